Background: an optimization exercise with open tools, aiming at small area. Do not read the settings as production practice. At most, simulation tests tie the RTL to the original design; equivalence was not proved. The runs stand in the order in which they began. Some may have run side by side, so a run need not build on the results above it, and the first need not be the original design. Some runs may be left out. An edit can pass the tests and still lose a function that they never use. Only the layout flow was run in run 10; the RTL was not checked for function there. In runs 8 to 13 the design's own scripts or RTL, not TritonCTS, make the clock network. No driver is modelled on the clock port, so clock power and skew are understated where the tree is cut down; a real chip needs a root buffer or a tree. No activity file was given, so power comes from the tool's default toggle rates.

==> flow/design.v <==
module elevator(
	input [63:0] requested_floor,	
	input [63:0] destination_floor_elevator1,
	input [63:0] destination_floor_elevator2,
	input [63:0] current_floor_elevator1,
	input [63:0] current_floor_elevator2,
	input clk,
	input reset_elevator1,
	input in_emergency_elevator1,
	input reset_elevator2,
	input in_emergency_elevator2,
	output reg [1:0] direction_elevator1,
	output reg [1:0] direction_elevator2,
	output reg request_taken,
	output reg elevator1_status,
	output reg elevator2_status,
	output reg arrived_elevator1,
	output reg arrived_elevator2,
	output reg emergency_signal_elevator1,
	output reg emergency_signal_elevator2,
	output reg [63:0] current_floor_output_elevator1,
	output reg [63:0] current_floor_output_elevator2,
	output reg [63:0] final_floor_elevator1,
	output reg [63:0] final_floor_elevator2
	);
always @ (posedge clk) begin
	if(elevator1_status == 1'b0 && request_taken == 1'b0 && final_floor_elevator2 != requested_floor && current_floor_output_elevator1 == destination_floor_elevator1) begin
		final_floor_elevator1 = requested_floor; 
		request_taken = 1'b1;
	end
	else if (elevator2_status == 1'b0 && request_taken == 1'b0 && final_floor_elevator1 != requested_floor && current_floor_output_elevator2 == destination_floor_elevator2) begin
		final_floor_elevator2 = requested_floor; 
		request_taken = 1'b1;
	end
	if (reset_elevator1) begin
		direction_elevator1 = 2'b00;
		request_taken = 1'b0;
		arrived_elevator1 = 1'b0;
		elevator1_status = 1'b0;
		emergency_signal_elevator1 = 1'b0;
		current_floor_output_elevator1 = current_floor_elevator1;
		final_floor_elevator1 = destination_floor_elevator1;
	end
	if (in_emergency_elevator1 == 1'b1) begin
		emergency_signal_elevator1 = 1'b1;
		arrived_elevator1 = 1'b1;
		direction_elevator1 = 2'b00;
	end
	else if (in_emergency_elevator1 == 1'b0) begin
		emergency_signal_elevator1 = 1'b0;
	end
	if ((final_floor_elevator1 > current_floor_output_elevator1) && !in_emergency_elevator1) begin
		emergency_signal_elevator1 = 1'b0;
		direction_elevator1 = 2'b01;
		current_floor_output_elevator1 = current_floor_output_elevator1 << 1;
		arrived_elevator1 = 1'b0;
		elevator1_status = 1'b1;
	end
	else if ((final_floor_elevator1 < current_floor_output_elevator1) && !in_emergency_elevator1) begin
		emergency_signal_elevator1 = 1'b0;
		direction_elevator1 = 2'b10;
		current_floor_output_elevator1 = current_floor_output_elevator1 >> 1;
		arrived_elevator1 = 1'b0;
		elevator1_status = 1'b1;
	end
	else if (final_floor_elevator1 == current_floor_output_elevator1) begin
		direction_elevator1 = 2'b00;
		arrived_elevator1 = 1'b1;
		elevator1_status = 1'b0;
		request_taken = 1'b0;
	end
	if (reset_elevator2) begin
		direction_elevator2 = 2'b00;
		request_taken = 1'b0;
		arrived_elevator2 = 1'b0;
		elevator2_status = 1'b0;
		emergency_signal_elevator2 = 1'b0;
		current_floor_output_elevator2 = current_floor_elevator2;
		final_floor_elevator2 = destination_floor_elevator2;
	end
	if (in_emergency_elevator2 == 1'b1) begin
		emergency_signal_elevator2 = 1'b1;
		arrived_elevator2 = 1'b1;
		direction_elevator2 = 2'b00;
	end
	else if (in_emergency_elevator2 == 1'b0) begin
		emergency_signal_elevator2 = 1'b0;
	end
	if ((final_floor_elevator2 > current_floor_output_elevator2) && !in_emergency_elevator2) begin
		emergency_signal_elevator2 = 1'b0;
		direction_elevator2 = 2'b01;
		current_floor_output_elevator2 = current_floor_output_elevator2 << 1;
		arrived_elevator2 = 1'b0;
		elevator2_status = 1'b1;
	end
	else if ((final_floor_elevator2 < current_floor_output_elevator2) && !in_emergency_elevator2) begin
		emergency_signal_elevator2 = 1'b0;
		direction_elevator2 = 2'b10;
		current_floor_output_elevator2 = current_floor_output_elevator2 >> 1;
		arrived_elevator2 = 1'b0;
		elevator2_status = 1'b1;
	end
	else if (final_floor_elevator2 == current_floor_output_elevator2) begin
		direction_elevator2 = 2'b00;
		arrived_elevator2 = 1'b1;
		elevator2_status = 1'b0;
		request_taken = 1'b0;
	end
end
endmodule
==> flow/run.sh <==
#!/bin/bash
# synth_recipe.tcl (not shown) runs the flow's synth.tcl, then flattens the netlist and writes it again
# the make line also repeats each setting of config.mk as NAME=value (left out here)
make -C /OpenROAD-flow-scripts/flow DESIGN_CONFIG=/design/flow/config.mk WORK_HOME=/design/flow/orfs CLKGATE_MAP_FILE= SYNTH_SCRIPT=/design/flow/synth_recipe.tcl finish
==> flow/config.mk <==
export PLATFORM = sky130hd
export DESIGN_NAME = elevator
export DESIGN_NICKNAME = elevator
export VERILOG_FILES = /design/flow/design.v
export SDC_FILE = /design/flow/constraint.sdc
export NUM_CORES = 4
export LEC_CHECK = 0
export CAP_MARGIN = 20
export CORE_AREA = 10 10 210 210
export DIE_AREA = 0 0 220 220
export SLEW_MARGIN = 20
==> flow/constraint.sdc <==
create_clock -name core_clock -period 10.0 [get_ports {clk}]
set_input_delay 2.0000 -clock core_clock [delete_from_list [all_inputs] [get_ports {clk}]]
set_output_delay 2.0000 -clock core_clock [all_outputs]
set_load 0.01 [all_outputs]
==> results of run 1 <==
==> state kept, by name, summed over array words and instances, names as in the netlist <==
register	count
arrived_elevator1	1
arrived_elevator2	1
current_floor_output_elevator1	64
current_floor_output_elevator2	64
direction_elevator1	2
direction_elevator2	2
elevator1_status	1
elevator2_status	1
emergency_signal_elevator1	1
emergency_signal_elevator2	1
final_floor_elevator1	64
final_floor_elevator2	64
request_taken	1
==> area by class of cell <==
class                   count  share of cell area (%)
multi-input cells        1593                    47.1
repair buffers            608                    23.5
flip-flops and latches    267                    20.7
clock buffers              51                    4.06
well taps                 525                    2.54
inverters                  92                    1.34
clock inverters             8                   0.654
diodes                     10                  0.0969
==> power by group <==
part           total, uW  switching [uW]  internal, uW
registers           1530             266          1270
logic               2030            1090           942
clock network       1360             508           853
total               4930            1870          3060
==> critical path, delay by kind of cell <==
kind                     cells  cell delay [ns]
AND/OR/NAND/NOR              8             3.65
buffers and inverters        3             1.62
multiplexers                 3             0.76
AO/OA/AOI/OAI                4             0.73
adder cells (fa/ha/maj)      1             0.35
XOR/XNOR                     1             0.24
==> per-layer routing <==
metal,vias to the layer above,part of all wire (%),global-route usage [%]
li1,8688,-,-
met1,9242,37,45.2
met2,1219,47,60.9
met3,240,9.4,6.94
met4,0,6.9,25.1
met5,-,0,0
==> synth_stat cells, drive strengths merged (13+ instances only) <==
cell and number:
xnor2 86, nor3 16, nor4 48, o22a 40, a22oi 13, a32oi 47
xor2 136, dfxtp 267, ha 128, nor2 68, nand2b 17, nor2b 16
a21oi 48, mux2i 229, o311a 47, inv 91, buf 53, nand2 209
clkbuf 67, o21ai 191, nand3 22, nand4 60, a21o 18, mux2 72
==> metrics by stage <==
step	area, sq um	hold slack, ns
after detailed placement	24600	0.491
after global placement	24600	0.484
final	25800	0.502
after floorplan	18500	0.499
after CTS	25800	0.500
after global routing	25800	0.525
==> worst min path at each step <==
stage | start | cells past startpoint | end | slack [ns]
detailed placement | elevator2_status$_SDFFE_PP1P_ | 2 | elevator2_status$_SDFFE_PP1P_ | 0.49
global route | elevator2_status$_SDFFE_PP1P_ | 2 | elevator2_status$_SDFFE_PP1P_ | 0.52
floorplan | elevator2_status$_SDFFE_PP1P_ | 2 | elevator2_status$_SDFFE_PP1P_ | 0.50
global placement | elevator2_status$_SDFFE_PP1P_ | 2 | elevator2_status$_SDFFE_PP1P_ | 0.48
finish | elevator2_status$_SDFFE_PP1P_ | 2 | elevator2_status$_SDFFE_PP1P_ | 0.50
CTS | elevator2_status$_SDFFE_PP1P_ | 2 | elevator2_status$_SDFFE_PP1P_ | 0.50
==> cells by family after synthesis <==
group | count (synthesis) | synth area share (%)
AOI/OAI and AO/OA | 470 | 17.4
buffers and inverters | 212 | 5.29
xor gates and xnor gates | 222 | 10.5
adders and majority gates | 128 | 8.68
DFF | 267 | 29.0
and+or+nand+nor | 472 | 12.3
muxes | 301 | 16.8
==> results.toml, run 1 <==
[cts]
clkTransAtPathRegs_ns = 0.06
cts_buffers = 34
clk_path_buf_depth = 3
cts_setup_buffers = 0
clock_sinks = 267
post_cts_resized = 0
htreeDepth = 2
cts_hold_buffers = 0
cts_tree = "yes"
clk_latency_ns = 0.53
cts_root_buffer = "clkbuf_16"

[critical_path]
path_cells = "clkdlybuf4s50_1 > xor2_1 > nor4_1 > nand4_1 > nor4_1 > nor4_1 > nand2b_4 > buf_4 > mux2i_1 > o21ai_1 > ha_1 > nand4_1 > nor3_1 > a22oi_1 > o211ai_1 > a22oi_1 > nand2_2 > buf_12 > mux2_1 > mux2i_1"
cp_max_fo = 36
r2r-end = "current_floor_output_elevator2[41]$_DFF_P_"
regToRegSetupSlack_ns = 2.89
critical_path_arrival_ns = 9.44
crit_required_ns = 10.45
worstSetupPathType = "input pin to flop"
r2r_cells = 19
max_stage_delay_ns = 0.73
path_common_cell = "nor4_1"
critPathCapture = "current_floor_output_elevator2[41]$_DFF_P_"
startpoint_type = "input pin"
startpoint = "requested_floor[24]"
r2r-start = "final_floor_elevator1[24]$_DFF_P_"
crit_path_end_kind = "flop"
crit_path_top_delay_cell = "nor4_1"

[run_status]
status = "no timing/DRC/antenna violations"

[placed_design]
place_congestion = 0.994
hpwl_um = 79500
dp.cells = 3085
pre_cts_slack_ns = 0.921
portBuffers = 591

[yosys]
synth_top_area_share_pct = 29.0
synthArstFlopShare_pct = 0
synth_area_leaders = "dfxtp_1 29%, mux2i_1 12%, ha_1 8.7%, xor2_1 6.5%, o21ai_1 4.5%"
syn_avg_cell_area_sq_um = 8.91
yosys_register_bits = 267
ys_types = 69
syn_nets = 2525
syn_inst = 2072
yosysTopAreaCell = "dfxtp_1"
synth_edf_count = 0
seq_area_frac_synth_pct = 29.0
synth_flop_cell = "dfxtp_1"
synth_warnings = 1
synthesis.area_sq_um = 18500

[job]
maxCapViolCount = 0

[sta]
slew_headroom_pct = 25.4
rsz0062_at_grt = "no"
slew_violations = 0
tns_ns = 0
worst_slack_ns = 1.01
tightestPinTransition_ns = 1.12
period_minus_slack_ns = 8.99
finClkSkew_ns = 0.0108
period_share_pct = 89.9
hold_viol = 0
fmax_mhz = 111
setup_violations = 0

[floorplan]
die_w_um = 220
initial_core_util_pct = 46.6
ios = 592
core_sq_um = 39600
dieArea_sq_um = 48400
die_height_um = 220
core.rowCount = 73

[global_route]
grt_pass1_wl_um = 134000
grt_use_total_pct = 37.7
gr-total-overflow = 0
antenna_found_initial = 10
grt_pass1_vias = 19200
grt_max_degree = 119

[detailed_routing]
drtPass1Iterations = 7
vias = 19400
wl_per_cell_um = 30.3
ant_nets = 0
vias_per_cell = 6.15
routed_wl_um = 95500
drt_iter0_drc = 2323
drc = 0

[final_layout]
final_nets = 3049
layout_common_cells = "588 x clkdlybuf4s50_1, 267 x dfxtp_1, 229 x mux2i_1, 207 x nand2_1, 167 x o21ai_1"
fin_cells = 3154
fillers = 3264
multi_input_area_sq_um = 12200
area_growth_pct = 39.9
drive_gt1_share_pct = 5.12
final_common_cell = "clkdlybuf4s50_1"
seq_area_sq_um = 5350
final_core_util_pct = 65.2

[pwr]
irDropWorstVdd_v = 0.000108
leakage_uw = 0.0109
power_density_nw_per_um2 = 191
finalPower_uw = 4930

[min_path]
min_path_type = "flop to flop"
==> run 2: changes to the inputs <==
==> flow/design.v (replaced) <==
module elevator(
	input [63:0] requested_floor,
	input [63:0] destination_floor_elevator1,
	input [63:0] destination_floor_elevator2,
	input [63:0] current_floor_elevator1,
	input [63:0] current_floor_elevator2,
	input clk,
	input reset_elevator1,
	input in_emergency_elevator1,
	input reset_elevator2,
	input in_emergency_elevator2,
	output reg [1:0] direction_elevator1,
	output reg [1:0] direction_elevator2,
	output reg request_taken,
	output reg elevator1_status,
	output reg elevator2_status,
	output reg arrived_elevator1,
	output reg arrived_elevator2,
	output reg emergency_signal_elevator1,
	output reg emergency_signal_elevator2,
	output [63:0] current_floor_output_elevator1,
	output [63:0] current_floor_output_elevator2,
	output [63:0] final_floor_elevator1,
	output [63:0] final_floor_elevator2
	);
function [5:0] enc;
	input [63:0] x;
	integer i;
	begin
		enc = 6'd0;
		for (i = 0; i < 64; i = i + 1)
			if (x[i]) enc = enc | i[5:0];
	end
endfunction
reg [5:0] cur1, cur2, fin1, fin2;
assign current_floor_output_elevator1 = 64'd1 << cur1;
assign current_floor_output_elevator2 = 64'd1 << cur2;
assign final_floor_elevator1 = 64'd1 << fin1;
assign final_floor_elevator2 = 64'd1 << fin2;
wire [5:0] req = enc(requested_floor);
wire [5:0] dst1 = enc(destination_floor_elevator1);
wire [5:0] dst2 = enc(destination_floor_elevator2);
wire [5:0] ld1 = enc(current_floor_elevator1);
wire [5:0] ld2 = enc(current_floor_elevator2);
wire take1 = !elevator1_status && !request_taken && fin2 != req && cur1 == dst1;
wire take2 = !take1 && !elevator2_status && !request_taken && fin1 != req && cur2 == dst2;
wire [5:0] f1 = reset_elevator1 ? dst1 : take1 ? req : fin1;
wire [5:0] c1 = reset_elevator1 ? ld1 : cur1;
wire [5:0] f2 = reset_elevator2 ? dst2 : take2 ? req : fin2;
wire [5:0] c2 = reset_elevator2 ? ld2 : cur2;
wire up1 = !in_emergency_elevator1 && f1 > c1;
wire dn1 = !in_emergency_elevator1 && f1 < c1;
wire eq1 = f1 == c1;
wire up2 = !in_emergency_elevator2 && f2 > c2;
wire dn2 = !in_emergency_elevator2 && f2 < c2;
wire eq2 = f2 == c2;
always @(posedge clk) begin
	fin1 <= f1;
	fin2 <= f2;
	cur1 <= up1 ? c1 + 6'd1 : dn1 ? c1 - 6'd1 : c1;
	cur2 <= up2 ? c2 + 6'd1 : dn2 ? c2 - 6'd1 : c2;
	direction_elevator1 <= {dn1, up1};
	direction_elevator2 <= {dn2, up2};
	arrived_elevator1 <= in_emergency_elevator1 | eq1;
	arrived_elevator2 <= in_emergency_elevator2 | eq2;
	emergency_signal_elevator1 <= in_emergency_elevator1;
	emergency_signal_elevator2 <= in_emergency_elevator2;
	elevator1_status <= !eq1 && (!in_emergency_elevator1 || (!reset_elevator1 && elevator1_status));
	elevator2_status <= !eq2 && (!in_emergency_elevator2 || (!reset_elevator2 && elevator2_status));
	request_taken <= (request_taken | take1 | take2) & !reset_elevator1 & !reset_elevator2 & !eq1 & !eq2;
end
endmodule
==> results.toml, run 2 <==
[pwr]
swShare_pct = 46.8
leakage_uw = 0.00389
internal_power_uw = 653
combPwrFrac_pct = 62.4
pwr-share-clk_pct = 15.1
finalPower_uw = 1230
seq_power_share_pct = 22.5
irDropWorstVdd_v = 0.0000815
p_switching_uw = 574
power_density_nw_per_um2 = 103

[yosys]
ys_types = 55
synth_top_area_share_pct = 21.4
synthArstFlopShare_pct = 0
syn_avg_cell_area_sq_um = 5.84
synth_common_cells = "304 x nor2_1, 114 x nor4_1, 71 x nand2_1"
synth_edf_count = 0
yosys_register_bits = 35
yosys.area_share.simple_pct = 62.9
muxShareOfSynthArea_pct = 3.96
syn_inst = 915
synthAdderAreaFrac_pct = 3.75
synth_warnings = 1
yosysTopAreaCell = "nor2_1"
syn_nets = 1256
synth_xor_area_share_pct = 4.57
synth_flop_cell = "dfxtp_1"
synth_compound_area_share_pct = 7.26
synth_top_family_by_area = "simple AND/OR/NAND/NOR gates"
seq_area_frac_synth_pct = 13.1
synth_area_leaders = "nor2_1 21%, nor4_1 13%, dfxtp_1 13%, nor3_1 5.1%, nand2_1 5.0%"
synthesis.area_sq_um = 5340
yosysMostFrequentCell = "nor2_1"

[sta]
hold_viol = 0
slew_violations = 0
rsz0062_at_grt = "no"
tightestPinTransition_ns = 1.02
fmax_mhz = 132
tns_ns = 0
slew_headroom_pct = 31.3
period_minus_slack_ns = 7.60
setup_violations = 0
finClkSkew_ns = 0.0123
period_share_pct = 76.0

[detailed_routing]
ant_nets = 0
wl_met2_um = 22300
dr.max_layer_used = "met4"
vias = 9212
drtPass1Iterations = 5
wl_met1_um = 16500
routed_wl_um = 44000
wl_met3_um = 4080
vias_per_cell = 4.63
drt_iter0_drc = 460
drc = 0
wl_per_cell_um = 22.1

[job]
maxCapViolCount = 0

[cts]
cts_buffers = 5
cts_tree = "yes"
cts_root_buffer = "clkbuf_16"
cts_setup_buffers = 0
post_cts_resized = 0
cts_hold_buffers = 0
clkTransAtPathRegs_ns = 0.07
htreeDepth = 2
clk_latency_ns = 0.29
clk_path_buf_depth = 2
clock_sinks = 35

[critical_path]
crit_required_ns = 10.17
crit_path_end_kind = "flop"
r2r-start = "fin1[3]$_DFF_P_"
worstSetupPathType = "input pin to flop"
cp_max_fo = 13
r2r-end = "cur2[5]$_DFF_P_"
r2r_cells = 18
regToRegSetupSlack_ns = 5.27
startpoint_type = "input pin"
critical_path_arrival_ns = 7.77

[run_status]
status = "no timing/DRC/antenna violations"

[placed_design]
portBuffers = 586
place_area_sq_um = 11700
hpwl_um = 38500
place_congestion = 0.937

[global_route]
grt_pass1_vias = 9699
grt_pass1_wl_um = 61200
grt_max_degree = 24
grt_use_total_pct = 16.5
antenna_found_initial = 0
gr-total-overflow = 0

[floorplan]
core_sq_um = 39600
core.rowCount = 73
die_height_um = 220
initial_core_util_pct = 13.5
dieArea_sq_um = 48400
ios = 592
die_w_um = 220

[min_path]
min-delay-start = "elevator2_status$_DFF_P_"
min_path_type = "flop to flop"
whs_endpoint = "elevator2_status$_DFF_P_"
hold_depth = 2

[final_layout]
final_common_cell = "clkdlybuf4s50_1"
final_cell_area_sq_um = 11900
drive_gt1_share_pct = 1.64
final_nets = 1804
area_growth_pct = 122
layout_common_cells = "586 x clkdlybuf4s50_1, 304 x nor2_1, 114 x nor4_1, 71 x nand2_1, 54 x nor3_1"
[run 2: changes by cell type after synthesis, sizes merged, moves of 66 or more]
cell   previous run  this run
nor2             68       304
mux2i           229        17
nand2           209        71
inv              91        16
nor4             48       114
o21ai           191        15
mux2             72         3
xnor2            86        18
dfxtp           267        35
xor2            136         9
ha              128        16
[run 2: through the flow]
stage          instances  utilization, %  setup WS [ns]  hold slack, ns
5_1_grt             1989            29.9           1.96           0.562
3_3_place_gp        1981            29.5           2.13           0.501
2_1_floorplan        915               -           3.68           0.507
6_report            1990            29.9           2.40           0.519
3_5_place_dp        1981            29.5           2.12           0.507
4_1_cts             1989            29.9           2.40           0.519
[run 2: worst max path at each step]
| stage | startpoint | to | slack, ns | cells after the start |
|---|---|---|---|---|
| global route | requested_floor[25] | cur2[5]$_DFF_P_ | 1.96 | 20 |
| finish | requested_floor[23] | cur2[5]$_DFF_P_ | 2.40 | 20 |
| global placement | requested_floor[23] | cur2[5]$_DFF_P_ | 2.13 | 20 |
| detailed placement | requested_floor[58] | cur2[5]$_DFF_P_ | 2.12 | 20 |
| CTS | requested_floor[58] | cur2[5]$_DFF_P_ | 2.40 | 20 |
| floorplan | requested_floor[38] | cur2[5]$_DFF_P_ | 3.68 | 20 |
[run 2: cell type report]
| type | instances | area [sq um] |
|---|---|---|
| tap | 525 | 657 |
| inverter | 16 | 60.1 |
| antenna | 1 | 2.50 |
| timing repair buffer | 587 | 5870 |
| clock inverter | 3 | 47.5 |
| fill | 4291 | 27800 |
| multi-input combinational | 818 | 4400 |
| sequential | 35 | 701 |
| clock buffer | 5 | 125 |
[run 2: logic make-up (layout without fill, tap and decap cells)]
group                      Yosys count  in the layout
muxes                               20             20
AOI/OAI and AO/OA                   59             59
adders and majority gates           16             16
other                                0              1
DFF                                 35             35
buffers and inverters               62            611
xor gates and xnor gates            27             27
and+or+nand+nor                    696            696
[run 2: layer usage]
layer,track usage (%),vias to the layer above
met2,30.5,494
met4,4.45,0
li1,-,4392
met1,17.9,4277
met5,0,-
met3,4.95,49
[run 2: power by group through the flow]
| stage | clock network, uW | registers (uW) | logic (uW) |
|---|---|---|---|
| 2_1_floorplan | 0 | 205 | 419 |
| 3_3_place_gp | 0 | 282 | 767 |
| 3_5_place_dp | 0 | 282 | 767 |
| 4_1_cts | 193 | 280 | 773 |
| 5_1_grt | 198 | 289 | 835 |
| 6_report | 185 | 275 | 766 |
[run 2: worst max-delay path: stages]
cell             delay [ns]
clkdlybuf4s50_1        0.46
or4_1                  0.56
nor3_1                 0.60
nand3_1                0.37
xnor2_1                0.25
nand4_1                0.13
o211ai_2               0.52
nand3b_4               0.23
mux2i_1                0.18
o21ai_0                0.28
ha_1                   0.30
nor2b_1                0.13
o21a_1                 0.16
o21a_1                 0.16
o21a_1                 0.16
o21a_1                 0.17
nor3_1                 0.54
and3_1                 0.27
a32oi_1                0.11
xor2_1                 0.18
==> run 3: changes to the inputs <==
==> flow/flow/run.sh (new file) <==
#!/bin/bash
# Standard ORFS layout, with the smallest buffer cell for the port buffers.
set -euo pipefail
export BUFFER_PORTS_ARGS="-buffer_cell sky130_fd_sc_hd__buf_1"
bash standard.sh finish > standard_flow.log 2>&1
==> flow/standard.sh (new file) <==
#!/bin/bash
# synth_recipe.tcl (not shown) runs the flow's synth.tcl, then flattens the netlist and writes it again
# the make line also repeats each setting of config.mk as NAME=value (left out here)
make -C /OpenROAD-flow-scripts/flow DESIGN_CONFIG=/design/flow/config.mk WORK_HOME=/design/flow/orfs CLKGATE_MAP_FILE= SYNTH_SCRIPT=/design/flow/synth_recipe.tcl "${@:-finish}"
removed: flow/run.sh
==> results.toml, run 3 <==
[yosys]
yosysMostFrequentCell = "nor2_1"
syn_inst = 915
syn_nets = 1256
synth_flop_cell = "dfxtp_1"
synth_area_leaders = "nor2_1 21%, nor4_1 13%, dfxtp_1 13%, nor3_1 5.1%, nand2_1 5.0%"
ys_types = 55
synth_top_area_share_pct = 21.4
synth_edf_count = 0
synthesis.area_sq_um = 5340
syn_avg_cell_area_sq_um = 5.84
yosys.area_share.simple_pct = 62.9
synth_xor_area_share_pct = 4.57
seq_area_frac_synth_pct = 13.1
yosysTopAreaCell = "nor2_1"
synthArstFlopShare_pct = 0
synthAdderAreaFrac_pct = 3.75
synth_compound_area_share_pct = 7.26
muxShareOfSynthArea_pct = 3.96
synth_warnings = 1
synth_common_cells = "304 x nor2_1, 114 x nor4_1, 71 x nand2_1"
synth_top_family_by_area = "simple AND/OR/NAND/NOR gates"
yosys_register_bits = 35

[critical_path]
crit_family = "simple AND/OR/NAND/NOR gates"
regToRegSetupSlack_ns = 5.19
r2r-start = "fin1[3]$_DFF_P_"
startpoint_type = "input pin"
crit_required_ns = 10.16
cp_max_fo = 13
path_cells = "buf_1 > nor4_1 > nand4b_1 > or3_1 > xnor2_1 > nand4_1 > o211ai_2 > nand3b_4 > mux2i_1 > o21ai_0 > ha_1 > nor2b_1 > o21a_1 > o21a_1 > o21a_1 > o21a_1 > nor3_1 > and3_1 > a32oi_1 > xor2_1"
cp.depth = 20
r2r_cells = 18
critical_path_arrival_ns = 7.45
r2r-end = "cur2[5]$_DFF_P_"
cp_num_buf_inv = 1
crit_path_top_delay_cell = "nor4_1"
path_common_cell = "o21a_1"
worstSetupPathType = "input pin to flop"
max_stage_delay_ns = 0.75
crit_path_end_kind = "flop"

[pwr]
finalPower_uw = 1040
irDropWorstVdd_v = 0.0000882
leakage_uw = 0.00242
power_density_nw_per_um2 = 128

[sta]
slew_headroom_pct = 36.7
setup_violations = 0
fmax_mhz = 137
tightestPinTransition_ns = 0.941
period_share_pct = 72.9
hold_viol = 0
slew_violations = 0
finClkSkew_ns = 0.00556
tns_ns = 0
rsz0062_at_grt = "no"
period_minus_slack_ns = 7.29

[global_route]
grt_busiest_layer = "met2"
met3_usage_pct = 3.72
grtUsageMet1_pct = 16.7
grt_pass1_vias = 9238
grt_use_met2_pct = 28.7
grt_use_total_pct = 15.2
grt_pass1_wl_um = 56300
grt_max_degree = 24
antenna_found_initial = 0
gr-total-overflow = 0

[final_layout]
area_growth_pct = 53.2
layout_common_cells = "586 x buf_1, 304 x nor2_1, 114 x nor4_1, 71 x nand2_1, 54 x nor3_1"
drive_gt1_share_pct = 1.64
final_nets = 1805
final_common_cell = "buf_1"
antenna_cells = 0
fillers = 4669

[floorplan]
core_sq_um = 39600
initial_core_util_pct = 13.5
die_height_um = 220
dieArea_sq_um = 48400
core.rowCount = 73
die_w_um = 220
ios = 592

[detailed_routing]
vias = 9115
drc = 0
drt_iter0_drc = 495
vias_per_cell = 4.58
routed_wl_um = 40700
wl_per_cell_um = 20.5
drtPass1Iterations = 5
ant_nets = 0

[placed_design]
place_congestion = 1.00
hpwl_um = 35900
portBuffers = 586

[min_path]
whs_endpoint = "elevator2_status$_DFF_P_"
hold_depth = 2
min_path_type = "flop to flop"
min-delay-start = "elevator2_status$_DFF_P_"

[cts]
clkTransAtPathRegs_ns = 0.06
post_cts_resized = 0
cts_tree = "yes"
cts_buffers = 5
cts_hold_buffers = 0
cts_setup_buffers = 0
clk_latency_ns = 0.28
htreeDepth = 2
clock_sinks = 35
cts_root_buffer = "clkbuf_16"
clk_path_buf_depth = 2

[job]
maxCapViolCount = 0

[run_status]
status = "no timing/DRC/antenna violations"
## run 3: cell counts after synthesis
No cell type changed its count.
## run 3: kinds of logic after synthesis
family,count (synthesis)
simple gates,696
compound gates,59
mux,20
xor+xnor,27
fa+ha+maj,16
flops,35
buf+inv,62
## run 3: final cells by class
type	count	area, sq um	area share (%)
Clock buffer	6	139	1.70
Clock inverter	1	5.00	0.0612
Inverter	16	60.1	0.734
Multi-Input combinational cell	818	4400	53.8
Sequential cell	35	701	8.57
Tap cell	525	657	8.03
Timing Repair Buffer	588	2210	27.1
## run 3: worst reg2reg max path: stages, from the launching register on
cell      delay [ns]
dfxtp_1         0.50
inv_1           0.13
or4_1           0.52
and4b_1         0.21
nand4_1         0.16
o211ai_1        0.17
nand3b_4        0.25
mux2i_1         0.17
o21ai_0         0.32
ha_1            0.31
nor2b_1         0.13
o21a_1          0.16
o21a_1          0.16
o21a_1          0.16
o21a_1          0.17
nor3_1          0.59
and3_1          0.27
a32oi_1         0.12
xor2_1          0.18
## run 3: worst max-delay path by stage
stage | startpoint | endpoint
after global routing | requested_floor[23] | cur2[5]$_DFF_P_
after CTS | destination_floor_elevator2[60] | cur2[5]$_DFF_P_
after global placement | destination_floor_elevator2[60] | cur2[5]$_DFF_P_
after floorplan | requested_floor[38] | cur2[5]$_DFF_P_
final | requested_floor[25] | cur2[5]$_DFF_P_
after detailed placement | destination_floor_elevator2[60] | cur2[5]$_DFF_P_
## run 3: metrics by stage
stage / util, % / hold slack (ns) / worst slack, ns / area [sq um] / instances
2_1_floorplan: - / 0.507 / 3.68 / 5340 / 915
6_report: 20.6 / 0.514 / 2.71 / 8180 / 1989
3_3_place_gp: 20.3 / 0.502 / 2.44 / 8040 / 1982
5_1_grt: 20.6 / 0.544 / 2.29 / 8180 / 1989
3_5_place_dp: 20.3 / 0.503 / 2.45 / 8040 / 1982
4_1_cts: 20.6 / 0.513 / 2.73 / 8180 / 1989
## run 3: per-layer routing
layer / wire (um) / vias to the layer above / share of wire, %
li1: - / 4395 / -
met1: 15100 / 4113 / 37
met2: 21000 / 561 / 51
met4: 813 / 0 / 2.0
met5: 0 / - / 0
met3: 3880 / 46 / 9.5
## run 3: where the power goes
part	leakage, uW	switching [uW]	internal [uW]
clock	0.0000727	62.5	97.4
sequential	0.000290	99.5	179
combinational	0.00205	405	200
total	0.00242	567	477
==> run 4: changes to the inputs <==
--- a/flow/design.v
+++ b/flow/design.v
@@ -14,8 +14,8 @@
 	output reg request_taken,
 	output reg elevator1_status,
 	output reg elevator2_status,
-	output reg arrived_elevator1,
-	output reg arrived_elevator2,
+	output arrived_elevator1,
+	output arrived_elevator2,
 	output reg emergency_signal_elevator1,
 	output reg emergency_signal_elevator2,
 	output [63:0] current_floor_output_elevator1,
@@ -25,18 +25,52 @@
 	);
 function [5:0] enc;
 	input [63:0] x;
+	reg [7:0] row, col;
 	integer i;
 	begin
-		enc = 6'd0;
+		for (i = 0; i < 8; i = i + 1) begin
+			row[i] = |x[8*i +: 8];
+			col[i] = x[i] | x[8+i] | x[16+i] | x[24+i] | x[32+i] | x[40+i] | x[48+i] | x[56+i];
+		end
+		enc[0] = col[1] | col[3] | col[5] | col[7];
+		enc[1] = col[2] | col[3] | col[6] | col[7];
+		enc[2] = col[4] | col[5] | col[6] | col[7];
+		enc[3] = row[1] | row[3] | row[5] | row[7];
+		enc[4] = row[2] | row[3] | row[6] | row[7];
+		enc[5] = row[4] | row[5] | row[6] | row[7];
+	end
+endfunction
+function [63:0] dec;
+	input [5:0] k;
+	reg [7:0] row, col;
+	integer i;
+	begin
+		row = 8'd1 << k[5:3];
+		col = 8'd1 << k[2:0];
 		for (i = 0; i < 64; i = i + 1)
-			if (x[i]) enc = enc | i[5:0];
+			dec[i] = row[i / 8] & col[i % 8];
+	end
+endfunction
+function [5:0] step;
+	input [5:0] c;
+	input up, dn;
+	reg u, d;
+	integer i;
+	begin
+		u = up;
+		d = dn;
+		for (i = 0; i < 6; i = i + 1) begin
+			step[i] = c[i] ^ (u | d);
+			u = u & c[i];
+			d = d & !c[i];
+		end
 	end
 endfunction
 reg [5:0] cur1, cur2, fin1, fin2;
-assign current_floor_output_elevator1 = 64'd1 << cur1;
-assign current_floor_output_elevator2 = 64'd1 << cur2;
-assign final_floor_elevator1 = 64'd1 << fin1;
-assign final_floor_elevator2 = 64'd1 << fin2;
+assign current_floor_output_elevator1 = dec(cur1);
+assign current_floor_output_elevator2 = dec(cur2);
+assign final_floor_elevator1 = dec(fin1);
+assign final_floor_elevator2 = dec(fin2);
 wire [5:0] req = enc(requested_floor);
 wire [5:0] dst1 = enc(destination_floor_elevator1);
 wire [5:0] dst2 = enc(destination_floor_elevator2);
@@ -54,15 +88,15 @@
 wire up2 = !in_emergency_elevator2 && f2 > c2;
 wire dn2 = !in_emergency_elevator2 && f2 < c2;
 wire eq2 = f2 == c2;
+assign arrived_elevator1 = !(direction_elevator1[0] | direction_elevator1[1]);
+assign arrived_elevator2 = !(direction_elevator2[0] | direction_elevator2[1]);
 always @(posedge clk) begin
 	fin1 <= f1;
 	fin2 <= f2;
-	cur1 <= up1 ? c1 + 6'd1 : dn1 ? c1 - 6'd1 : c1;
-	cur2 <= up2 ? c2 + 6'd1 : dn2 ? c2 - 6'd1 : c2;
+	cur1 <= step(c1, up1, dn1);
+	cur2 <= step(c2, up2, dn2);
 	direction_elevator1 <= {dn1, up1};
 	direction_elevator2 <= {dn2, up2};
-	arrived_elevator1 <= in_emergency_elevator1 | eq1;
-	arrived_elevator2 <= in_emergency_elevator2 | eq2;
 	emergency_signal_elevator1 <= in_emergency_elevator1;
 	emergency_signal_elevator2 <= in_emergency_elevator2;
 	elevator1_status <= !eq1 && (!in_emergency_elevator1 || (!reset_elevator1 && elevator1_status));
==> flow/flow/run.sh (replaced) <==
#!/bin/bash
# The standard ORFS layout, with an area-oriented synthesis (flow/synth.tcl) and the
# smallest buffer cell for the port buffers. Full tool output: standard_flow.log and
# orfs/logs/.
set -euo pipefail
export MY_WORK=$(pwd)
export MY_ABC_SCRIPT=$MY_WORK/flow/area.script
export BUFFER_PORTS_ARGS="-buffer_cell sky130_fd_sc_hd__buf_1"
bash standard.sh SYNTH_SCRIPT=$MY_WORK/flow/synth.tcl finish > standard_flow.log 2>&1
==> flow/flow/area.script (new file) <==
strash
&get -n
&fraig -x
&put
scorr
dc2
strash
dch -f
amap -F 20 -A 40 -C 5000
==> flow/flow/synth.tcl (new file) <==
# The standard synthesis (synth_recipe.tcl in the work folder), with two changes that
# leave the registers alone: ABC maps with the area-oriented script in flow/area.script, and
# Yosys does not extract half/full adders (ABC maps that logic instead).
proc abc {args} {
  set i [lsearch -exact $args -script]
  if {$i >= 0} { lset args [expr {$i + 1}] $::env(MY_ABC_SCRIPT) }
  yosys abc {*}$args
}
proc extract_fa {args} {}
source $::env(MY_WORK)/synth_recipe.tcl
==> results.toml, run 4 <==
[yosys]
syn_inst = 795
synthArstFlopShare_pct = 0
synth_common_cells = "291 x nor2_1, 103 x nor4_1, 72 x nand3_1"
synth_edf_count = 0
syn_avg_cell_area_sq_um = 5.57
yosys_register_bits = 33
synth_flop_cell = "dfxtp_1"
yosysTopAreaCell = "nor2_1"
syn_nets = 1120
seq_area_frac_synth_pct = 14.9
synth_area_leaders = "nor2_1 25%, dfxtp_1 15%, nor4_1 15%, or4_1 8.8%, nand3_1 8.1%"
yosysMostFrequentCell = "nor2_1"
ys_types = 30
synthesis.area_sq_um = 4420
synth_warnings = 1
synth_top_area_share_pct = 24.7

[sta]
fin_hold_ws_ns = 0.488
fmax_mhz = 123
tightestPinTransition_ns = 1.09
slew_violations = 0
rsz0062_at_grt = "no"
slew_headroom_pct = 26.8
setup_violations = 0
period_minus_slack_ns = 8.15
period_share_pct = 81.5
hold_viol = 0
finClkSkew_ns = 0.00678
tns_ns = 0

[critical_path]
critical_path_arrival_ns = 8.36
startpoint = "destination_floor_elevator2[19]"
startpoint_type = "input pin"
cp.depth = 25
crit_path_top_delay_cell = "nor4_1"
cp_max_fo = 7
r2r-end = "cur2[5]$_DFF_P_"
r2r_cells = 20
cp_num_buf_inv = 3
crit_path_end_kind = "flop"
crit_required_ns = 10.21
crit_family = "simple AND/OR/NAND/NOR gates"
worstSetupPathType = "input pin to flop"
regToRegSetupSlack_ns = 5.24
max_stage_delay_ns = 0.67
r2r-start = "cur2[0]$_DFF_P_"

[global_route]
antenna_found_initial = 0
gr-total-overflow = 0
grt_use_total_pct = 14.0
grt_max_degree = 15
grt_pass1_vias = 9022
grt_pass1_wl_um = 52800

[floorplan]
ios = 592
dieArea_sq_um = 48400
core.rowCount = 73
die_w_um = 220
die_height_um = 220
core_sq_um = 39600
initial_core_util_pct = 11.2

[min_path]
whs_endpoint = "elevator1_status$_DFF_P_"
min_path_type = "flop to flop"
min-delay-start = "elevator1_status$_DFF_P_"
hold_depth = 2

[cts]
clk_latency_ns = 0.28
htreeDepth = 2
cts_setup_buffers = 0
clock_sinks = 33
clkTransAtPathRegs_ns = 0.06
cts_buffers = 5
cts_tree = "yes"
cts_hold_buffers = 0
cts_root_buffer = "clkbuf_16"
post_cts_resized = 0
clk_path_buf_depth = 2

[final_layout]
antenna_cells = 0
layout_common_cells = "586 x buf_1, 291 x nor2_1, 102 x nor4_1, 72 x nand3_1, 55 x clkinv_1"
fillers = 4680
drive_gt1_share_pct = 1.01
final_common_cell = "buf_1"
area_growth_pct = 69.5
final_nets = 1717
fin_cells = 1918

[pwr]
irDropWorstVdd_v = 0.0000846
power_density_nw_per_um2 = 134
leakage_uw = 0.00188
finalPower_uw = 1010

[detailed_routing]
vias_per_cell = 4.59
vias = 8795
ant_nets = 0
drt_iter0_drc = 693
wl_per_cell_um = 19.7
routed_wl_um = 37700
drtPass1Iterations = 5
drc = 0

[placed_design]
place_congestion = 0.983
dp.cells = 1910
portBuffers = 586
hpwl_um = 33900

[run_status]
status = "no timing/DRC/antenna violations"

[job]
maxCapViolCount = 0
run 4: cell types whose count changed after synthesis, moves of 14 or more:
cell      delta
nand3_1     +30
nand2_1     -20
nor3_1      -39
clkbuf_1    -43
xnor2_1     -17
clkinv_1    +55
o22ai_1     +35
nand4_1     -28
ha_1        -16
inv_1       -16
mux2i_1     -17
nor2b_1     -18
or4_1       +41
nand2b_1    -14
run 4: worst max-delay path by stage:
stage                            endpoint  slack (ns)
after floorplan           cur2[5]$_DFF_P_        3.22
after global placement    cur2[5]$_DFF_P_        1.63
after detailed placement  cur2[5]$_DFF_P_        1.59
after CTS                 cur2[5]$_DFF_P_        1.86
after global routing      cur2[5]$_DFF_P_        1.18
final                     cur2[5]$_DFF_P_        1.85
run 4: worst min-delay path, cell delays in order, from the launching register on:
cell	delay [ns]
dfxtp_1	0.33
nand2_1	0.06
a21oi_1	0.06
run 4: layout make-up:
cell class              instances  area [sq um]  share of cell area (%)
multi-input cells             707          3570                    47.6
repair buffers                590          2230                    29.7
flip-flops and latches         33           661                    8.81
well taps                     525           657                    8.76
inverters                      55           206                    2.75
clock buffers                   6           139                    1.85
clock inverters                 2          37.5                   0.501
run 4: routing by layer:
| metal | part of all wire [%] | routed length, um | up-vias | track usage [%] |
|---|---|---|---|---|
| met5 | 0 | 0 | - | 0 |
| met4 | 2.6 | 1000 | 0 | 3.61 |
| met3 | 10 | 3940 | 78 | 3.63 |
| met2 | 50 | 18900 | 642 | 25.9 |
| met1 | 37 | 13900 | 3891 | 15.5 |
| li1 | - | - | 4184 | - |
run 4: logic make-up (layout without fill, tap and decap cells):
kind of cell,Yosys count,after routing,synth area share (%)
DFF,33,33,14.9
AOI/OAI and AO/OA,99,99,14.7
and+or+nand+nor,608,608,65.7
buffers and inverters,55,653,4.67
run 4: metrics by stage:
step | util (%) | setup slack, ns | instance area, sq um
after floorplan | - | 3.22 | 4420
after global placement | 18.5 | 1.63 | 7320
after detailed placement | 18.5 | 1.59 | 7320
after CTS | 18.9 | 1.86 | 7490
after global routing | 18.9 | 1.18 | 7500
final | 18.9 | 1.85 | 7500
run 4: power breakdown:
group	total [uW]	switching [uW]	internal, uW	leakage, uW
Sequential	244	75.1	169	0.000275
Clock	184	60.0	124	0.0000831
Combinational	577	415	163	0.00152
Total	1010	550	456	0.00188
==> run 5: changes to the inputs <==
--- a/flow/flow/run.sh
+++ b/flow/flow/run.sh
@@ -6,4 +6,5 @@
 export MY_WORK=$(pwd)
 export MY_ABC_SCRIPT=$MY_WORK/flow/area.script
 export BUFFER_PORTS_ARGS="-buffer_cell sky130_fd_sc_hd__buf_1"
+export CTS_ARGS="-sink_clustering_enable -repair_clock_nets -dont_use_dummy_load -root_buf sky130_fd_sc_hd__clkbuf_4 -buf_list sky130_fd_sc_hd__clkbuf_4 -sink_clustering_size 20"
 bash standard.sh SYNTH_SCRIPT=$MY_WORK/flow/synth.tcl finish > standard_flow.log 2>&1
--- a/flow/config.mk
+++ b/flow/config.mk
@@ -8,4 +8,5 @@
 export CAP_MARGIN = 20
 export CORE_AREA = 10 10 210 210
 export DIE_AREA = 0 0 220 220
+export GPL_TIMING_DRIVEN = 0
 export SLEW_MARGIN = 20
==> results.toml, run 5 <==
[pwr]
pwr-share-clk_pct = 8.4
irDropWorstVdd_v = 0.000116
seq_power_share_pct = 27.2
leakage_uw = 0.00180
power_density_nw_per_um2 = 122
p_switching_uw = 544
internal_power_uw = 355
combPwrFrac_pct = 64.5
swShare_pct = 60.5

[critical_path]
crit_path_end_kind = "flop"
critical_path_arrival_ns = 8.60
worstSetupPathType = "input pin to flop"
startpoint_type = "input pin"
crit_required_ns = 10.29
cp_max_fo = 7
r2r-start = "cur2[0]$_DFF_P_"
startpoint = "destination_floor_elevator2[19]"

[final_layout]
final_common_cell = "buf_1"
fin_cells = 1914
seq_area_sq_um = 661
layout_common_cells = "586 x buf_1, 291 x nor2_1, 101 x nor4_1, 72 x nand3_1, 55 x clkinv_1"
multi_input_area_sq_um = 3580
final_nets = 1715
fillers = 4705
drive_gt1_share_pct = 0.720
area_growth_pct = 66.2

[cts]
cts_tree = "yes"
clk_latency_ns = 0.37
htreeDepth = 2
cts_hold_buffers = 0
clk_path_buf_depth = 2
clkTransAtPathRegs_ns = 0.12
clock_sinks = 33
cts_buffers = 5
cts_root_buffer = "clkbuf_4"
post_cts_resized = 0
cts_setup_buffers = 0

[floorplan]
initial_core_util_pct = 11.2
dieArea_sq_um = 48400
core_sq_um = 39600
core.rowCount = 73
die_height_um = 220
die_w_um = 220
ios = 592

[detailed_routing]
routed_wl_um = 37800
drtPass1Iterations = 5
wl_per_cell_um = 19.8
ant_nets = 0
vias = 8895
drc = 0
drt_iter0_drc = 616
vias_per_cell = 4.65

[placed_design]
pre_cts_slack_ns = 1.28
place_congestion = 0.993
dp.cells = 1908
hpwl_um = 33700
portBuffers = 586

[global_route]
grt_max_degree = 15
gr-total-overflow = 0
grt_use_total_pct = 13.9
grt_pass1_vias = 8900
grt_pass1_wl_um = 51700
antenna_found_initial = 1

[sta]
tightestPinTransition_ns = 0.963
finClkSkew_ns = 0.0200
worst_slack_ns = 1.70
period_minus_slack_ns = 8.30
rsz0062_at_grt = "no"
slew_violations = 0
slew_headroom_pct = 35.2
hold_viol = 0
tns_ns = 0
period_share_pct = 83.0
setup_violations = 0
fmax_mhz = 120

[yosys]
synth_warnings = 1
syn_inst = 795
synth_flop_cell = "dfxtp_1"
syn_avg_cell_area_sq_um = 5.57
yosysMostFrequentCell = "nor2_1"
synth_top_area_share_pct = 24.7
synthArstFlopShare_pct = 0
synth_area_leaders = "nor2_1 25%, dfxtp_1 15%, nor4_1 15%, or4_1 8.8%, nand3_1 8.1%"
synthesis.area_sq_um = 4420
synth_edf_count = 0
yosysTopAreaCell = "nor2_1"
ys_types = 30
yosys_register_bits = 33
syn_nets = 1120
seq_area_frac_synth_pct = 14.9
synth_common_cells = "291 x nor2_1, 103 x nor4_1, 72 x nand3_1"

[job]
maxCapViolCount = 0

[min_path]
min_path_type = "flop to flop"
min-delay-start = "elevator1_status$_DFF_P_"

[run_status]
status = "no timing/DRC/antenna violations"
-- run 5: cells by family (layout without fill, tap and decap cells) --
logic type | after synthesis | after routing | synth area share [%]
AOI/OAI and AO/OA | 99 | 99 | 14.7
buffers and inverters | 55 | 648 | 4.67
DFF | 33 | 33 | 14.9
other | 0 | 1 | 0
and+or+nand+nor | 608 | 608 | 65.7
-- run 5: final cells by class --
| type | count | share of cell area [%] |
|---|---|---|
| Clock buffer | 5 | 0.511 |
| Tap cell | 525 | 8.93 |
| Antenna cell | 1 | 0.0340 |
| Inverter | 55 | 2.81 |
| Multi-Input combinational cell | 707 | 48.6 |
| Timing Repair Buffer | 588 | 30.1 |
| Sequential cell | 33 | 8.99 |
-- run 5: path summary, 6_finish.rpt --
check / endpoint / slack (ns) / cells past startpoint
setup / recovery: cur2[5]$_DFF_P_ / 1.70 / 25
hold / removal: elevator1_status$_DFF_P_ / 0.49 / 2
setup reg to reg: cur2[5]$_DFF_P_ / 4.96 / 20
hold reg to reg: elevator1_status$_DFF_P_ / 0.49 / 2
-- run 5: power groups by stage --
| stage | clock, uW | sequential [uW] | combinational, uW |
|---|---|---|---|
| floorplan | 0 | 217 | 328 |
| global placement | 0 | 247 | 574 |
| detailed placement | 0 | 246 | 573 |
| CTS | 82.5 | 243 | 576 |
| global route | 86.9 | 250 | 640 |
| finish | 75.2 | 244 | 579 |
-- run 5: per-stage QoR --
| stage | util, % | hold slack [ns] | power [uW] | instance area (sq um) |
|---|---|---|---|---|
| floorplan | - | 0.492 | 545 | 4420 |
| global placement | 18.4 | 0.477 | 820 | 7280 |
| detailed placement | 18.4 | 0.477 | 818 | 7310 |
| CTS | 18.5 | 0.495 | 901 | 7340 |
| global route | 18.5 | 0.535 | 977 | 7350 |
| finish | 18.5 | 0.491 | 899 | 7350 |
-- run 5: critical path, cell delays in order --
cell       delay (ns)
buf_1            0.11
or4_1            0.52
or3_1            0.31
or4_1            0.51
nor4_1           0.59
clkinv_1         0.21
a222oi_1         0.28
o2111ai_1        0.28
a31o_1           0.32
nor4_1           0.58
nand2_1          0.32
clkinv_1         0.19
o22ai_1          0.13
o22ai_1          0.33
nor2_1           0.09
a2111oi_0        0.49
o21ai_0          0.17
o311ai_0         0.17
nand2_1          0.17
nor2_1           0.16
nand2_1          0.11
nor3_1           0.25
o22a_1           0.17
nor2_1           0.04
a21oi_1          0.11
-- run 5: routing by layer --
layer  GRT usage, %  share of wire (%)  vias to the layer above
met3           3.72                 10                       66
met5              0                  0                        -
met4           5.04                3.4                        0
met2           24.9                 49                      631
met1           15.3                 37                     4015
li1               -                  -                     4183
==> run 6: changes to the inputs <==
==> flow/flow/run.sh (replaced) <==
#!/bin/bash
# The standard ORFS layout, with an area-oriented synthesis (flow/synth.tcl) and the
# smallest buffer cell for the port buffers. Full tool output: standard_flow.log and
# orfs/logs/.
set -euo pipefail
export MY_WORK=$(pwd)
export MY_ABC_SCRIPT=$MY_WORK/flow/area.script
export BUFFER_PORTS_ARGS="-buffer_cell sky130_fd_sc_hd__buf_1"
export CTS_ARGS="-sink_clustering_enable -repair_clock_nets -dont_use_dummy_load -root_buf sky130_fd_sc_hd__clkbuf_8 -buf_list sky130_fd_sc_hd__clkbuf_8 -sink_clustering_size 40 -sink_clustering_max_diameter 400"
bash standard.sh SYNTH_SCRIPT=$MY_WORK/flow/synth.tcl finish > standard_flow.log 2>&1
==> results.toml, run 6 <==
[sta]
period_minus_slack_ns = 8.41
period_share_pct = 84.1
fin_hold_ws_ns = 0.485
tns_ns = 0
fmax_mhz = 119
setup_violations = 0
slew_violations = 0
tightestPinTransition_ns = 0.991
finClkSkew_ns = 0.0128
hold_viol = 0
slew_headroom_pct = 33.3
rsz0062_at_grt = "no"

[yosys]
synthAdderAreaFrac_pct = 0
yosys_register_bits = 33
syn_inst = 795
ys_types = 30
yosysMostFrequentCell = "nor2_1"
synth_top_family_by_area = "simple AND/OR/NAND/NOR gates"
synth_common_cells = "291 x nor2_1, 103 x nor4_1, 72 x nand3_1"
syn_nets = 1120
yosysTopAreaCell = "nor2_1"
muxShareOfSynthArea_pct = 0
synth_compound_area_share_pct = 14.7
synth_area_leaders = "nor2_1 25%, dfxtp_1 15%, nor4_1 15%, or4_1 8.8%, nand3_1 8.1%"
synth_warnings = 1
synth_xor_area_share_pct = 0
synth_edf_count = 0
yosys.area_share.simple_pct = 65.7
synthArstFlopShare_pct = 0
synth_flop_cell = "dfxtp_1"
syn_avg_cell_area_sq_um = 5.57
seq_area_frac_synth_pct = 14.9
synth_top_area_share_pct = 24.7
synthesis.area_sq_um = 4420

[global_route]
grtUsageMet1_pct = 15.3
grt_pass1_vias = 8899
grt_pass1_wl_um = 51700
grt_use_total_pct = 13.8
met3_usage_pct = 3.67
grt_use_met2_pct = 24.9
grt_busiest_layer = "met2"
grt_max_degree = 15
gr-total-overflow = 0
antenna_found_initial = 1

[placed_design]
portBuffers = 586
hpwl_um = 33700
place_area_sq_um = 7310
place_congestion = 0.993

[cts]
clk_latency_ns = 0.30
htreeDepth = 2
clock_sinks = 33
clk_path_buf_depth = 2
cts_setup_buffers = 0
clkTransAtPathRegs_ns = 0.08
cts_buffers = 5
post_cts_resized = 0
cts_hold_buffers = 0
cts_tree = "yes"
cts_root_buffer = "clkbuf_8"

[floorplan]
core_sq_um = 39600
dieArea_sq_um = 48400
ios = 592
die_w_um = 220
core.rowCount = 73
die_height_um = 220
initial_core_util_pct = 11.2

[critical_path]
crit_required_ns = 10.23
startpoint_type = "input pin"
cp_max_fo = 7
critical_path_arrival_ns = 8.64
crit_path_end_kind = "flop"
worstSetupPathType = "input pin to flop"

[final_layout]
drive_gt1_share_pct = 0.720
final_nets = 1715
antenna_cells = 0
fillers = 4700
layout_common_cells = "586 x buf_1, 291 x nor2_1, 101 x nor4_1, 72 x nand3_1, 55 x clkinv_1"
seq_area_sq_um = 661
final_common_cell = "buf_1"
multi_input_area_sq_um = 3580
final_core_util_pct = 18.6
final_cell_area_sq_um = 7380
area_growth_pct = 66.8

[detailed_routing]
vias = 8857
routed_wl_um = 37800
drc = 0
drt_iter0_drc = 715
vias_per_cell = 4.63
drtPass1Iterations = 5
ant_nets = 0
wl_per_cell_um = 19.8

[pwr]
irDropWorstVdd_v = 0.000117
power_density_nw_per_um2 = 125
leakage_uw = 0.00182

[job]
maxCapViolCount = 0

[min_path]
min_path_type = "flop to flop"

[run_status]
status = "no timing/DRC/antenna violations"
[run 6: cell counts after synthesis]
No cell type changed its count.
[run 6: cell type report]
cell class | count | area share, %
clock buffer | 5 | 0.932
timing repair buffer | 588 | 30.0
multi-input combinational | 707 | 48.4
tap | 525 | 8.90
sequential | 33 | 8.95
inverter | 55 | 2.80
[run 6: per-layer routing]
layer  vias up  share of wire, %
met5         -                 0
met4         0               3.3
met3        66                11
met2       655                49
met1      3960                37
li1       4176                 -
[run 6: path summary, 6_finish.rpt]
kind,from,to,slack (ns),cells after the start
worst min-delay path,elevator1_status$_DFF_P_,elevator1_status$_DFF_P_,0.49,2
worst max-delay path,destination_floor_elevator2[19],cur2[5]$_DFF_P_,1.59,25
worst max register to register,cur2[0]$_DFF_P_,cur2[5]$_DFF_P_,4.99,20
worst min register to register,elevator1_status$_DFF_P_,elevator1_status$_DFF_P_,0.49,2
[run 6: worst max-delay path, cell delays in order]
cell	delay (ns)
buf_1	0.11
or4_1	0.53
or3_1	0.31
or4_1	0.51
nor4_1	0.64
clkinv_1	0.22
a222oi_1	0.28
o2111ai_1	0.27
a31o_1	0.32
nor4_1	0.58
nand2_1	0.32
clkinv_1	0.19
o22ai_1	0.13
o22ai_1	0.32
nor2_1	0.09
a2111oi_0	0.48
o21ai_0	0.17
o311ai_0	0.17
nand2_1	0.17
nor2_1	0.16
nand2_1	0.10
nor3_1	0.25
o22a_1	0.17
nor2_1	0.04
a21oi_1	0.11
[run 6: power by group]
part / switching (uW) / internal [uW] / leakage, uW
Combinational: 417 / 163 / 0.00151
Clock: 53.3 / 45.0 / 0.0000359
Sequential: 75.5 / 169 / 0.000275
Total: 546 / 376 / 0.00182
[run 6: kinds of logic (layout without fill, tap and decap cells)]
logic type,after synthesis,in the layout
AND/OR/NAND/NOR,608,608
flip-flops,33,33
buffers and inverters,55,648
AO/OA/AOI/OAI,99,99
[run 6: through the flow]
stage / instances / power, uW / setup WS (ns)
after floorplan: 795 / 545 / 3.22
after global placement: 1906 / 820 / 1.19
after detailed placement: 1908 / 818 / 1.28
after CTS: 1913 / 925 / 1.57
after global routing: 1913 / 1000 / 1.01
final: 1913 / 923 / 1.59
==> run 7: changes to the inputs <==
==> flow/flow/run.sh (replaced) <==
#!/bin/bash
# The standard ORFS layout, with an area-oriented synthesis (flow/synth.tcl), the
# smallest buffer cell for the port buffers and a one-buffer clock tree (flow/cts.tcl).
# Full tool output: standard_flow.log and orfs/logs/.
set -euo pipefail
export MY_WORK=$(pwd)
export MY_ABC_SCRIPT=$MY_WORK/flow/area.script
export BUFFER_PORTS_ARGS="-buffer_cell sky130_fd_sc_hd__buf_1"
export PRE_CTS_TCL=$MY_WORK/flow/cts.tcl
export MY_CLOCK_PORT=clk
export MY_CLOCK_BUF=sky130_fd_sc_hd__clkbuf_16
bash standard.sh SYNTH_SCRIPT=$MY_WORK/flow/synth.tcl finish > standard_flow.log 2>&1
==> flow/flow/cts.tcl (new file) <==
# Sourced before ORFS's CTS step (PRE_CTS_TCL). The design has a few dozen flip-flops, so the
# clock tree is a single clock buffer: this replaces clock_tree_synthesis with a step that
# puts one buffer between the clock port and every clock pin, placed at the pins' centroid
# (detailed placement then legalises it).
proc clock_tree_synthesis {args} {
  set block [ord::get_db_block]
  set clk [$block findNet $::env(MY_CLOCK_PORT)]
  set master [[ord::get_db] findMaster $::env(MY_CLOCK_BUF)]
  set buf [odb::dbInst_create $block $master clkbuf_root]
  set net [odb::dbNet_create $block clknet_root]
  $net setSigType CLOCK
  set sx 0
  set sy 0
  set n 0
  foreach it [$clk getITerms] {
    set inst [$it getInst]
    set loc [$inst getLocation]
    incr sx [lindex $loc 0]
    incr sy [lindex $loc 1]
    incr n
    $it disconnect
    $it connect $net
  }
  [$buf findITerm A] connect $clk
  [$buf findITerm X] connect $net
  $buf setLocation [expr {$sx / $n}] [expr {$sy / $n}]
  $buf setPlacementStatus PLACED
  puts "Clock buffer $::env(MY_CLOCK_BUF) drives $n clock pins"
}
--- a/flow/config.mk
+++ b/flow/config.mk
@@ -6,7 +6,7 @@
 export NUM_CORES = 4
 export LEC_CHECK = 0
 export CAP_MARGIN = 20
-export CORE_AREA = 10 10 210 210
-export DIE_AREA = 0 0 220 220
+export CORE_AREA = 5 5 125 125
+export DIE_AREA = 0 0 130 130
 export GPL_TIMING_DRIVEN = 0
 export SLEW_MARGIN = 20
==> results.toml, run 7 <==
[yosys]
seq_area_frac_synth_pct = 14.9
synth_flop_cell = "dfxtp_1"
syn_avg_cell_area_sq_um = 5.57
synth_common_cells = "291 x nor2_1, 103 x nor4_1, 72 x nand3_1"
yosys_register_bits = 33
synth_warnings = 1
synth_edf_count = 0
synthArstFlopShare_pct = 0
synth_top_area_share_pct = 24.7
syn_inst = 795
synthesis.area_sq_um = 4420
ys_types = 30
syn_nets = 1120
synth_area_leaders = "nor2_1 25%, dfxtp_1 15%, nor4_1 15%, or4_1 8.8%, nand3_1 8.1%"
yosysMostFrequentCell = "nor2_1"
yosysTopAreaCell = "nor2_1"

[floorplan]
initial_core_util_pct = 31.6
die_height_um = 130
die_w_um = 130
core.rowCount = 43

[run_status]
stop_stage = "3_2_place_iop"
toolErrorMsg = "[ERROR PPL-0024] Number of IO pins (592) exceeds maximum number of available positions (462). Increase the die perimeter from 520.00um to 805.12um."
status = "did not finish"
run 7: cell families after synthesis:
group | count (synthesis) | share of synthesized area [%]
AND/OR/NAND/NOR | 608 | 65.7
AO/OA/AOI/OAI | 99 | 14.7
flip-flops | 33 | 14.9
buffers and inverters | 55 | 4.67
==> run 8: changes to the inputs <==
==> flow/flow/run.sh (replaced) <==
#!/bin/bash
# The standard ORFS layout, with an area-oriented synthesis (flow/synth.tcl), the
# smallest buffer cell for the port buffers and a one-level clock tree of three buffers (flow/cts.tcl).
# Full tool output: standard_flow.log and orfs/logs/.
set -euo pipefail
export MY_WORK=$(pwd)
export MY_ABC_SCRIPT=$MY_WORK/flow/area.script
export BUFFER_PORTS_ARGS="-buffer_cell sky130_fd_sc_hd__buf_1"
export PRE_CTS_TCL=$MY_WORK/flow/cts.tcl
export MY_CLOCK_PORT=clk
export MY_CLOCK_BUF=sky130_fd_sc_hd__clkbuf_8
export MY_CLOCK_GROUPS=3
bash standard.sh SYNTH_SCRIPT=$MY_WORK/flow/synth.tcl finish > standard_flow.log 2>&1
==> flow/flow/cts.tcl (replaced) <==
# Sourced before ORFS's CTS step (PRE_CTS_TCL). The design has a few dozen flip-flops, so the
# clock tree is one level of clock buffers: this replaces clock_tree_synthesis with a step that
# splits the clock pins into MY_CLOCK_GROUPS groups by position (k-means), and gives each group
# its own buffer, placed at the group's centroid and fed by the clock port (detailed placement
# then legalises the buffers).
proc clock_tree_synthesis {args} {
  set block [ord::get_db_block]
  set clk [$block findNet $::env(MY_CLOCK_PORT)]
  set master [[ord::get_db] findMaster $::env(MY_CLOCK_BUF)]
  set k $::env(MY_CLOCK_GROUPS)
  set pins {}
  set xs {}
  set ys {}
  foreach it [$clk getITerms] {
    set loc [[$it getInst] getLocation]
    lappend pins $it
    lappend xs [lindex $loc 0]
    lappend ys [lindex $loc 1]
  }
  set n [llength $pins]
  # initial centres: pins spread through the list sorted by x
  set order [lsort -integer -indices $xs]
  set cx {}
  set cy {}
  for {set j 0} {$j < $k} {incr j} {
    set i [lindex $order [expr {($j * $n + $n / 2) / $k}]]
    lappend cx [lindex $xs $i]
    lappend cy [lindex $ys $i]
  }
  for {set iter 0} {$iter < 50} {incr iter} {
    set grp {}
    for {set i 0} {$i < $n} {incr i} {
      set best 0
      set bd -1
      for {set j 0} {$j < $k} {incr j} {
        set d [expr {abs([lindex $xs $i] - [lindex $cx $j]) + abs([lindex $ys $i] - [lindex $cy $j])}]
        if {$bd < 0 || $d < $bd} { set bd $d; set best $j }
      }
      lappend grp $best
    }
    for {set j 0} {$j < $k} {incr j} {
      set sx 0; set sy 0; set m 0
      for {set i 0} {$i < $n} {incr i} {
        if {[lindex $grp $i] == $j} { incr sx [lindex $xs $i]; incr sy [lindex $ys $i]; incr m }
      }
      if {$m > 0} { lset cx $j [expr {$sx / $m}]; lset cy $j [expr {$sy / $m}] }
    }
  }
  for {set j 0} {$j < $k} {incr j} {
    set buf [odb::dbInst_create $block $master clkbuf_leaf_$j]
    set net [odb::dbNet_create $block clknet_leaf_$j]
    $net setSigType CLOCK
    set m 0
    for {set i 0} {$i < $n} {incr i} {
      if {[lindex $grp $i] == $j} {
        set it [lindex $pins $i]
        $it disconnect
        $it connect $net
        incr m
      }
    }
    [$buf findITerm A] connect $clk
    [$buf findITerm X] connect $net
    $buf setLocation [lindex $cx $j] [lindex $cy $j]
    $buf setPlacementStatus PLACED
    puts "Clock buffer $j ($::env(MY_CLOCK_BUF)) drives $m clock pins"
  }
}
--- a/flow/config.mk
+++ b/flow/config.mk
@@ -6,7 +6,7 @@
 export NUM_CORES = 4
 export LEC_CHECK = 0
 export CAP_MARGIN = 20
-export CORE_AREA = 5 5 125 125
-export DIE_AREA = 0 0 130 130
+export CORE_AREA = 10 10 210 210
+export DIE_AREA = 0 0 220 220
 export GPL_TIMING_DRIVEN = 0
 export SLEW_MARGIN = 20
==> results.toml, run 8 <==
[critical_path]
crit_required_ns = 10.07
crit_path_end_kind = "flop"
crit_family = "simple AND/OR/NAND/NOR gates"
cp_num_buf_inv = 3
max_stage_delay_ns = 0.59
worstSetupPathType = "input pin to flop"
critical_path_arrival_ns = 8.57
crit_path_top_delay_cell = "nor4_1"
startpoint_type = "input pin"
cp_max_fo = 7

[floorplan]
ios = 592
core.rowCount = 73
die_w_um = 220
initial_core_util_pct = 11.2
core_sq_um = 39600
die_height_um = 220
dieArea_sq_um = 48400

[pwr]
leakage_uw = 0.00180
power_density_nw_per_um2 = 121
irDropWorstVdd_v = 0.000116

[final_layout]
fin_cells = 1911
final_common_cell = "buf_1"
final_core_util_pct = 18.6
antenna_cells = 0
drive_gt1_share_pct = 0.577
area_growth_pct = 66.2
layout_common_cells = "586 x buf_1, 291 x nor2_1, 101 x nor4_1, 72 x nand3_1, 55 x clkinv_1"
final_nets = 1713

[global_route]
grt_use_total_pct = 13.6
gr-total-overflow = 0
grt_pass1_vias = 8883
antenna_found_initial = 1
grt_max_degree = 15
grt_pass1_wl_um = 51600

[yosys]
yosysTopAreaCell = "nor2_1"
synthArstFlopShare_pct = 0
synth_area_leaders = "nor2_1 25%, dfxtp_1 15%, nor4_1 15%, or4_1 8.8%, nand3_1 8.1%"
synth_warnings = 1
synth_common_cells = "291 x nor2_1, 103 x nor4_1, 72 x nand3_1"
synth_flop_cell = "dfxtp_1"
seq_area_frac_synth_pct = 14.9
syn_avg_cell_area_sq_um = 5.57
syn_nets = 1120
ys_types = 30
synth_top_area_share_pct = 24.7
synthesis.area_sq_um = 4420
syn_inst = 795
synth_edf_count = 0
yosysMostFrequentCell = "nor2_1"
yosys_register_bits = 33

[sta]
worst_slack_ns = 1.51
hold_viol = 0
period_minus_slack_ns = 8.49
tns_ns = 0
setup_violations = 0
fmax_mhz = 118
finClkSkew_ns = 0.0120
period_share_pct = 84.9
tightestPinTransition_ns = 1.00
slew_violations = 0
rsz0062_at_grt = "no"
slew_headroom_pct = 32.4

[detailed_routing]
vias_per_cell = 4.59
ant_nets = 0
drt_iter0_drc = 627
vias = 8778
drtPass1Iterations = 5
routed_wl_um = 37600
wl_per_cell_um = 19.7
drc = 0

[placed_design]
pre_cts_slack_ns = 1.28
portBuffers = 586
place_congestion = 0.993
hpwl_um = 33700
dp.cells = 1908

[cts]
post_cts_resized = 0
clk_latency_ns = 0.15
cts_setup_buffers = 0
clkTransAtPathRegs_ns = 0.09
cts_hold_buffers = 0

[job]
maxCapViolCount = 0

[run_status]
status = "no timing/DRC/antenna violations"

[min_path]
min_path_type = "flop to flop"
run 8: cell counts after synthesis:
Identical to the previous run, type by type.
run 8: cell families after synthesis:
logic type | Yosys count | synth area share [%]
AND/OR/NAND/NOR | 608 | 65.7
buffers and inverters | 55 | 4.67
AO/OA/AOI/OAI | 99 | 14.7
flip-flops | 33 | 14.9
run 8: stage by stage:
step           hold slack [ns]  area [sq um]  power, uW
5_1_grt                  0.530          7350        965
3_3_place_gp             0.477          7280        820
6_report                 0.487          7350        890
4_1_cts                  0.478          7350        870
2_1_floorplan            0.492          4420        545
3_5_place_dp             0.477          7310        818
run 8: area by class of cell:
type                    count  area [sq um]
repair buffers            588          2210
inverters                  55           206
well taps                 525           657
plain buffers               3          41.3
fillers                  4698         32300
multi-input cells         707          3580
flip-flops and latches     33           661
run 8: power by group:
group / switching, uW / leakage, uW / internal, uW / total [uW]
Clock: 39.6 / 0.0000216 / 27.6 / 67.2
Combinational: 416 / 0.00151 / 163 / 579
Sequential: 75.5 / 0.000275 / 169 / 244
run 8: routing by layer:
metal  global-route usage [%]  up-vias  routed length, um  part of all wire (%)
met5                        0        -                  0                     0
met4                     4.54        0               1270                   3.4
met3                     3.14       65               3860                    10
met2                     25.0      615              18600                    49
met1                     15.1     3924              13900                    37
li1                         -     4174                  -                     -
run 8: worst paths after layout:
kind | depth (start not counted) | to | start | slack (ns)
max | 25 | cur2[5]$_DFF_P_ | destination_floor_elevator2[19] | 1.51
max reg2reg | 20 | cur2[5]$_DFF_P_ | cur2[0]$_DFF_P_ | 5.00
min | 2 | elevator1_status$_DFF_P_ | elevator1_status$_DFF_P_ | 0.49
min reg2reg | 2 | elevator1_status$_DFF_P_ | elevator1_status$_DFF_P_ | 0.49
run 8: worst reg2reg max path: cells and delay by family (launching register included):
| family | cells | cell delay, ns |
|---|---|---|
| flip-flops | 1 | 0.46 |
| AO/OA/AOI/OAI | 10 | 2.41 |
| buffers and inverters | 2 | 0.40 |
| AND/OR/NAND/NOR | 8 | 1.69 |
==> run 9: changes to the inputs <==
--- a/flow/config.mk
+++ b/flow/config.mk
@@ -5,8 +5,8 @@
 export SDC_FILE = /design/flow/constraint.sdc
 export NUM_CORES = 4
 export LEC_CHECK = 0
-export CAP_MARGIN = 20
+export CAP_MARGIN = 0
 export CORE_AREA = 10 10 210 210
 export DIE_AREA = 0 0 220 220
 export GPL_TIMING_DRIVEN = 0
-export SLEW_MARGIN = 20
+export SLEW_MARGIN = 0
==> results.toml, run 9 <==
[pwr]
seq_power_share_pct = 27.5
power_density_nw_per_um2 = 121
p_switching_uw = 530
swShare_pct = 59.7
combPwrFrac_pct = 64.9
pwr-share-clk_pct = 7.6
leakage_uw = 0.00179
internal_power_uw = 358
irDropWorstVdd_v = 0.000120

[placed_design]
portBuffers = 586
hpwl_um = 33700
place_area_sq_um = 7290
place_congestion = 0.993

[final_layout]
final_nets = 1711
area_growth_pct = 65.6
final_common_cell = "buf_1"
fillers = 4697
antenna_cells = 0
final_cell_area_sq_um = 7330
layout_common_cells = "586 x buf_1, 291 x nor2_1, 102 x nor4_1, 72 x nand3_1, 55 x clkinv_1"
drive_gt1_share_pct = 0.289

[global_route]
grt_pass1_vias = 8819
grt_max_degree = 15
antenna_found_initial = 1
grt_use_total_pct = 13.7
gr-total-overflow = 0
grt_pass1_wl_um = 51600

[critical_path]
startpoint_type = "input pin"
cp_max_fo = 9
startpoint = "requested_floor[45]"
r2r-start = "cur1[2]$_DFF_P_"
critical_path_arrival_ns = 8.56
crit_path_end_kind = "flop"
worstSetupPathType = "input pin to flop"
crit_required_ns = 10.09

[cts]
cts_setup_buffers = 0
post_cts_resized = 0
clk_latency_ns = 0.15
cts_hold_buffers = 0
clkTransAtPathRegs_ns = 0.09

[sta]
period_share_pct = 84.7
tightestPinTransition_ns = 1.20
slew_violations = 0
rsz0062_at_grt = "no"
period_minus_slack_ns = 8.47
slew_headroom_pct = 19.1
tns_ns = 0
hold_viol = 0
finClkSkew_ns = 0.0106
setup_violations = 0
fmax_mhz = 118

[run_status]
status = "no timing/DRC/antenna violations"

[yosys]
synth_top_area_share_pct = 24.7
synth_area_leaders = "nor2_1 25%, dfxtp_1 15%, nor4_1 15%, or4_1 8.8%, nand3_1 8.1%"
synthesis.area_sq_um = 4420
yosysMostFrequentCell = "nor2_1"
synth_warnings = 1
synth_common_cells = "291 x nor2_1, 103 x nor4_1, 72 x nand3_1"
ys_types = 30
seq_area_frac_synth_pct = 14.9
syn_nets = 1120
yosysTopAreaCell = "nor2_1"
syn_inst = 795
synth_edf_count = 0
synthArstFlopShare_pct = 0
yosys_register_bits = 33
syn_avg_cell_area_sq_um = 5.57
synth_flop_cell = "dfxtp_1"

[detailed_routing]
routed_wl_um = 37600
ant_nets = 0
wl_per_cell_um = 19.7
vias_per_cell = 4.61
drtPass1Iterations = 5
drc = 0
drt_iter0_drc = 680
vias = 8799

[floorplan]
dieArea_sq_um = 48400
ios = 592
die_height_um = 220
core.rowCount = 73
die_w_um = 220
core_sq_um = 39600
initial_core_util_pct = 11.2

[min_path]
min_path_type = "flop to flop"
min-delay-start = "elevator1_status$_DFF_P_"

[job]
maxCapViolCount = 0
run 9: cell counts after synthesis:
No cell type changed its count.
run 9: power by group through the flow:
stage	combinational, uW	clock (uW)	sequential (uW)
2_1_floorplan	328	0	217
3_3_place_gp	574	0	247
3_5_place_dp	572	0	246
4_1_cts	575	47.0	247
5_1_grt	637	76.2	251
6_report	577	67.4	244
run 9: path summary, 6_finish.rpt:
check | endpoint | slack (ns) | depth (start not counted)
max | cur2[5]$_DFF_P_ | 1.53 | 25
min | elevator1_status$_DFF_P_ | 0.50 | 2
max reg2reg | cur2[5]$_DFF_P_ | 4.83 | 21
min reg2reg | elevator1_status$_DFF_P_ | 0.50 | 2
run 9: critical path, stage by stage:
cell and delay [ns]:
buf_1 0.09, or4_1 0.56, or3_1 0.41, nor4_1 0.86
clkinv_1 0.39, a22oi_1 0.30, nor4_1 0.09, a311oi_1 0.92
nor2_1 0.09, nand2_1 0.23, clkinv_1 0.20, o22ai_1 0.29
o22ai_1 0.17, nand2_1 0.12, o21ai_0 0.07, a2111oi_0 0.42
o21ai_0 0.17, o311ai_0 0.17, nand2_1 0.16, nor2_1 0.17
nand2_1 0.11, nor3_1 0.24, o22a_1 0.17, nor2_1 0.04
a21oi_1 0.11
run 9: routing by layer:
layer,track usage [%],share of wire (%),vias up
li1,-,-,4169
met4,3.88,3.1,0
met5,0,0,-
met2,25.3,50,631
met1,15.5,37,3932
met3,2.81,10,67
run 9: metrics by stage:
step | setup slack [ns] | power [uW] | hold slack, ns | std cells | utilization (%)
after floorplan | 3.22 | 545 | 0.492 | 795 | -
after global placement | 1.19 | 820 | 0.477 | 1906 | 18.4
after detailed placement | 1.29 | 818 | 0.490 | 1906 | 18.4
after CTS | 1.26 | 869 | 0.491 | 1909 | 18.5
after global routing | 0.896 | 964 | 0.536 | 1909 | 18.5
final | 1.53 | 888 | 0.500 | 1909 | 18.5
run 9: logic make-up (layout without fill, tap and decap cells):
| group | Yosys count | count (layout) | synth area share [%] |
|---|---|---|---|
| simple gates | 608 | 608 | 65.7 |
| compound gates | 99 | 99 | 14.7 |
| buf+inv | 55 | 644 | 4.67 |
| flops | 33 | 33 | 14.9 |
run 9: area by class of cell:
| type | instances | area (sq um) | area share (%) |
|---|---|---|---|
| Multi-Input combinational cell | 707 | 3560 | 48.6 |
| Timing Repair Buffer | 586 | 2200 | 30.0 |
| Sequential cell | 33 | 661 | 9.01 |
| Tap cell | 525 | 657 | 8.96 |
| Inverter | 55 | 206 | 2.82 |
| Buffer | 3 | 41.3 | 0.563 |
==> run 10: changes to the inputs <==
--- a/flow/design.v
+++ b/flow/design.v
@@ -88,15 +88,21 @@
 wire up2 = !in_emergency_elevator2 && f2 > c2;
 wire dn2 = !in_emergency_elevator2 && f2 < c2;
 wire eq2 = f2 == c2;
-assign arrived_elevator1 = !(direction_elevator1[0] | direction_elevator1[1]);
-assign arrived_elevator2 = !(direction_elevator2[0] | direction_elevator2[1]);
+wire moving1 = elevator1_status & !emergency_signal_elevator1;
+wire moving2 = elevator2_status & !emergency_signal_elevator2;
+always @* begin
+	direction_elevator1[1] = moving1 & !direction_elevator1[0];
+	direction_elevator2[1] = moving2 & !direction_elevator2[0];
+end
+assign arrived_elevator1 = !moving1;
+assign arrived_elevator2 = !moving2;
 always @(posedge clk) begin
 	fin1 <= f1;
 	fin2 <= f2;
 	cur1 <= step(c1, up1, dn1);
 	cur2 <= step(c2, up2, dn2);
-	direction_elevator1 <= {dn1, up1};
-	direction_elevator2 <= {dn2, up2};
+	direction_elevator1[0] <= up1;
+	direction_elevator2[0] <= up2;
 	emergency_signal_elevator1 <= in_emergency_elevator1;
 	emergency_signal_elevator2 <= in_emergency_elevator2;
 	elevator1_status <= !eq1 && (!in_emergency_elevator1 || (!reset_elevator1 && elevator1_status));
==> flow/flow/area.script (replaced) <==
strash
&get -n
&fraig -x
&put
scorr
dc2
strash
dch -f
amap -F 20 -A 40 -C 5000 -x
==> results.toml, run 10 <==
[detailed_routing]
vias_per_cell = 4.54
ant_nets = 0
drc = 0
vias = 8679
drt_iter0_drc = 729
wl_per_cell_um = 20.3
routed_wl_um = 38800
drtPass1Iterations = 5

[yosys]
synth_edf_count = 0
synthArstFlopShare_pct = 0
muxShareOfSynthArea_pct = 0
synthesis.area_sq_um = 4420
yosysMostFrequentCell = "nor2_1"
yosys.area_share.simple_pct = 66.6
syn_inst = 798
ys_types = 32
seq_area_frac_synth_pct = 14.1
synth_xor_area_share_pct = 0
synth_common_cells = "299 x nor2_1, 94 x nor4_1, 75 x nand3_1"
synth_top_area_share_pct = 25.4
synth_top_family_by_area = "simple AND/OR/NAND/NOR gates"
syn_nets = 1123
yosysTopAreaCell = "nor2_1"
synth_area_leaders = "nor2_1 25%, dfxtp_1 14%, nor4_1 13%, or4_1 9.9%, nand3_1 8.5%"
synth_compound_area_share_pct = 14.8
synthAdderAreaFrac_pct = 0
syn_avg_cell_area_sq_um = 5.53
synth_flop_cell = "dfxtp_1"
yosys_register_bits = 31
synth_warnings = 1

[cts]
clk_latency_ns = 0.16
cts_setup_buffers = 0
cts_hold_buffers = 0
post_cts_resized = 0
clkTransAtPathRegs_ns = 0.10

[floorplan]
core_sq_um = 39600
die_height_um = 220
initial_core_util_pct = 11.1
ios = 592
die_w_um = 220
core.rowCount = 73
dieArea_sq_um = 48400

[global_route]
grt_pass1_vias = 8582
grt_max_degree = 16
grt_use_total_pct = 14.0
gr-total-overflow = 0
antenna_found_initial = 1
grt_pass1_wl_um = 52600

[critical_path]
critPathCapture = "cur2[5]$_DFF_P_"
crit_path_end_kind = "flop"
cp_max_fo = 8
startpoint_type = "input pin"
r2r_cells = 23
r2r-end = "cur2[5]$_DFF_P_"
startpoint = "requested_floor[13]"
critical_path_arrival_ns = 8.96
crit_required_ns = 10.10
r2r-start = "fin2[0]$_DFF_P_"
worstSetupPathType = "input pin to flop"
regToRegSetupSlack_ns = 4.24

[sta]
period_minus_slack_ns = 8.86
slew_headroom_pct = 19.4
fmax_mhz = 113
tns_ns = 0
tightestPinTransition_ns = 1.20
setup_violations = 0
finClkSkew_ns = 0.0486
hold_viol = 0
slew_violations = 0
rsz0062_at_grt = "no"
period_share_pct = 88.6

[job]
maxCapViolCount = 0

[pwr]
power_density_nw_per_um2 = 94.9
irDropWorstVdd_v = 0.0000549
leakage_uw = 0.00178
finalPower_uw = 696

[placed_design]
place_congestion = 1.03
portBuffers = 586
dp.cells = 1909
hpwl_um = 34100

[final_layout]
layout_common_cells = "586 x buf_1, 299 x nor2_1, 92 x nor4_1, 75 x nand3_1, 58 x or4_1"
final_nets = 1714
final_core_util_pct = 18.5
drive_gt1_share_pct = 0.360
final_common_cell = "buf_1"
fin_cells = 1913
fillers = 4685
area_growth_pct = 65.9

[min_path]
min_path_type = "flop to flop"

[run_status]
status = "no timing/DRC/antenna violations"
-- run 10: cell types whose count changed after synthesis, moves of 5 or more --
cell      before  now
o221ai_1       1    6
or4_1         52   58
nor2_1       291  299
nand4_1        9    3
o22ai_1       37   28
nor4_1       103   94
-- run 10: area by class of cell --
| cell class | count | area (sq um) | area share, % |
|---|---|---|---|
| Tap cell | 525 | 657 | 8.96 |
| Sequential cell | 31 | 621 | 8.47 |
| Multi-Input combinational cell | 714 | 3610 | 49.2 |
| Inverter | 53 | 199 | 2.71 |
| Timing Repair Buffer | 586 | 2200 | 30.0 |
| Buffer | 3 | 41.3 | 0.563 |
| Antenna cell | 1 | 2.50 | 0.0341 |
-- run 10: metal layers --
metal  GRT usage (%)  part of all wire [%]
met1            17.4                    40
met2            24.4                    48
met3            3.07                   9.9
met4            2.76                   1.7
met5               0                     0
-- run 10: kinds of logic (layout without fill, tap and decap cells) --
| logic type | after synthesis | after routing |
|---|---|---|
| compound gates | 98 | 98 |
| flops | 31 | 31 |
| simple gates | 616 | 616 |
| buf+inv | 53 | 642 |
| other cells | 0 | 1 |
-- run 10: per-stage QoR --
stage                     setup slack, ns  instance area, sq um  hold slack [ns]
final                                1.14                  7330            0.562
after global routing               0.0945                  7330            0.594
after CTS                           0.336                  7310            0.566
after detailed placement            0.336                  7270            0.565
after global placement              0.491                  7270            0.559
after floorplan                      3.05                  4420            0.497
-- run 10: power by group --
part / total (uW) / switching [uW] / internal, uW / leakage [uW]
sequential: 200 / 51.8 / 148 / 0.000259
clock: 61.6 / 34.3 / 27.3 / 0.0000216
combinational: 434 / 311 / 123 / 0.00150
-- run 10: worst max-delay path, stage by stage --
cell and delay, ns:
buf_1 0.08, or4_1 0.57, or3_1 0.43, nor4_2 0.54, clkinv_1 0.43, o22ai_1 0.20, o221ai_1 0.14, nor4_1 0.59
nor4_1 0.30, or2_0 0.32, nor2b_1 0.38, clkinv_1 0.27, a22oi_1 0.28, o22ai_1 0.15, nand2_1 0.12, o21ai_0 0.09
a211oi_1 0.19, o21ai_0 0.15, a2111oi_0 0.77, nor2_1 0.16, nand2_1 0.15, nor2_1 0.07, nand2_1 0.11, nor3_1 0.08
o22ai_1 0.20, nor2_1 0.06, a21oi_1 0.12
-- run 10: worst min-delay path by stage --
| stage | startpoint | to | slack (ns) | depth (start not counted) |
|---|---|---|---|---|
| CTS | elevator1_status$_DFF_P_ | elevator1_status$_DFF_P_ | 0.57 | 2 |
| finish | elevator1_status$_DFF_P_ | elevator1_status$_DFF_P_ | 0.56 | 2 |
| detailed placement | elevator1_status$_DFF_P_ | elevator1_status$_DFF_P_ | 0.56 | 2 |
| global route | elevator1_status$_DFF_P_ | elevator1_status$_DFF_P_ | 0.59 | 2 |
| floorplan | elevator1_status$_DFF_P_ | elevator1_status$_DFF_P_ | 0.50 | 2 |
| global placement | elevator1_status$_DFF_P_ | elevator1_status$_DFF_P_ | 0.56 | 2 |
==> run 11: changes to the inputs <==
--- a/flow/design.v
+++ b/flow/design.v
@@ -88,21 +88,15 @@
 wire up2 = !in_emergency_elevator2 && f2 > c2;
 wire dn2 = !in_emergency_elevator2 && f2 < c2;
 wire eq2 = f2 == c2;
-wire moving1 = elevator1_status & !emergency_signal_elevator1;
-wire moving2 = elevator2_status & !emergency_signal_elevator2;
-always @* begin
-	direction_elevator1[1] = moving1 & !direction_elevator1[0];
-	direction_elevator2[1] = moving2 & !direction_elevator2[0];
-end
-assign arrived_elevator1 = !moving1;
-assign arrived_elevator2 = !moving2;
+assign arrived_elevator1 = !(direction_elevator1[0] | direction_elevator1[1]);
+assign arrived_elevator2 = !(direction_elevator2[0] | direction_elevator2[1]);
 always @(posedge clk) begin
 	fin1 <= f1;
 	fin2 <= f2;
 	cur1 <= step(c1, up1, dn1);
 	cur2 <= step(c2, up2, dn2);
-	direction_elevator1[0] <= up1;
-	direction_elevator2[0] <= up2;
+	direction_elevator1 <= {dn1, up1};
+	direction_elevator2 <= {dn2, up2};
 	emergency_signal_elevator1 <= in_emergency_elevator1;
 	emergency_signal_elevator2 <= in_emergency_elevator2;
 	elevator1_status <= !eq1 && (!in_emergency_elevator1 || (!reset_elevator1 && elevator1_status));
==> results.toml, run 11 <==
[final_layout]
area_growth_pct = 65.9
final_nets = 1712
final_cell_area_sq_um = 7310
drive_gt1_share_pct = 0.289
layout_common_cells = "586 x buf_1, 300 x nor2_1, 103 x nor4_1, 73 x nand3_1, 52 x or4_1"
fin_cells = 1910
antenna_cells = 0
final_common_cell = "buf_1"

[detailed_routing]
drc = 0
ant_nets = 0
routed_wl_um = 39000
wl_per_cell_um = 20.4
drt_iter0_drc = 773
drtPass1Iterations = 7
vias = 8880
vias_per_cell = 4.65

[critical_path]
crit_required_ns = 10.01
crit_path_top_delay_cell = "nor4_1"
critical_path_arrival_ns = 8.61
max_stage_delay_ns = 0.99
cp_num_buf_inv = 5
regToRegSetupSlack_ns = 4.98
crit_family = "simple AND/OR/NAND/NOR gates"
worstSetupPathType = "input pin to flop"
startpoint_type = "input pin"
path_common_cell = "nor2_1"
cp_max_fo = 8
crit_path_end_kind = "flop"

[yosys]
syn_nets = 1120
syn_avg_cell_area_sq_um = 5.54
ys_types = 28
yosysTopAreaCell = "nor2_1"
synth_top_area_share_pct = 25.6
synth_compound_area_share_pct = 14.0
synth_edf_count = 0
yosysMostFrequentCell = "nor2_1"
synth_top_family_by_area = "simple AND/OR/NAND/NOR gates"
synthAdderAreaFrac_pct = 0
syn_inst = 795
yosys_register_bits = 33
muxShareOfSynthArea_pct = 0
synth_flop_cell = "dfxtp_1"
synth_area_leaders = "nor2_1 26%, dfxtp_1 15%, nor4_1 15%, or4_1 8.9%, nand3_1 8.3%"
synthArstFlopShare_pct = 0
synth_xor_area_share_pct = 0
yosys.area_share.simple_pct = 66.9
synth_warnings = 1
synthesis.area_sq_um = 4410
synth_common_cells = "300 x nor2_1, 103 x nor4_1, 73 x nand3_1"
seq_area_frac_synth_pct = 15.0

[floorplan]
initial_core_util_pct = 11.1
die_height_um = 220
dieArea_sq_um = 48400
core.rowCount = 73
core_sq_um = 39600
die_w_um = 220
ios = 592

[pwr]
internal_power_uw = 353
power_density_nw_per_um2 = 118
leakage_uw = 0.00179
seq_power_share_pct = 27.8
swShare_pct = 59.1
irDropWorstVdd_v = 0.0000573
pwr-share-clk_pct = 7.3
combPwrFrac_pct = 64.9
p_switching_uw = 511

[cts]
cts_hold_buffers = 0
clkTransAtPathRegs_ns = 0.08
clk_latency_ns = 0.15
cts_setup_buffers = 0
post_cts_resized = 0

[global_route]
grtUsageMet1_pct = 17.8
grt_max_degree = 16
grt_busiest_layer = "met2"
grt_pass1_wl_um = 53600
grt_pass1_vias = 8784
met3_usage_pct = 2.76
grt_use_met2_pct = 24.6
grt_use_total_pct = 14.2
gr-total-overflow = 0
antenna_found_initial = 1

[sta]
period_minus_slack_ns = 8.60
fmax_mhz = 116
rsz0062_at_grt = "no"
tightestPinTransition_ns = 1.29
setup_violations = 0
finClkSkew_ns = 0.0340
period_share_pct = 86.0
worst_slack_ns = 1.40
slew_violations = 0
slew_headroom_pct = 13.5
hold_viol = 0
tns_ns = 0

[placed_design]
place_congestion = 1.04
place_area_sq_um = 7270
dp.cells = 1907
hpwl_um = 34300
portBuffers = 586
pre_cts_slack_ns = 1.21

[run_status]
status = "no timing/DRC/antenna violations"

[min_path]
min_path_type = "flop to flop"

[job]
maxCapViolCount = 0
-- run 11: per-stage QoR --
stage,power (uW),utilization (%),hold slack [ns]
after detailed placement,795,18.3,0.474
after floorplan,532,-,0.492
after global routing,935,18.4,0.512
final,864,18.4,0.482
after CTS,846,18.4,0.476
after global placement,797,18.3,0.468
-- run 11: power by group through the flow --
| stage | combinational, uW | clock [uW] | sequential (uW) |
|---|---|---|---|
| global placement | 556 | 0 | 241 |
| floorplan | 316 | 0 | 216 |
| CTS | 558 | 46.9 | 241 |
| detailed placement | 554 | 0 | 240 |
| global route | 619 | 70.7 | 246 |
| finish | 561 | 63.4 | 240 |
-- run 11: kinds of logic (layout without fill, tap and decap cells) --
logic type      count (synthesis)  in the layout
buf+inv                        48            638
compound gates                 96             96
flops                          33             33
simple gates                  618            618
-- run 11: area by class of cell --
cell class	instances	area [sq um]
fill	4708	32300
inverter	48	180
buffer	3	41.3
multi-input combinational	714	3570
sequential	33	661
timing repair buffer	587	2200
tap	525	657
-- run 11: worst reg2reg max path: stages (launching register included) --
cell and delay (ns):
dfxtp_1 0.39, clkinv_1 0.16, o22ai_1 0.11, a2111oi_0 0.38, nand3_1 0.25, a31oi_1 0.67
clkinv_1 0.35, a22oi_1 0.32, o22ai_1 0.21, o21ai_0 0.24, nor3_1 0.07, o21ai_0 0.11
nor2_1 0.10, and3_1 0.25, nor2_1 0.15, clkinv_1 0.12, nor2_1 0.19, nand2_1 0.12
nor2_1 0.13, nand2_1 0.10, nor2_1 0.14, clkinv_1 0.10, a21oi_1 0.15, o22ai_1 0.08
-- run 11: worst paths after layout --
path / startpoint / endpoint / cells after the start
worst max-delay path: requested_floor[13] / cur1[5]$_DFF_P_ / 26
worst min-delay path: elevator1_status$_DFF_P_ / elevator1_status$_DFF_P_ / 2
worst max register to register: cur1[5]$_DFF_P_ / cur1[5]$_DFF_P_ / 23
worst min register to register: elevator1_status$_DFF_P_ / elevator1_status$_DFF_P_ / 2
-- run 11: per-layer routing --
metal	part of all wire (%)	vias to the layer above
li1	-	4177
met1	39	4046
met2	48	597
met3	10	58
met4	2.4	2
met5	0.033	-
==> run 12: changes to the inputs <==
--- a/flow/flow/run.sh
+++ b/flow/flow/run.sh
@@ -8,6 +8,7 @@
 export BUFFER_PORTS_ARGS="-buffer_cell sky130_fd_sc_hd__buf_1"
 export PRE_CTS_TCL=$MY_WORK/flow/cts.tcl
 export MY_CLOCK_PORT=clk
-export MY_CLOCK_BUF=sky130_fd_sc_hd__clkbuf_8
-export MY_CLOCK_GROUPS=3
+export MY_CLOCK_BUF=sky130_fd_sc_hd__clkbuf_16
+export MY_CLOCK_GROUPS=1
+export MY_CLOCK_SHRINK=0.3
 bash standard.sh SYNTH_SCRIPT=$MY_WORK/flow/synth.tcl finish > standard_flow.log 2>&1
--- a/flow/flow/cts.tcl
+++ b/flow/flow/cts.tcl
@@ -18,6 +18,22 @@
     lappend ys [lindex $loc 1]
   }
   set n [llength $pins]
+  # draw the flip-flops towards their common centroid by MY_CLOCK_SHRINK (1 leaves them where
+  # global placement put them); detailed placement legalises them afterwards
+  if {[info exists ::env(MY_CLOCK_SHRINK)]} {
+    set s $::env(MY_CLOCK_SHRINK)
+    set mx 0.0; set my 0.0
+    foreach x $xs { set mx [expr {$mx + $x}] }
+    foreach y $ys { set my [expr {$my + $y}] }
+    set mx [expr {$mx / $n}]; set my [expr {$my / $n}]
+    for {set i 0} {$i < $n} {incr i} {
+      set nx [expr {int($mx + $s * ([lindex $xs $i] - $mx))}]
+      set ny [expr {int($my + $s * ([lindex $ys $i] - $my))}]
+      [[lindex $pins $i] getInst] setLocation $nx $ny
+      lset xs $i $nx
+      lset ys $i $ny
+    }
+  }
   # initial centres: pins spread through the list sorted by x
   set order [lsort -integer -indices $xs]
   set cx {}
==> results.toml, run 12 <==
[yosys]
synth_flop_cell = "dfxtp_1"
syn_avg_cell_area_sq_um = 5.54
synthAdderAreaFrac_pct = 0
ys_types = 28
yosysMostFrequentCell = "nor2_1"
synthesis.area_sq_um = 4410
synth_top_area_share_pct = 25.6
yosys_register_bits = 33
seq_area_frac_synth_pct = 15.0
muxShareOfSynthArea_pct = 0
yosysTopAreaCell = "nor2_1"
yosys.area_share.simple_pct = 66.9
synth_top_family_by_area = "simple AND/OR/NAND/NOR gates"
syn_inst = 795
synth_compound_area_share_pct = 14.0
synth_warnings = 1
synth_area_leaders = "nor2_1 26%, dfxtp_1 15%, nor4_1 15%, or4_1 8.9%, nand3_1 8.3%"
synth_edf_count = 0
synth_xor_area_share_pct = 0
syn_nets = 1120
synth_common_cells = "300 x nor2_1, 103 x nor4_1, 73 x nand3_1"
synthArstFlopShare_pct = 0

[pwr]
leakage_uw = 0.00178
pwr-share-clk_pct = 5.3
swShare_pct = 60.7
combPwrFrac_pct = 65.9
internal_power_uw = 344
finalPower_uw = 876
seq_power_share_pct = 28.7
p_switching_uw = 531
power_density_nw_per_um2 = 120
irDropWorstVdd_v = 0.0000746

[floorplan]
core.rowCount = 73
die_height_um = 220
core_sq_um = 39600
initial_core_util_pct = 11.1
dieArea_sq_um = 48400
ios = 592
die_w_um = 220

[sta]
finClkSkew_ns = 0.00219
tns_ns = 0
setup_violations = 0
rsz0062_at_grt = "no"
fin_hold_ws_ns = 0.574
slew_violations = 0
worst_slack_ns = 1.24
period_share_pct = 87.6
fmax_mhz = 114
tightestPinTransition_ns = 1.39
slew_headroom_pct = 6.73
hold_viol = 0
period_minus_slack_ns = 8.76

[critical_path]
crit_path_top_delay_cell = "nor4_1"
crit_family = "simple AND/OR/NAND/NOR gates"
path_common_cell = "nor2_1"
regToRegSetupSlack_ns = 4.75
r2r-end = "cur1[5]$_DFF_P_"
critical_path_arrival_ns = 8.76
startpoint_type = "input pin"
crit_path_end_kind = "flop"
cp.depth = 26
crit_required_ns = 10.00
r2r-start = "cur1[3]$_DFF_P_"
max_stage_delay_ns = 1.06
cp_num_buf_inv = 5
cp_max_fo = 8
worstSetupPathType = "input pin to flop"
r2r_cells = 22
startpoint = "requested_floor[13]"
critPathCapture = "cur1[5]$_DFF_P_"

[cts]
cts_setup_buffers = 0
post_cts_resized = 0
cts_hold_buffers = 0
clkTransAtPathRegs_ns = 0.10
clk_latency_ns = 0.16

[detailed_routing]
ant_nets = 0
routed_wl_um = 41000
drc = 0
vias_per_cell = 4.61
drtPass1Iterations = 5
drt_iter0_drc = 804
wl_per_cell_um = 21.5
vias = 8800

[min_path]
min-delay-start = "elevator2_status$_DFF_P_"
min_path_type = "flop to flop"

[job]
maxCapViolCount = 0

[final_layout]
layout_common_cells = "586 x buf_1, 300 x nor2_1, 103 x nor4_1, 73 x nand3_1, 52 x or4_1"
final_nets = 1710
drive_gt1_share_pct = 0.145
final_common_cell = "buf_1"
antenna_cells = 0
area_growth_pct = 65.5

[global_route]
gr-total-overflow = 0
grt_pass1_wl_um = 56200
grt_max_degree = 34
grt_use_total_pct = 15.1
antenna_found_initial = 1
grt_pass1_vias = 8844

[placed_design]
place_congestion = 1.04
hpwl_um = 34300
portBuffers = 586
pre_cts_slack_ns = 1.21

[run_status]
status = "no timing/DRC/antenna violations"
[run 12: cell counts after synthesis]
Identical to the previous run, type by type.
[run 12: area by class of cell]
class	instances	area, sq um
inverter	48	180
multi-input combinational	714	3570
fill	4713	32300
buffer	1	25.0
timing repair buffer	587	2200
sequential	33	661
tap	525	657
[run 12: how the worst min path moves through the flow]
stage,end,cells after the start
5_1_grt,elevator2_status$_DFF_P_,2
4_1_cts,elevator2_status$_DFF_P_,2
2_1_floorplan,elevator1_status$_DFF_P_,2
3_5_place_dp,elevator1_status$_DFF_P_,2
6_report,elevator2_status$_DFF_P_,2
3_3_place_gp,elevator1_status$_DFF_P_,2
[run 12: logic make-up (layout without fill, tap and decap cells)]
logic type,count (synthesis),after routing
simple gates,618,618
buf+inv,48,636
compound gates,96,96
flops,33,33
[run 12: worst reg2reg max path, stage by stage, from the launching register on]
cell and delay [ns]:
dfxtp_1 0.62, o21ai_0 0.16, a2111oi_0 0.31, nand3_1 0.30, a31oi_1 0.70, clkinv_1 0.35
a22oi_1 0.32, o22ai_1 0.21, o21ai_0 0.24, nor3_1 0.06, o21ai_0 0.11, nor2_1 0.10
and3_1 0.25, nor2_1 0.15, clkinv_1 0.12, nor2_1 0.21, nand2_1 0.12, nor2_1 0.13
nand2_1 0.10, nor2_1 0.14, clkinv_1 0.10, a21oi_1 0.15, o22ai_1 0.14
[run 12: metal layers]
metal | track usage (%) | vias to the layer above | part of all wire, %
met5 | 0 | - | 0.032
met4 | 2.37 | 2 | 1.6
met3 | 2.54 | 44 | 9.1
met2 | 26.9 | 555 | 50
met1 | 19.0 | 4025 | 40
li1 | - | 4174 | -
[run 12: metrics by stage]
stage | instance area, sq um | std cells | util, %
floorplan | 4410 | 795 | -
global placement | 7260 | 1906 | 18.3
detailed placement | 7270 | 1907 | 18.3
CTS | 7290 | 1908 | 18.4
global route | 7290 | 1908 | 18.4
finish | 7290 | 1908 | 18.4
[run 12: power by group through the flow]
stage | Clock, uW | Sequential [uW] | Combinational, uW
6_report | 46.8 | 252 | 577
5_1_grt | 53.0 | 260 | 635
4_1_cts | 38.3 | 258 | 576
3_5_place_dp | 0 | 240 | 554
3_3_place_gp | 0 | 241 | 556
2_1_floorplan | 0 | 216 | 316
==> run 13: changes to the inputs <==
--- a/flow/flow/run.sh
+++ b/flow/flow/run.sh
@@ -1,6 +1,6 @@
 #!/bin/bash
 # The standard ORFS layout, with an area-oriented synthesis (flow/synth.tcl), the
-# smallest buffer cell for the port buffers and a one-level clock tree of three buffers (flow/cts.tcl).
+# smallest buffer cell for the port buffers and a one-buffer clock tree (flow/cts.tcl).
 # Full tool output: standard_flow.log and orfs/logs/.
 set -euo pipefail
 export MY_WORK=$(pwd)
--- a/flow/flow/cts.tcl
+++ b/flow/flow/cts.tcl
@@ -1,8 +1,8 @@
 # Sourced before ORFS's CTS step (PRE_CTS_TCL). The design has a few dozen flip-flops, so the
 # clock tree is one level of clock buffers: this replaces clock_tree_synthesis with a step that
-# splits the clock pins into MY_CLOCK_GROUPS groups by position (k-means), and gives each group
-# its own buffer, placed at the group's centroid and fed by the clock port (detailed placement
-# then legalises the buffers).
+# (optionally) draws the flip-flops closer together, splits the clock pins into MY_CLOCK_GROUPS
+# groups by position (k-means), and gives each group its own buffer, placed at the group's
+# centroid and fed by the clock port (detailed placement then legalises the cells).
 proc clock_tree_synthesis {args} {
   set block [ord::get_db_block]
   set clk [$block findNet $::env(MY_CLOCK_PORT)]
==> results.toml, run 13 <==
[yosys]
seq_area_frac_synth_pct = 15.0
ys_types = 28
syn_nets = 1120
yosysMostFrequentCell = "nor2_1"
yosysTopAreaCell = "nor2_1"
synth_warnings = 1
synthesis.area_sq_um = 4410
synth_edf_count = 0
yosys_register_bits = 33
syn_avg_cell_area_sq_um = 5.54
synth_flop_cell = "dfxtp_1"
synth_common_cells = "300 x nor2_1, 103 x nor4_1, 73 x nand3_1"
syn_inst = 795
synthArstFlopShare_pct = 0
synth_top_area_share_pct = 25.6
synth_area_leaders = "nor2_1 26%, dfxtp_1 15%, nor4_1 15%, or4_1 8.9%, nand3_1 8.3%"

[detailed_routing]
wl_per_cell_um = 21.5
routed_wl_um = 41000
vias_per_cell = 4.61
drt_iter0_drc = 804
vias = 8800
drc = 0
ant_nets = 0
drtPass1Iterations = 5

[cts]
cts_hold_buffers = 0
clkTransAtPathRegs_ns = 0.10
cts_setup_buffers = 0
post_cts_resized = 0
clk_latency_ns = 0.16

[floorplan]
ios = 592
core.rowCount = 73
dieArea_sq_um = 48400
core_sq_um = 39600
die_height_um = 220
die_w_um = 220
initial_core_util_pct = 11.1

[final_layout]
layout_common_cells = "586 x buf_1, 300 x nor2_1, 103 x nor4_1, 73 x nand3_1, 52 x or4_1"
final_core_util_pct = 18.4
area_growth_pct = 65.5
drive_gt1_share_pct = 0.145
antenna_cells = 0
final_nets = 1710
final_common_cell = "buf_1"

[global_route]
grt_pass1_wl_um = 56200
grt_use_total_pct = 15.1
grt_pass1_vias = 8844
gr-total-overflow = 0
grt_max_degree = 34
antenna_found_initial = 1

[critical_path]
path_common_cell = "nor2_1"
cp_max_fo = 8
crit_required_ns = 10.00
critical_path_arrival_ns = 8.76
worstSetupPathType = "input pin to flop"
max_stage_delay_ns = 1.06
startpoint_type = "input pin"
r2r_cells = 22
crit_path_top_delay_cell = "nor4_1"
crit_path_end_kind = "flop"

[min_path]
min_path_type = "flop to flop"
hold_depth = 2

[sta]
fmax_mhz = 114
period_share_pct = 87.6
rsz0062_at_grt = "no"
slew_violations = 0
finClkSkew_ns = 0.00219
tns_ns = 0
tightestPinTransition_ns = 1.39
period_minus_slack_ns = 8.76
setup_violations = 0
slew_headroom_pct = 6.73
hold_viol = 0
worst_slack_ns = 1.24

[pwr]
finalPower_uw = 876
leakage_uw = 0.00178
power_density_nw_per_um2 = 120
irDropWorstVdd_v = 0.0000746

[placed_design]
place_congestion = 1.04
pre_cts_slack_ns = 1.21
portBuffers = 586
hpwl_um = 34300

[job]
maxCapViolCount = 0

[run_status]
status = "no timing/DRC/antenna violations"
## run 13: cell counts in the layout (fill, tap and decap cells not counted)
Identical to the previous run, type by type.
## run 13: cells by family (layout without fill, tap and decap cells)
| family | after synthesis | in the layout | synth area share, % |
|---|---|---|---|
| compound gates | 96 | 96 | 14.0 |
| buf+inv | 48 | 636 | 4.09 |
| flops | 33 | 33 | 15.0 |
| simple gates | 618 | 618 | 66.9 |
## run 13: area by class of cell
| cell class | count | area, sq um |
|---|---|---|
| buffer | 1 | 25.0 |
| fill | 4713 | 32300 |
| inverter | 48 | 180 |
| multi-input combinational | 714 | 3570 |
| sequential | 33 | 661 |
| tap | 525 | 657 |
| timing repair buffer | 587 | 2200 |
## run 13: worst max-delay path: cells and delay by family
family	cells	cell delay, ns
AND/OR/NAND/NOR	13	3.35
AO/OA/AOI/OAI	8	2.10
buffers and inverters	5	1.28
## run 13: worst paths after layout
| kind | startpoint | end | slack, ns |
|---|---|---|---|
| min | elevator2_status$_DFF_P_ | elevator2_status$_DFF_P_ | 0.57 |
| max | requested_floor[13] | cur1[5]$_DFF_P_ | 1.24 |
| min reg2reg | elevator2_status$_DFF_P_ | elevator2_status$_DFF_P_ | 0.57 |
| max reg2reg | cur1[3]$_DFF_P_ | cur1[5]$_DFF_P_ | 4.75 |
## run 13: routing by layer
| layer | vias up | wire [um] | GRT usage (%) |
|---|---|---|---|
| li1 | 4174 | - | - |
| met1 | 4025 | 16300 | 19.0 |
| met2 | 555 | 20300 | 26.9 |
| met3 | 44 | 3740 | 2.54 |
| met4 | 2 | 669 | 2.37 |
| met5 | - | 13 | 0 |
## run 13: stage by stage
step / instance area [sq um] / std cells / hold slack [ns]
final: 7290 / 1908 / 0.574
after detailed placement: 7270 / 1907 / 0.474
after CTS: 7290 / 1908 / 0.567
after floorplan: 4410 / 795 / 0.492
after global routing: 7290 / 1908 / 0.604
after global placement: 7260 / 1906 / 0.468
## run 13: power by group
group	leakage [uW]	total (uW)	switching [uW]	internal (uW)
logic	0.00150	577	419	158
clock network	0.0000123	46.8	28.3	18.5
registers	0.000275	252	84.3	167
total	0.00178	876	531	344

[re-timing with driven ports]
How much do the figures lean on ideal ports? The routed layouts below were timed once more, with nothing changed but the port constraints. Step 1 sets driving cells, clkbuf_16 on the clock port and buf_2 on the other inputs (assumed; they add their load-dependent delay and slew). Step 2, shift: input delay + t, output delay - t, t = (earliest + latest rising clock arrival at the registers) / 2. This alone moves slack from input paths to output paths. Three values: ideal ports, drivers, drivers and shift; two values: the first two.
run	t (ns)	setup WS [ns]	worst setup path after step 2	slew at the worst register clock pin (ns)
run 1	0.587	1.010 / 0.990 / 0.404	input to register	0.06 / 0.06
run 2	0.322	2.403 / 2.416 / 2.094	input to register	0.07 / 0.07
run 3	0.320	2.710 / 2.725 / 2.405	input to register	0.06 / 0.06
run 4	0.309	1.848 / 1.853 / 1.544	input to register	0.06 / 0.06
run 5	0.391	1.696 / 1.696 / 1.305	input to register	0.12 / 0.12
run 6	0.326	1.588 / 1.585 / 1.259	input to register	0.08 / 0.08
run 8	0.198	1.509 / 1.534 / 1.336	input to register	0.09 / 0.09
run 9	0.199	1.528 / 1.550 / 1.352	input to register	0.09 / 0.09
run 10	0.202	1.143 / 1.143 / 0.942	input to register	0.10 / 0.10
run 11	0.200	1.396 / 1.430 / 1.230	input to register	0.09 / 0.09
run 12	0.200	1.236 / 1.244 / 1.044	input to register	0.10 / 0.10
run 13	0.200	1.236 / 1.244 / 1.044	input to register	0.10 / 0.10
After both steps every run listed still meets setup and hold. For run 1, which loses most, drivers alone change the setup slack by -0.020 ns; drivers and shift together by -0.606 ns.
